Background: an optimization exercise with open tools, aiming at small area, a short achievable clock period and few clock cycles. Do not read the settings as production practice. Where RTL was checked, it was by simulation tests only, not by an equivalence proof against the original. The runs stand in the order in which they began. Some may have run side by side, so a run need not build on the results above it, and the first need not be the original design. Not every run is shown, and edits may drop behaviour that the tests do not exercise. Function not checked in runs 2 to 4: the RTL went through the layout flow alone. No activity file was given, so power comes from the tool's default toggle rates.

`design.v`:
```
module Controller (
	input  wire  rst_n,
	input  wire  CLK,
	input  wire	 Mem_Wr,
	input  wire  Mem_Rd,
	input  wire  Miss,
	input  wire  Ready,
	output reg   block_wr,
	output reg   EnMain_Rd,
	output reg	 stall
);
localparam IDLE       = 2'b00;
localparam READ_DATA  = 2'b01;
localparam WRITE_DATA = 2'b10;
reg [1:0]   CS;
reg [1:0]   NS;
always @(posedge CLK,negedge rst_n) begin
	if(!rst_n) begin
		CS <= IDLE;
	end 
	else begin
		CS <= NS;
	end
end
always @(*) begin
	case (CS)
		IDLE: begin
			if (Mem_Wr) begin
				NS = WRITE_DATA;
			end
			else if (Mem_Rd && Miss) begin
				NS = READ_DATA;
			end
			else begin
				NS = IDLE;
			end
		end
		READ_DATA: begin
			if (Ready) begin
				NS = IDLE;
			end
			else begin
				NS = READ_DATA;
			end
		end
		WRITE_DATA: begin
			if (Ready) begin
				NS = IDLE;
			end
			else begin
				NS = WRITE_DATA;
			end
		end
		default: begin
			NS = IDLE;
		end
	endcase
end
always @(*) begin
	stall     = 1'b0;
	EnMain_Rd = 1'b0;
	block_wr  = 1'b0;
	if ((CS == IDLE && Miss) || (CS == IDLE && Mem_Wr)) begin
		stall     = 1'b1;
	end
	else if (CS == READ_DATA && Ready) begin
		block_wr  = 1'b1;
		stall     = 1'b1;
	end
	else if (CS == READ_DATA) begin
		stall     = 1'b1;
		EnMain_Rd = 1'b1;
	end
	else if (CS == WRITE_DATA && !Ready) begin
		stall      = 1'b1;
	end
	else begin
		stall     = 1'b0;
		EnMain_Rd = 1'b0;
	end
end
endmodule
module Cache_Memory #(
	parameter DATA_WIDTH = 32, 		  
	parameter ADDR_WIDTH = 10,  		    
	parameter BLOCKS_NUM = 32,  		    
	parameter INDEX      = $clog2(BLOCKS_NUM), 
	parameter OFFSET     = 2,               
	parameter TAG        = ADDR_WIDTH - INDEX - OFFSET
)
(
	input  wire 	              rst_n,
	input  wire 	              CLK,
	input  wire                   block_wr,
	input  wire                   Mem_Wr,
	input  wire                   Mem_Rd,
	input  wire [ADDR_WIDTH-1:0]  Address,
	input  wire [DATA_WIDTH-1:0]  Data_in,    
	input  wire [DATA_WIDTH-1:0]  cache_in0,  
	input  wire [DATA_WIDTH-1:0]  cache_in1,
	input  wire [DATA_WIDTH-1:0]  cache_in2,
	input  wire [DATA_WIDTH-1:0]  cache_in3,
	output reg                    Miss,
	output reg  [DATA_WIDTH-1:0]  Data_out    
);
integer i;
wire [INDEX-1:0]     index_mapping;
wire [TAG-1:0]       tag_mapping; 
wire [OFFSET-1:0]    offset_mapping; 
reg [TAG-1:0] tag   [BLOCKS_NUM-1:0];
reg 		  valid [BLOCKS_NUM-1:0];
assign offset_mapping = Address[OFFSET-1:0];
assign index_mapping  = Address[ADDR_WIDTH-TAG-1:ADDR_WIDTH-TAG-INDEX];
assign tag_mapping    = Address[ADDR_WIDTH-1:ADDR_WIDTH-TAG];
reg [DATA_WIDTH-1:0] cache_word0 [BLOCKS_NUM-1:0];
reg [DATA_WIDTH-1:0] cache_word1 [BLOCKS_NUM-1:0];
reg [DATA_WIDTH-1:0] cache_word2 [BLOCKS_NUM-1:0];
reg [DATA_WIDTH-1:0] cache_word3 [BLOCKS_NUM-1:0];
always @(posedge CLK,negedge rst_n) begin
	if (!rst_n) begin
		for (i = 0;i < BLOCKS_NUM;i = i + 1) begin
			valid[i]       <= 1'b0;
			tag[i]         <= 'b0;
			cache_word0[i] <= 'b0;
			cache_word1[i] <= 'b0;
			cache_word2[i] <= 'b0;
			cache_word3[i] <= 'b0;
		end
	end
	else if (block_wr) begin
		cache_word0[index_mapping] <= cache_in0;
		cache_word1[index_mapping] <= cache_in1;
		cache_word2[index_mapping] <= cache_in2;
		cache_word3[index_mapping] <= cache_in3;
		valid[index_mapping]       <= 1'b1;
		tag[index_mapping]         <= tag_mapping;
	end
	else if (Mem_Wr && !Miss) begin
		if (offset_mapping == 2'b00) begin       
			cache_word0[index_mapping] <= Data_in;
		end 
		else if (offset_mapping == 2'b01) begin  
			cache_word1[index_mapping] <= Data_in;
		end
		else if (offset_mapping == 2'b10) begin  
			cache_word2[index_mapping] <= Data_in;
		end
		else begin                          
			cache_word3[index_mapping] <= Data_in;
		end
	end
end
always @(*) begin
	if (Mem_Wr || Mem_Rd) begin
		if ((tag[index_mapping] != tag_mapping) || !valid[index_mapping]) begin
			Miss = 1'b1;
		end
		else begin
			Miss = 1'b0;
		end
	end
	else begin
		Miss = 1'b0;
	end
end
always @(*) begin
	if (offset_mapping == 2'b00) begin
		Data_out = cache_word0[index_mapping];
	end
	else if (offset_mapping == 2'b01) begin
		Data_out = cache_word1[index_mapping];
	end
	else if (offset_mapping == 2'b10) begin
		Data_out = cache_word2[index_mapping];
	end
	else begin
		Data_out = cache_word3[index_mapping];
	end
end
endmodule
module data_memory_system #(
	parameter DATA_WIDTH = 32,
	parameter ADDR_WIDTH = 10
)
(
	input  wire  			     CLK,
	input  wire  				 rst_n,
	input  wire 				 MemRead,
	input  wire  				 MemWrite,
	input  wire [ADDR_WIDTH-1:0] WordAddress,
	input  wire [DATA_WIDTH-1:0] DataIn,
	output wire                  Stall,
	output wire [DATA_WIDTH-1:0] DataOut,
	output wire                  MainRead,
	output wire                  MainWrite,
	output wire [ADDR_WIDTH-1:0] MainAddress,
	output wire [DATA_WIDTH-1:0] MainWriteData,
	input  wire                  MainReady,
	input  wire [DATA_WIDTH-1:0] MainData0,
	input  wire [DATA_WIDTH-1:0] MainData1,
	input  wire [DATA_WIDTH-1:0] MainData2,
	input  wire [DATA_WIDTH-1:0] MainData3
);
wire                  block_wr_int;
wire                  Miss_int;
wire                  EnMain_Rd_int;
Controller ctrl (
	.rst_n(rst_n),
	.CLK(CLK),
	.Mem_Wr(MemWrite),
	.Mem_Rd(MemRead),
	.Miss(Miss_int),
	.Ready(MainReady),
	.block_wr(block_wr_int),
	.EnMain_Rd(EnMain_Rd_int),
	.stall(Stall)
);
Cache_Memory #(
	.DATA_WIDTH(DATA_WIDTH),
	.ADDR_WIDTH(ADDR_WIDTH)
) cache (
	.rst_n(rst_n),
	.CLK(CLK),
	.block_wr(block_wr_int),
	.Address(WordAddress),
	.Data_in(DataIn),
	.Mem_Rd(MemRead),
	.Mem_Wr(MemWrite),
	.cache_in0(MainData0),
	.cache_in1(MainData1),
	.cache_in2(MainData2),
	.cache_in3(MainData3),
	.Miss(Miss_int),
	.Data_out(DataOut)
);
assign MainRead      = EnMain_Rd_int;
assign MainWrite     = MemWrite;
assign MainAddress   = WordAddress;
assign MainWriteData = DataIn;
endmodule
```
`run.sh`:
```
#!/bin/bash
# synth_recipe.tcl (not shown) runs the flow's synth.tcl, then flattens the netlist and writes it again
# the make line also repeats each setting of config.mk as NAME=value (left out here)
make -C /OpenROAD-flow-scripts/flow DESIGN_CONFIG=/design/flow/config.mk WORK_HOME=/design/flow/orfs CLKGATE_MAP_FILE= SYNTH_SCRIPT=/design/flow/synth_recipe.tcl finish
```
`config.mk`:
```
export PLATFORM = sky130hd
export DESIGN_NAME = data_memory_system
export DESIGN_NICKNAME = data_memory_system
export VERILOG_FILES = /design/flow/design.v
export SDC_FILE = /design/flow/constraint.sdc
export NUM_CORES = 8
export LEC_CHECK = 0
export CAP_MARGIN = 20
export CORE_MARGIN = 2
export CORE_UTILIZATION = 40
export SETUP_SLACK_MARGIN = 0.4
export SLEW_MARGIN = 20
```
`constraint.sdc`:
```
create_clock -name core_clock -period 12.0 [get_ports {CLK}]
set_input_delay 2.4000 -clock core_clock [delete_from_list [all_inputs] [get_ports {CLK}]]
set_output_delay 2.4000 -clock core_clock [all_outputs]
set_load 0.01 [all_outputs]
```
==> metrics.csv, run 1 <==
metric,value,unit
sequential power share,48.3,%
worst-case clock buffer depth,4,
CTS root buffer,clkbuf_16,
Vias,147304,
Synth top area share,55.3,%
Worst Max-Slew Pin Slew,1370,ps
Setup TNS,0,ps
post-synthesis net count,14786,
"FFs w/ async S/R, synth",100,%
routability cong.,0.968,
layout cells sized above 1,29.1,%
Critical Path RT,9600,ps
CP startpoint kind,input pin,
fin area,218000,µm²
net switching power,0.00912,W
total grt overflow,0,
Worst Path Max Fanout,39,
Sink Count,4226,
drt pass-1 iters,7,
Rel. slew slack,8.39,%
I/O Buffers,251,
GRT Util Overall,34.3,%
clock share of power,41.3,%
Core ar.,475000,µm²
Internal Power,0.0258,W
Post-CTS Setup Repair Bufs,0,
Cells after Synth,14611,
CTS resizes,0,
Ports,252,
leakage power of the design,99.6,nW
Clock transition at path regs,60,ps
worst r2r src,cache.tag[29][0]$_DFFE_PN0P_,
total of max-cap violations,0,
Final nets,14499,
cell area after synthesis,191000,µm²
Row Count,253,
clk_skew,80.8,ps
Hold Path Sink,cache.valid[28]$_DFFE_PN0P_,
mean post-synth cell area,13.1,µm²
Filler cells,42832,
r2r setup slk,6210,ps
"commonest non-fill, non-tap cells in the layout","4226 x dfrtp_1, 1883 x a22oi_1, 1528 x a2bb2oi_2",
RSZ-0062 raised after global routing,false,
number of synthesized register bits,4226,
post-synth top area cell,dfrtp_1,
initial antenna violation count,60,
CP arrival,8770,ps
total wire length,850000,µm
Post-synth top flop,dfrtp_1,
endpoints failing hold,0,
number of enable flip-flop cells after synthesis,0,
WS Path Type,input pin to output port,
number of distinct library cells after synthesis,72,
Sw Ratio,26.1,%
hold wc startpoint,cache.valid[28]$_DFFE_PN0P_,
DRC Markers,0,
DIE AREA,483000,µm²
Die X,695,µm
outcome,no timing/DRC/antenna violations,
"commonest non-fill, non-tap cell in the layout",dfrtp_1,
Pins Over Slew Limit,0,
Worst Reg-to-Reg Cells,11,
Die Height,695,µm
Inst Count DP,20242,
crit path time final,11170,ps
sequential cell area fraction in the yosys report,55.3,%
Max Freq,0.0895,GHz
Yosys warnings,8,
vias in the first global route,142399,
RR Endpoint,cache.cache_word0[8][4]$_DFFE_PN0P_,
Gate power share,10.4,%
Final ANT Viol Nets,0,
hold depth,1,
CTS tree,yes,
final setup fails,0,
first-pass GRT wire length,1180000,µm
fin crit share,93.1,%
largest net degree at the start of global routing,188,
Sequential Area,106000,µm²
CP Capture Type,output port,
fin cells,21162,
peak supply drop,0.130,mV
CTS Hold Bufs,0,
H-tree depth,5,
Placed Area,202000,µm²
initial DRC count,21365,
DR vias/cell,6.96,
worst hold-check path type,flip-flop to flip-flop,
Pwr Density,160,nW/µm²
total CTS buffers,450,
Starting Density,40.2,%
dpl hpwl,505000,µm
post-DR wirelength/cell,40.1,µm
multi-input combinational cell area,78800,µm²
Area Growth Syn to Fin,13.8,%
Clock Latency Late Sink,1080,ps
synth top area cells,"dfrtp_1 55%, a2bb2oi_2 12%, a22oi_1 7.4%, o22a_1 6.0%, mux2_2 5.4%",
-- worst max-delay path, cell delays in order --
cell and delay, ps:
clkdlybuf4s50_1 650, or2_1 850, nor2_4 360, buf_12 310
buf_4 400, a22oi_1 230, nand2_1 90, nor4_1 450
a21oi_1 240, nor2_1 1070, o21ai_0 700, buf_4 350
clkdlybuf4s50_1 490
-- synthesized netlist by cell type (all sizes together), types with 19 or more instances --
master / instances
a221oi: 34
nor2b: 24
mux2: 1041
o22ai: 52
nand3: 89
mux2i: 19
dfrtp: 4226
nand2: 1115
and3: 24
a41oi: 21
nand2b: 56
a2bb2oi: 1760
nor4: 185
nor3: 103
o21ai: 187
nor2: 141
a21oi: 320
buf: 790
a22oi: 1883
o22a: 1314
clkbuf: 945
o41ai: 26
nand4: 79
-- metrics by stage --
stage	hold slack (ps)	util [%]	setup WS [ps]	total power, W
after floorplan	425	-	4590	0.0190
after global placement	444	42.4	597	0.0205
after detailed placement	444	42.5	1240	0.0206
after CTS	459	45.7	1200	0.0348
after global routing	466	45.7	1080	0.0358
final	460	45.8	830	0.0349
-- power by group through the flow --
stage | Clock (W) | Sequential, W | Combinational [W]
after floorplan | 0 | 0.0168 | 0.00225
after global placement | 0 | 0.0170 | 0.00345
after detailed placement | 0 | 0.0171 | 0.00354
after CTS | 0.0144 | 0.0168 | 0.00354
after global routing | 0.0150 | 0.0170 | 0.00380
final | 0.0144 | 0.0168 | 0.00362
-- sequential cells by signal, indices dropped and copies added (netlist names) --
register / cells
cache.cache_word0: 1024
cache.cache_word1: 1024
cache.cache_word2: 1024
cache.cache_word3: 1024
cache.tag: 96
cache.valid: 32
ctrl.CS: 2
-- cell families (layout without fill, tap and decap cells) --
kind of cell    count (synthesis)  in the layout  synth area share [%]
buf+inv                      1749           1832                  4.55
other cells                     0             93                     0
mux                          1060           1060                  6.23
xor+xnor                        1              1               0.00458
compound gates               5694           5694                  29.4
flops                        4226           4226                  55.3
simple gates                 1881           1881                  4.44
-- worst max-delay path by stage --
stage,from,end,cells past startpoint
2_1_floorplan,WordAddress[5],DataOut[8],13
3_3_place_gp,WordAddress[5],DataOut[10],14
3_5_place_dp,WordAddress[5],DataOut[19],12
4_1_cts,WordAddress[5],DataOut[19],12
5_1_grt,WordAddress[5],DataOut[19],13
6_report,WordAddress[2],DataOut[8],13
-- routing by layer --
layer | global-route usage [%] | vias up | share of wire (%)
li1 | - | 55810 | -
met1 | 45.3 | 78064 | 39
met2 | 47.8 | 10615 | 41
met3 | 13.8 | 2757 | 14
met4 | 18.5 | 58 | 6.5
met5 | 1.14 | - | 0.092
-- layout make-up --
type | count | share of cell area [%]
sequential | 4226 | 48.6
multi-input combinational | 8636 | 36.2
clock buffer | 679 | 6.06
timing repair buffer | 996 | 4.46
tap | 6375 | 3.67
clock inverter | 143 | 0.840
antenna | 93 | 0.107
inverter | 14 | 0.0242
Testbench counts, summed over its fixed seeds: cycles 104,262.
==> run 2: changes to the inputs <==
==> design.v (replaced) <==
module Controller (
	input  wire  rst_n,
	input  wire  CLK,
	input  wire  Mem_Wr,
	input  wire  Mem_Rd,
	input  wire  Hit,
	input  wire  Ready,
	output wire  idle,
	output wire  mem,
	output reg   EnMain_Rd,
	output reg   EnMain_Wr,
	output reg   st_hit,
	output reg   stall
);
localparam IDLE = 2'd0;
localparam MEM  = 2'd1;
localparam DONE = 2'd2;
reg [1:0] CS;
assign idle = (CS == IDLE);
assign mem  = (CS == MEM);
always @(posedge CLK, negedge rst_n) begin
	if (!rst_n) begin
		CS        <= IDLE;
		stall     <= 1'b1;
		EnMain_Rd <= 1'b0;
		EnMain_Wr <= 1'b0;
	end
	else begin
		case (CS)
			IDLE: begin
				if (Mem_Wr) begin
					CS        <= MEM;
					EnMain_Wr <= 1'b1;
				end
				else if (Mem_Rd && !Hit) begin
					CS        <= MEM;
					EnMain_Rd <= 1'b1;
				end
				else if (Mem_Rd) begin
					CS        <= DONE;
					stall     <= 1'b0;
				end
			end
			MEM: begin
				if (Ready) begin
					CS        <= DONE;
					stall     <= 1'b0;
					EnMain_Rd <= 1'b0;
					EnMain_Wr <= 1'b0;
				end
			end
			default: begin
				CS    <= IDLE;
				stall <= 1'b1;
			end
		endcase
	end
end
always @(posedge CLK) begin
	if (CS == IDLE)
		st_hit <= Hit;
end
endmodule
module Cache_Memory #(
	parameter DATA_WIDTH = 32,
	parameter ADDR_WIDTH = 10,
	parameter BLOCKS_NUM = 32,
	parameter INDEX      = $clog2(BLOCKS_NUM),
	parameter OFFSET     = 2,
	parameter TAG        = ADDR_WIDTH - INDEX - OFFSET
)
(
	input  wire                   rst_n,
	input  wire                   CLK,
	input  wire [ADDR_WIDTH-1:0]  Address,
	output wire                   Hit,
	output wire [DATA_WIDTH-1:0]  Data_out,
	input  wire [ADDR_WIDTH-1:0]  Wr_Address,
	input  wire                   Tag_wr,     
	input  wire                   Fill_wr,    
	input  wire                   Word_wr,    
	input  wire [DATA_WIDTH-1:0]  Word_in,
	input  wire [DATA_WIDTH-1:0]  cache_in0,
	input  wire [DATA_WIDTH-1:0]  cache_in1,
	input  wire [DATA_WIDTH-1:0]  cache_in2,
	input  wire [DATA_WIDTH-1:0]  cache_in3
);
integer i;
wire [INDEX-1:0]  index_mapping  = Address[OFFSET+INDEX-1:OFFSET];
wire [TAG-1:0]    tag_mapping    = Address[ADDR_WIDTH-1:OFFSET+INDEX];
wire [OFFSET-1:0] offset_mapping = Address[OFFSET-1:0];
wire [INDEX-1:0]  wr_index  = Wr_Address[OFFSET+INDEX-1:OFFSET];
wire [TAG-1:0]    wr_tag    = Wr_Address[ADDR_WIDTH-1:OFFSET+INDEX];
wire [OFFSET-1:0] wr_offset = Wr_Address[OFFSET-1:0];
reg [TAG-1:0]        tag   [BLOCKS_NUM-1:0];
reg                  valid [BLOCKS_NUM-1:0];
reg [DATA_WIDTH-1:0] cache_word0 [BLOCKS_NUM-1:0];
reg [DATA_WIDTH-1:0] cache_word1 [BLOCKS_NUM-1:0];
reg [DATA_WIDTH-1:0] cache_word2 [BLOCKS_NUM-1:0];
reg [DATA_WIDTH-1:0] cache_word3 [BLOCKS_NUM-1:0];
always @(posedge CLK, negedge rst_n) begin
	if (!rst_n) begin
		for (i = 0; i < BLOCKS_NUM; i = i + 1)
			valid[i] <= 1'b0;
	end
	else if (Tag_wr) begin
		valid[wr_index] <= 1'b1;
	end
end
always @(posedge CLK) begin
	if (Tag_wr)
		tag[wr_index] <= wr_tag;
	if (Fill_wr || (Word_wr && wr_offset == 2'd0))
		cache_word0[wr_index] <= Fill_wr ? cache_in0 : Word_in;
	if (Fill_wr || (Word_wr && wr_offset == 2'd1))
		cache_word1[wr_index] <= Fill_wr ? cache_in1 : Word_in;
	if (Fill_wr || (Word_wr && wr_offset == 2'd2))
		cache_word2[wr_index] <= Fill_wr ? cache_in2 : Word_in;
	if (Fill_wr || (Word_wr && wr_offset == 2'd3))
		cache_word3[wr_index] <= Fill_wr ? cache_in3 : Word_in;
end
assign Hit = valid[index_mapping] && (tag[index_mapping] == tag_mapping);
reg [DATA_WIDTH-1:0] word;
always @(*) begin
	case (offset_mapping)
		2'd0:    word = cache_word0[index_mapping];
		2'd1:    word = cache_word1[index_mapping];
		2'd2:    word = cache_word2[index_mapping];
		default: word = cache_word3[index_mapping];
	endcase
end
assign Data_out = word;
endmodule
module data_memory_system #(
	parameter DATA_WIDTH = 32,
	parameter ADDR_WIDTH = 10
)
(
	input  wire  			     CLK,
	input  wire  				 rst_n,
	input  wire 				 MemRead,
	input  wire  				 MemWrite,
	input  wire [ADDR_WIDTH-1:0] WordAddress,
	input  wire [DATA_WIDTH-1:0] DataIn,
	output wire                  Stall,
	output wire [DATA_WIDTH-1:0] DataOut,
	output wire                  MainRead,
	output wire                  MainWrite,
	output wire [ADDR_WIDTH-1:0] MainAddress,
	output wire [DATA_WIDTH-1:0] MainWriteData,
	input  wire                  MainReady,
	input  wire [DATA_WIDTH-1:0] MainData0,
	input  wire [DATA_WIDTH-1:0] MainData1,
	input  wire [DATA_WIDTH-1:0] MainData2,
	input  wire [DATA_WIDTH-1:0] MainData3
);
wire                  idle, mem, st_hit, hit;
wire [DATA_WIDTH-1:0] lookup_data;
reg  [ADDR_WIDTH-1:0] addr_q;
reg  [DATA_WIDTH-1:0] wdata_q;
reg  [DATA_WIDTH-1:0] dout_q;
Controller ctrl (
	.rst_n(rst_n),
	.CLK(CLK),
	.Mem_Wr(MemWrite),
	.Mem_Rd(MemRead),
	.Hit(hit),
	.Ready(MainReady),
	.idle(idle),
	.mem(mem),
	.EnMain_Rd(MainRead),
	.EnMain_Wr(MainWrite),
	.st_hit(st_hit),
	.stall(Stall)
);
Cache_Memory #(
	.DATA_WIDTH(DATA_WIDTH),
	.ADDR_WIDTH(ADDR_WIDTH)
) cache (
	.rst_n(rst_n),
	.CLK(CLK),
	.Address(WordAddress),
	.Hit(hit),
	.Data_out(lookup_data),
	.Wr_Address(addr_q),
	.Tag_wr(mem && MainRead),
	.Fill_wr(mem && MainRead),
	.Word_wr(mem && MainWrite && st_hit),
	.Word_in(wdata_q),
	.cache_in0(MainData0),
	.cache_in1(MainData1),
	.cache_in2(MainData2),
	.cache_in3(MainData3)
);
reg [DATA_WIDTH-1:0] main_word;
always @(*) begin
	case (addr_q[1:0])
		2'd0:    main_word = MainData0;
		2'd1:    main_word = MainData1;
		2'd2:    main_word = MainData2;
		default: main_word = MainData3;
	endcase
end
always @(posedge CLK) begin
	if (idle) begin
		addr_q  <= WordAddress;
		wdata_q <= DataIn;
	end
	dout_q <= idle ? lookup_data : main_word;
end
assign DataOut       = dout_q;
assign MainAddress   = addr_q;
assign MainWriteData = wdata_q;
endmodule
==> run 2 against run 1 <==
  * Critical endpoint is now dout_q[1]$_DFF_P_
  * Synthesized area fell by 13%
  * Global-route usage fell by 11 points
  * Largest power group unchanged
  * Sequential power rose by 14%
  * Still clean
  * Sequential cell count rose by 78
  * Sequential share of layout area rose by 19 points
  * Count of clock-buffer cells in the layout fell by 128
  * Critical path depth fell by 6
==> metrics.csv, run 2 <==
metric,value,unit,change
outcome,no timing/DRC/antenna violations,,
Post-synth top cells,"4235 x edfxtp_1, 1231 x mux4_2, 436 x nand2_1",,
setup ws final,6070,ps,+5240 ps
fin crit share,49.4,%,-44 points
Internal Power,0.0274,W,+6.3%
Final ANT Viol Nets,0,,unchanged
Synth top area share,76.8,%,+21 points
Post-synth top flop,edfxtp_1,,
Max Freq,0.169,GHz,+88%
slowest CP cell,buf_4,,
Row Count,236,,-6.7%
H-tree depth,5,,unchanged
initial DRC count,12862,,-40%
Clock Latency Late Sink,1030,ps,-50 ps
Total Power,0.0372,W,+6.8%
"FFs w/ async S/R, synth",0.860,%,-99 points
top-count cell post-synth,edfxtp_1,,
synth top area cells,"edfxtp_1 77%, mux4_2 17%, nand2_1 0.99%, mux2i_1 0.65%, dfrtp_1 0.54%",,
Ports,252,,unchanged
DIE AREA,419000,µm²,-13%
routability cong.,0.826,,-15%
"commonest non-fill, non-tap cell in the layout",edfxtp_1,,
met2 usage,37.9,%,-10 points
sequential cell area fraction in the yosys report,77.7,%,+22 points
Yosys warnings,4,,-4
Clock transition at path regs,60,ps,about the same
Post-CTS Setup Repair Bufs,0,,unchanged
Die Height,647,µm,-6.9%
CP startpoint kind,input pin,,
Starting Density,40.1,%,-0.078 points
Sink Count,4304,,+1.8%
net switching power,0.00985,W,+8.1%
Final nets,7938,,-45%
total of max-cap violations,0,,unchanged
Critical Path RT,12800,ps,+3200 ps
DR vias/cell,6.12,,-12%
clk_skew,116,ps,+34.7 ps
I/O Buffers,251,,unchanged
Setup TNS,0,ps,unchanged
total CTS buffers,428,,-4.9%
crit path time final,5930,ps,-5240 ps
leakage power of the design,58.9,nW,-41%
most frequent CP cell,buf_4,,
Core ar.,413000,µm²,-13%
post-DR wirelength/cell,37.1,µm,-7.6%
CP arrival,6730,ps,-2040 ps
Post-Place Setup Slack,5060,ps,+3820 ps
mean post-synth cell area,23.0,µm²,+76%
met3 Use GR,5.24,%,-8.6 points
Cells after Synth,7204,,-51%
Sw Ratio,26.5,%,+0.31 points
clock share of power,35.5,%,-5.8 points
final setup fails,0,,unchanged
sequential power share,51.3,%,+3.0 points
endpoints failing hold,0,,unchanged
largest net degree at the start of global routing,124,,-34%
worst hold-check path type,flip-flop to flip-flop,,
post-synth top area cell,edfxtp_1,,
total grt overflow,0,,unchanged
GRT Util Overall,23.8,%,-11 points
Worst Max-Slew Pin Slew,1210,ps,-158 ps
number of enable flip-flop cells after synthesis,4235,,+4235
DRC Markers,0,,unchanged
number of synthesized register bits,4304,,+1.8%
Filler cells,33764,,-21%
CTS Hold Bufs,0,,unchanged
vias in the first global route,82339,,-42%
CP top delay family,buffers and inverters,,
Gate power share,13.2,%,+2.8 points
WS Path Type,input pin to flip-flop,,
peak supply drop,0.138,mV,+6.3%
Vias,83378,,-43%
RSZ-0062 raised after global routing,false,,
Worst Path Max Fanout,48,,+23%
Rel. slew slack,19.1,%,+11 points
total wire length,505000,µm,-41%
worst path bufs/invs,4,,-1
delay of the slowest critical-path stage,840,ps,-230 ps
CP Capture Type,flip-flop,,
initial antenna violation count,30,,-50%
met1 usage in global routing,32.0,%,-13 points
CTS root buffer,clkbuf_16,,
Area Growth Syn to Fin,14.8,%,
layout cells sized above 1,29.0,%,-0.031 points
Pwr Density,196,nW/µm²,+22%
Die X,647,µm,-6.9%
worst-case clock buffer depth,4,,unchanged
dpl hpwl,277000,µm,-45%
cell area after synthesis,166000,µm²,-13%
GR peak layer,met2,,
"commonest non-fill, non-tap cells in the layout","4235 x edfxtp_1, 1231 x mux4_2, 431 x clkbuf_16",,
drt pass-1 iters,8,,+1
CTS tree,yes,,
crit-path cells,buf_4 -> inv_8 -> buf_4 -> buf_4 -> mux4_2 -> a32oi_1 -> a31oi_1,,
Pins Over Slew Limit,0,,unchanged
first-pass GRT wire length,683000,µm,-42%
CTS resizes,0,,unchanged
post-synthesis net count,7379,,-50%
number of distinct library cells after synthesis,64,,-11%
[run 2: area by class of cell]
type / instances / area [µm²] / area share [%]
clock buffer: 551 / 11300 / 5.96
antenna: 7 / 17.5 / 0.00921
multi-input combinational: 2499 / 36000 / 18.9
clock inverter: 254 / 2430 / 1.28
sequential: 4304 / 129000 / 67.7
inverter: 8 / 42.5 / 0.0224
timing repair buffer: 522 / 4750 / 2.50
tap: 5474 / 6850 / 3.60
[run 2: kinds of logic after synthesis]
kind of cell | Yosys count | synth area share (%)
AOI/OAI and AO/OA | 374 | 1.57
buffers and inverters | 401 | 1.26
DFF | 4304 | 77.7
muxes | 1354 | 17.5
and+or+nand+nor | 771 | 1.94
[run 2: worst paths after layout]
kind,startpoint,endpoint,slack [ps],cells after the start
setup / recovery,WordAddress[5],dout_q[1]$_DFF_P_,6070,7
hold / removal,cache.valid[3]$_DFFE_PN0P_,cache.valid[3]$_DFFE_PN0P_,460,1
setup reg to reg,ctrl.CS[0]$_DFFE_PN0P_,cache.cache_word0[5][11]$_DFFE_PP_,8040,6
hold reg to reg,cache.valid[3]$_DFFE_PN0P_,cache.valid[3]$_DFFE_PN0P_,460,1
max in group asynchronous,rst_n,cache.valid[18]$_DFFE_PN0P_,9750,1
min in group asynchronous,rst_n,ctrl.EnMain_Wr$_DFFE_PN0P_,1620,1
[run 2: per-stage QoR]
step / std cells / instance area, µm² / hold slack [ps] / util (%)
finish: 13619 / 190000 / 461 / 46.1
global route: 13613 / 190000 / 473 / 46.1
CTS: 13605 / 190000 / 460 / 46.0
detailed placement: 12800 / 176000 / 446 / 42.7
global placement: 12794 / 176000 / 443 / 42.7
floorplan: 7204 / 166000 / 430 / -
[run 2: power by group through the flow]
stage	Sequential [W]	Combinational, W	Clock (W)
floorplan	0.0193	0.00226	0
global placement	0.0194	0.00460	0
detailed placement	0.0195	0.00484	0
CTS	0.0191	0.00484	0.0134
global route	0.0191	0.00516	0.0139
finish	0.0191	0.00492	0.0132
[run 2: metal layers]
layer,wire length (µm),up-vias
met3,53300,891
li1,-,31792
met5,124,-
met4,23800,18
met1,189000,45752
met2,239000,4925
==> run 3: changes to the inputs <==
==> flow/run.sh (new file) <==
#!/bin/bash
# Standard ORFS layout, with timing repair aiming at a much tighter
# setup target than the 12 ns clock needs.
set -euo pipefail
bash standard.sh SETUP_SLACK_MARGIN=8.4 finish > make_finish.log 2>&1
==> standard.sh (new file) <==
#!/bin/bash
# synth_recipe.tcl (not shown) runs the flow's synth.tcl, then flattens the netlist and writes it again
# the make line also repeats each setting of config.mk as NAME=value (left out here)
make -C /OpenROAD-flow-scripts/flow DESIGN_CONFIG=/design/flow/config.mk WORK_HOME=/design/flow/orfs CLKGATE_MAP_FILE= SYNTH_SCRIPT=/design/flow/synth_recipe.tcl "${@:-finish}"
removed: run.sh
==> run 3 against run 2 <==
  * Die area did not move
  * Clock skew is 56 ps lower
  * Critical path depth grew 1
  * Cell area increased by 5.0%
  * Synthesized area unchanged
  * Register-to-register slack lost 30 ps
  * Count of clock-buffer cells in the layout fell by 26
  * Sequential cell count unchanged
  * Synthesized cell count unchanged
==> metrics.csv, run 3 <==
metric,value,unit,change
Placed Area,176000,µm²,about the same
Post-synth top cells,"4235 x edfxtp_1, 1231 x mux4_2, 436 x nand2_1",,
r2r setup slk,8010,ps,-30 ps
CP startpoint kind,input pin,,
Worst Max-Slew Pin Slew,1090,ps,-123 ps
post-synthesis net count,7379,,unchanged
Ports,252,,unchanged
number of enable flip-flop cells after synthesis,4235,,unchanged
Area Growth Syn to Fin,20.6,%,
I/O Buffers,251,,unchanged
WS Path Type,input pin to flip-flop,,
Hold Path Sink,cache.valid[20]$_DFFE_PN0P_,,
"commonest non-fill, non-tap cell in the layout",edfxtp_1,,
drt pass-1 iters,7,,-1
total grt overflow,0,,unchanged
Yosys warnings,4,,unchanged
Final ANT Viol Nets,0,,unchanged
Post-synth top flop,edfxtp_1,,
Clock Latency Late Sink,1000,ps,-30 ps
first-pass GRT wire length,728000,µm,+6.6%
Sink Count,4304,,unchanged
total CTS buffers,426,,-0.47%
vias in the first global route,85048,,+3.3%
Starting Density,40.1,%,unchanged
H-tree depth,5,,unchanged
hold wc startpoint,cache.valid[20]$_DFFE_PN0P_,,
Vias,87258,,+4.7%
crit path time final,4240,ps,-1690 ps
GRT Util Overall,25.6,%,+1.8 points
Core ar.,413000,µm²,unchanged
initial antenna violation count,20,,-33%
"commonest non-fill, non-tap cells in the layout","4235 x edfxtp_1, 1231 x mux4_2, 445 x clkbuf_16",,
fin cells,13995,,+2.8%
sequential cell area fraction in the yosys report,77.7,%,unchanged
CTS tree,yes,,
synth top area cells,"edfxtp_1 77%, mux4_2 17%, nand2_1 0.99%, mux2i_1 0.65%, dfrtp_1 0.54%",,
peak supply drop,0.166,mV,+20%
cell area after synthesis,166000,µm²,unchanged
post-synth top area cell,edfxtp_1,,
leakage power of the design,63.3,nW,+7.5%
worst-case clock buffer depth,4,,unchanged
DRC Markers,0,,unchanged
dpl hpwl,283000,µm,+2.2%
RR Endpoint,dout_q[4]$_DFF_P_,,
final setup fails,0,,unchanged
Setup TNS,0,ps,unchanged
initial DRC count,14064,,+9.3%
post-layout util,48.4,%,+2.3 points
Rel. slew slack,27.3,%,+8.2 points
clk_skew,59.1,ps,-56.4 ps
hold depth,1,,unchanged
fin crit share,35.3,%,-14 points
CP Capture Type,flip-flop,,
Worst Reg-to-Reg Cells,8,,+2
layout cells sized above 1,36.8,%,+7.7 points
routability cong.,0.856,,+3.5%
number of distinct library cells after synthesis,64,,unchanged
Clock transition at path regs,60,ps,about the same
total of max-cap violations,0,,unchanged
outcome,no timing/DRC/antenna violations,,
Filler cells,32803,,-2.8%
Die Height,647,µm,unchanged
Critical Path RT,12900,ps,+100 ps
CTS Hold Bufs,0,,unchanged
fin area,200000,µm²,+5.0%
number of synthesized register bits,4304,,unchanged
Synth top area share,76.8,%,unchanged
Cells after Synth,7204,,unchanged
worst r2r src,ctrl.CS[0]$_DFFE_PN0P_,,
DR vias/cell,6.23,,+1.8%
Max Freq,0.236,GHz,+40%
CP arrival,5140,ps,-1590 ps
Row Count,236,,unchanged
Worst Path Max Fanout,25,,-48%
DIE AREA,419000,µm²,unchanged
CTS root buffer,clkbuf_16,,
mean post-synth cell area,23.0,µm²,unchanged
post-DR wirelength/cell,38.8,µm,+4.6%
Inst Count DP,12802,,+0.016%
total wire length,543000,µm,+7.5%
endpoints failing hold,0,,unchanged
"FFs w/ async S/R, synth",0.860,%,unchanged
worst hold-check path type,flip-flop to flip-flop,,
Hold Slack,462,ps,+1.76 ps
Pins Over Slew Limit,0,,unchanged
largest net degree at the start of global routing,69,,-44%
top-count cell post-synth,edfxtp_1,,
Final nets,8334,,+5.0%
Pwr Density,190,nW/µm²,-2.9%
RSZ-0062 raised after global routing,true,,
Die X,647,µm,unchanged
[run 3: cell counts after synthesis]
No cell type changed its count.
[run 3: power by group]
group	internal (W)	leakage [nW]	total (W)	switching (W)
Combinational	0.00145	17.7	0.00563	0.00418
Clock	0.00749	6.73	0.0133	0.00576
Sequential	0.0188	38.9	0.0191	0.000224
Total	0.0278	63.3	0.0380	0.0102
[run 3: area by class of cell]
class,count,area (µm²),share of cell area [%]
Antenna cell,7,17.5,0.00877
Inverter,8,55.1,0.0276
Multi-Input combinational cell,2499,38000,19.0
Timing Repair Buffer,919,12200,6.11
Clock buffer,525,11300,5.68
Tap cell,5474,6850,3.43
Clock inverter,258,2380,1.19
Timing Repair inverter,1,8.76,0.00439
Sequential cell,4304,129000,64.5
[run 3: how the worst max path moves through the flow]
stage                          startpoint                  to  slack, ps  depth (start not counted)
CTS                 wdata_q[29]$_DFFE_PP_   MainWriteData[29]       7800                          2
detailed placement         WordAddress[2]  dout_q[14]$_DFF_P_       4800                          9
global placement           WordAddress[2]  dout_q[14]$_DFF_P_       4790                          9
global route               WordAddress[2]   dout_q[6]$_DFF_P_       7790                         11
floorplan                  WordAddress[2]  dout_q[17]$_DFF_P_       7620                          8
finish                     WordAddress[1]   dout_q[3]$_DFF_P_       7760                          8
[run 3: kinds of logic (layout without fill, tap and decap cells)]
kind of cell | after synthesis | count (layout) | share of synthesized area [%]
AOI/OAI and AO/OA | 374 | 374 | 1.57
buffers and inverters | 401 | 1711 | 1.26
DFF | 4304 | 4304 | 77.7
muxes | 1354 | 1354 | 17.5
other | 0 | 7 | 0
and+or+nand+nor | 771 | 771 | 1.94
[run 3: per-stage QoR]
| step | power (W) | worst slack (ps) |
|---|---|---|
| 4_1_cts | 0.0379 | 7800 |
| 3_5_place_dp | 0.0243 | 4800 |
| 6_report | 0.0380 | 7760 |
| 5_1_grt | 0.0388 | 7790 |
| 3_3_place_gp | 0.0241 | 4790 |
| 2_1_floorplan | 0.0216 | 7620 |
[run 3: worst max-delay path, cell delays in order]
cell	delay [ps]
buf_2	80
buf_6	310
buf_12	290
nand2_1	200
buf_4	290
a311oi_2	660
nand3_2	460
a31oi_1	280
[run 3: layer usage]
layer | global-route usage (%) | part of all wire [%] | up-vias
met1 | 33.9 | 36 | 47735
met3 | 5.60 | 11 | 1042
met2 | 40.9 | 47 | 5791
met5 | 0.197 | 0.034 | -
li1 | - | - | 32680
met4 | 11.0 | 5.3 | 10
[run 3: repair_timing]
action / 4_1_cts / 5_1_grt
setup endpoints to repair: 2862 / 1315
resized for setup: 1040 / 163
pin swaps: 93 / 78
cloned: 100 / 14
buffers inserted: 195 / 88
==> run 4: changes to the inputs <==
==> design.v (replaced) <==
module Controller (
	input  wire  rst_n,
	input  wire  CLK,
	input  wire  Mem_Wr,
	input  wire  Mem_Rd,
	input  wire  Hit,
	input  wire  Ready,
	output reg   idle,
	output reg   mem,
	output reg   fill,        
	output reg   st_hit,      
	output reg   EnMain_Rd,
	output reg   EnMain_Wr,
	output reg   stall
);
always @(posedge CLK, negedge rst_n) begin
	if (!rst_n) begin
		idle      <= 1'b1;
		mem       <= 1'b0;
		stall     <= 1'b1;
		EnMain_Rd <= 1'b0;
		EnMain_Wr <= 1'b0;
	end
	else if (idle) begin
		if (Mem_Wr) begin
			idle      <= 1'b0;
			mem       <= 1'b1;
			EnMain_Wr <= 1'b1;
		end
		else if (Mem_Rd && !Hit) begin
			idle      <= 1'b0;
			mem       <= 1'b1;
			EnMain_Rd <= 1'b1;
		end
		else if (Mem_Rd) begin
			idle      <= 1'b0;
			stall     <= 1'b0;
		end
	end
	else if (mem) begin
		if (Ready) begin
			mem       <= 1'b0;
			stall     <= 1'b0;
			EnMain_Rd <= 1'b0;
			EnMain_Wr <= 1'b0;
		end
	end
	else begin
		idle  <= 1'b1;
		stall <= 1'b1;
	end
end
always @(posedge CLK) begin
	if (idle) begin
		fill   <= Mem_Rd && !Hit;
		st_hit <= Mem_Wr && Hit;
	end
end
endmodule
module Cache_Memory #(
	parameter DATA_WIDTH = 32,
	parameter ADDR_WIDTH = 10,
	parameter BLOCKS_NUM = 32,
	parameter INDEX      = $clog2(BLOCKS_NUM),
	parameter OFFSET     = 2,
	parameter TAG        = ADDR_WIDTH - INDEX - OFFSET
)
(
	input  wire                   rst_n,
	input  wire                   CLK,
	input  wire                   Rd_en,      
	input  wire [ADDR_WIDTH-1:0]  Address,
	output reg                    Hit,
	output reg  [DATA_WIDTH-1:0]  Data_out,
	input  wire [ADDR_WIDTH-1:0]  Wr_Address,
	input  wire                   Fill_wr,    
	input  wire                   Word_wr,    
	input  wire [DATA_WIDTH-1:0]  Word_in,
	input  wire [DATA_WIDTH-1:0]  cache_in0,
	input  wire [DATA_WIDTH-1:0]  cache_in1,
	input  wire [DATA_WIDTH-1:0]  cache_in2,
	input  wire [DATA_WIDTH-1:0]  cache_in3
);
localparam WORDS = BLOCKS_NUM * 4;
integer i;
wire [INDEX-1:0]  index_mapping  = Address[OFFSET+INDEX-1:OFFSET];
wire [TAG-1:0]    tag_mapping    = Address[ADDR_WIDTH-1:OFFSET+INDEX];
wire [OFFSET+INDEX-1:0] word_mapping = Address[OFFSET+INDEX-1:0];
wire [INDEX-1:0]  wr_index  = Wr_Address[OFFSET+INDEX-1:OFFSET];
wire [TAG-1:0]    wr_tag    = Wr_Address[ADDR_WIDTH-1:OFFSET+INDEX];
wire [OFFSET-1:0] wr_offset = Wr_Address[OFFSET-1:0];
reg [TAG-1:0]        tag   [BLOCKS_NUM-1:0];
reg                  valid [BLOCKS_NUM-1:0];
reg [DATA_WIDTH-1:0] data  [WORDS-1:0];      
always @(posedge CLK, negedge rst_n) begin
	if (!rst_n) begin
		for (i = 0; i < BLOCKS_NUM; i = i + 1)
			valid[i] <= 1'b0;
	end
	else begin
		for (i = 0; i < BLOCKS_NUM; i = i + 1)
			if (Fill_wr && wr_index == i)
				valid[i] <= 1'b1;
	end
end
reg [DATA_WIDTH-1:0] wr_word [3:0];
always @(*) begin
	wr_word[0] = Fill_wr ? cache_in0 : Word_in;
	wr_word[1] = Fill_wr ? cache_in1 : Word_in;
	wr_word[2] = Fill_wr ? cache_in2 : Word_in;
	wr_word[3] = Fill_wr ? cache_in3 : Word_in;
end
always @(posedge CLK) begin
	for (i = 0; i < BLOCKS_NUM; i = i + 1)
		if (Fill_wr && wr_index == i)
			tag[i] <= wr_tag;
	for (i = 0; i < WORDS; i = i + 1)
		if ((Fill_wr || (Word_wr && wr_offset == i % 4)) && wr_index == i / 4)
			data[i] <= wr_word[i % 4];
end
always @(*) begin
	Hit = 1'b0;
	for (i = 0; i < BLOCKS_NUM; i = i + 1)
		Hit = Hit | ((index_mapping == i) && valid[i] && tag[i] == tag_mapping);
	Data_out = {DATA_WIDTH{1'b0}};
	for (i = 0; i < WORDS; i = i + 1)
		Data_out = Data_out | (data[i] & {DATA_WIDTH{Rd_en && word_mapping == i}});
end
endmodule
module data_memory_system #(
	parameter DATA_WIDTH = 32,
	parameter ADDR_WIDTH = 10
)
(
	input  wire  			     CLK,
	input  wire  				 rst_n,
	input  wire 				 MemRead,
	input  wire  				 MemWrite,
	input  wire [ADDR_WIDTH-1:0] WordAddress,
	input  wire [DATA_WIDTH-1:0] DataIn,
	output wire                  Stall,
	output wire [DATA_WIDTH-1:0] DataOut,
	output wire                  MainRead,
	output wire                  MainWrite,
	output wire [ADDR_WIDTH-1:0] MainAddress,
	output wire [DATA_WIDTH-1:0] MainWriteData,
	input  wire                  MainReady,
	input  wire [DATA_WIDTH-1:0] MainData0,
	input  wire [DATA_WIDTH-1:0] MainData1,
	input  wire [DATA_WIDTH-1:0] MainData2,
	input  wire [DATA_WIDTH-1:0] MainData3
);
wire                  idle, mem, fill, st_hit, hit;
wire [DATA_WIDTH-1:0] lookup_data;
reg  [ADDR_WIDTH-1:0] addr_q;
reg  [DATA_WIDTH-1:0] wdata_q;
reg  [ADDR_WIDTH-1:0] waddr_c;
reg  [DATA_WIDTH-1:0] wdata_c;
reg  [DATA_WIDTH-1:0] dout_q;
Controller ctrl (
	.rst_n(rst_n),
	.CLK(CLK),
	.Mem_Wr(MemWrite),
	.Mem_Rd(MemRead),
	.Hit(hit),
	.Ready(MainReady),
	.idle(idle),
	.mem(mem),
	.fill(fill),
	.st_hit(st_hit),
	.EnMain_Rd(MainRead),
	.EnMain_Wr(MainWrite),
	.stall(Stall)
);
Cache_Memory #(
	.DATA_WIDTH(DATA_WIDTH),
	.ADDR_WIDTH(ADDR_WIDTH)
) cache (
	.rst_n(rst_n),
	.CLK(CLK),
	.Rd_en(idle),
	.Address(WordAddress),
	.Hit(hit),
	.Data_out(lookup_data),
	.Wr_Address(waddr_c),
	.Fill_wr(mem && fill),
	.Word_wr(mem && st_hit),
	.Word_in(wdata_c),
	.cache_in0(MainData0),
	.cache_in1(MainData1),
	.cache_in2(MainData2),
	.cache_in3(MainData3)
);
reg [DATA_WIDTH-1:0] main_word;
always @(*) begin
	case (waddr_c[1:0])
		2'd0:    main_word = MainData0;
		2'd1:    main_word = MainData1;
		2'd2:    main_word = MainData2;
		default: main_word = MainData3;
	endcase
end
always @(posedge CLK) begin
	if (idle) begin
		addr_q  <= WordAddress;
		wdata_q <= DataIn;
	end
	if (idle && (MemRead || MemWrite))
		waddr_c <= WordAddress;
	if (idle && MemWrite)
		wdata_c <= DataIn;
	dout_q <= lookup_data | (main_word & {DATA_WIDTH{mem}});
end
assign DataOut       = dout_q;
assign MainAddress   = addr_q;
assign MainWriteData = wdata_q;
endmodule
==> flow/run.sh (replaced) <==
#!/bin/bash
# Standard ORFS layout, with timing repair aiming at a much tighter
# setup target than the 12 ns clock needs.
set -euo pipefail
bash standard.sh SETUP_SLACK_MARGIN=8.0 finish > make_finish.log 2>&1
--- a/config.mk
+++ b/config.mk
@@ -7,6 +7,6 @@
 export LEC_CHECK = 0
 export CAP_MARGIN = 20
 export CORE_MARGIN = 2
-export CORE_UTILIZATION = 40
+export CORE_UTILIZATION = 60
 export SETUP_SLACK_MARGIN = 0.4
 export SLEW_MARGIN = 20
==> run 4 against run 3 <==
  * The run now fails in global routing
  * Synthesized cell count grew 28%
  * Synthesized area shrank 2.4%
==> metrics.csv, run 4 <==
metric,value,unit,change
tool error,[ERROR GRT-0116] Global routing finished with congestion. Check the congestion regions in the DRC Viewer.,,
Ports,252,,unchanged
CTS root buffer,clkbuf_16,,
Die Height,523,µm,-19%
outcome,aborted with a tool error,,
worst-case clock buffer depth,4,,unchanged
Row Count,190,,-19%
synth top area cells,"edfxtp_1 80%, a22oi_1 6.3%, nand2_1 1.3%, clkbuf_1 0.94%, a22o_1 0.91%",,
"FFs w/ async S/R, synth",0.851,%,-0.0085 points
Post-synth top flop,edfxtp_1,,
Placed Area,175000,µm²,-0.91%
total grt overflow,2737,,
Inst Count DP,13170,,+2.9%
post-synthesis net count,9382,,+27%
cell area after synthesis,162000,µm²,-2.4%
mean post-synth cell area,17.5,µm²,-24%
Starting Density,60.3,%,+20 points
H-tree depth,5,,unchanged
number of distinct library cells after synthesis,80,,+25%
sequential cell area fraction in the yosys report,80.5,%,+2.7 points
number of enable flip-flop cells after synthesis,4278,,+1.0%
Yosys warnings,7,,+3
Cells after Synth,9207,,+28%
Die X,523,µm,-19%
post-synth top area cell,edfxtp_1,,
top-count cell post-synth,edfxtp_1,,
number of synthesized register bits,4347,,+1.0%
Post-synth top cells,"4278 x edfxtp_1, 1366 x a22oi_1, 552 x nand2_1",,
first-pass GRT wire length,1650000,µm,
dpl hpwl,680000,µm,+140%
largest net degree at the start of global routing,111,,
last stage reached,global routing,,
vias in the first global route,148996,,
routability cong.,1.21,,+42%
Sink Count,4347,,+1.0%
total CTS buffers,424,,-0.47%
Synth top area share,79.5,%,+2.7 points
GRT Util Overall,92.5,%,
I/O Buffers,251,,unchanged
## run 4: cell types whose count changed after synthesis, moves of 110 or more
cell,previous run,this run
nand4_1,2,208
mux4_2,1231,32
a22o_1,25,167
a221oi_1,15,125
clkbuf_1,123,406
nor2_1,206,373
a22oi_1,81,1366
nand2_1,436,552
## run 4: logic make-up after synthesis
group                     synth area share (%)
AOI/OAI and AO/OA                         10.8
xor gates and xnor gates                 0.520
buffers and inverters                     1.42
DFF                                       80.5
muxes                                     1.15
and+or+nand+nor                           5.67
## run 4: per-layer routing
| layer | track usage, % | overflow |
|---|---|---|
| met1 | 93.3 | 442 |
| met4 | 88.8 | 785 |
| met5 | 79.3 | 67 |
| met3 | 89.2 | 550 |
| met2 | 97.1 | 893 |
## run 4: worst max-delay path by stage
stage,startpoint,to,slack [ps],cells past startpoint
after CTS,WordAddress[5],dout_q[27]$_DFF_P_,7360,10
after detailed placement,WordAddress[0],dout_q[13]$_DFF_P_,4250,11
after global placement,WordAddress[0],dout_q[13]$_DFF_P_,4300,11
after floorplan,WordAddress[0],dout_q[17]$_DFF_P_,7140,10
## run 4: power groups by stage
stage               registers (W)  clock network [W]  logic (W)
floorplan                  0.0194                  0    0.00185
global placement           0.0195                  0    0.00629
detailed placement         0.0195                  0    0.00637
CTS                        0.0192             0.0132    0.00675
## run 4: metrics by stage
step	total power [W]	setup WS [ps]
after floorplan	0.0212	7140
after CTS	0.0391	7360
after detailed placement	0.0259	4250
after global placement	0.0258	4300
## run 4: what timing repair did
action / in CTS
resized for setup: 1395
pin swaps: 301
gates cloned: 46
setup endpoints to repair: 171
buffers inserted: 601
hold buffers: 0
==> run 5: changes to the inputs <==
--- a/design.v
+++ b/design.v
@@ -68,7 +68,6 @@
 (
 	input  wire                   rst_n,
 	input  wire                   CLK,
-	input  wire                   Rd_en,      
 	input  wire [ADDR_WIDTH-1:0]  Address,
 	output reg                    Hit,
 	output reg  [DATA_WIDTH-1:0]  Data_out,
@@ -91,7 +90,10 @@
 wire [OFFSET-1:0] wr_offset = Wr_Address[OFFSET-1:0];
 reg [TAG-1:0]        tag   [BLOCKS_NUM-1:0];
 reg                  valid [BLOCKS_NUM-1:0];
-reg [DATA_WIDTH-1:0] data  [WORDS-1:0];      
+reg [DATA_WIDTH-1:0] cache_word0 [BLOCKS_NUM-1:0];
+reg [DATA_WIDTH-1:0] cache_word1 [BLOCKS_NUM-1:0];
+reg [DATA_WIDTH-1:0] cache_word2 [BLOCKS_NUM-1:0];
+reg [DATA_WIDTH-1:0] cache_word3 [BLOCKS_NUM-1:0];
 always @(posedge CLK, negedge rst_n) begin
 	if (!rst_n) begin
 		for (i = 0; i < BLOCKS_NUM; i = i + 1)
@@ -114,17 +116,25 @@
 	for (i = 0; i < BLOCKS_NUM; i = i + 1)
 		if (Fill_wr && wr_index == i)
 			tag[i] <= wr_tag;
-	for (i = 0; i < WORDS; i = i + 1)
-		if ((Fill_wr || (Word_wr && wr_offset == i % 4)) && wr_index == i / 4)
-			data[i] <= wr_word[i % 4];
+	if (Fill_wr || (Word_wr && wr_offset == 2'd0))
+		cache_word0[wr_index] <= wr_word[0];
+	if (Fill_wr || (Word_wr && wr_offset == 2'd1))
+		cache_word1[wr_index] <= wr_word[1];
+	if (Fill_wr || (Word_wr && wr_offset == 2'd2))
+		cache_word2[wr_index] <= wr_word[2];
+	if (Fill_wr || (Word_wr && wr_offset == 2'd3))
+		cache_word3[wr_index] <= wr_word[3];
 end
 always @(*) begin
 	Hit = 1'b0;
 	for (i = 0; i < BLOCKS_NUM; i = i + 1)
 		Hit = Hit | ((index_mapping == i) && valid[i] && tag[i] == tag_mapping);
-	Data_out = {DATA_WIDTH{1'b0}};
-	for (i = 0; i < WORDS; i = i + 1)
-		Data_out = Data_out | (data[i] & {DATA_WIDTH{Rd_en && word_mapping == i}});
+	case (Address[OFFSET-1:0])
+		2'd0:    Data_out = cache_word0[index_mapping];
+		2'd1:    Data_out = cache_word1[index_mapping];
+		2'd2:    Data_out = cache_word2[index_mapping];
+		default: Data_out = cache_word3[index_mapping];
+	endcase
 end
 endmodule
 module data_memory_system #(
@@ -154,8 +164,6 @@
 wire [DATA_WIDTH-1:0] lookup_data;
 reg  [ADDR_WIDTH-1:0] addr_q;
 reg  [DATA_WIDTH-1:0] wdata_q;
-reg  [ADDR_WIDTH-1:0] waddr_c;
-reg  [DATA_WIDTH-1:0] wdata_c;
 reg  [DATA_WIDTH-1:0] dout_q;
 Controller ctrl (
 	.rst_n(rst_n),
@@ -178,14 +186,13 @@
 ) cache (
 	.rst_n(rst_n),
 	.CLK(CLK),
-	.Rd_en(idle),
 	.Address(WordAddress),
 	.Hit(hit),
 	.Data_out(lookup_data),
-	.Wr_Address(waddr_c),
+	.Wr_Address(addr_q),
 	.Fill_wr(mem && fill),
 	.Word_wr(mem && st_hit),
-	.Word_in(wdata_c),
+	.Word_in(wdata_q),
 	.cache_in0(MainData0),
 	.cache_in1(MainData1),
 	.cache_in2(MainData2),
@@ -193,7 +200,7 @@
 );
 reg [DATA_WIDTH-1:0] main_word;
 always @(*) begin
-	case (waddr_c[1:0])
+	case (addr_q[1:0])
 		2'd0:    main_word = MainData0;
 		2'd1:    main_word = MainData1;
 		2'd2:    main_word = MainData2;
@@ -201,15 +208,9 @@
 	endcase
 end
 always @(posedge CLK) begin
-	if (idle) begin
-		addr_q  <= WordAddress;
-		wdata_q <= DataIn;
-	end
-	if (idle && (MemRead || MemWrite))
-		waddr_c <= WordAddress;
-	if (idle && MemWrite)
-		wdata_c <= DataIn;
-	dout_q <= lookup_data | (main_word & {DATA_WIDTH{mem}});
+	addr_q  <= WordAddress;
+	wdata_q <= DataIn;
+	dout_q <= idle ? lookup_data : main_word;
 end
 assign DataOut       = dout_q;
 assign MainAddress   = addr_q;
==> flow/run.sh (replaced) <==
#!/bin/bash
# Standard ORFS layout (standard.sh), with timing repair aiming at
# a tighter setup target than the 12 ns clock needs.
set -euo pipefail
bash standard.sh SETUP_SLACK_MARGIN=8.0 finish > make_finish.log 2>&1
--- a/config.mk
+++ b/config.mk
@@ -7,6 +7,8 @@
 export LEC_CHECK = 0
 export CAP_MARGIN = 20
 export CORE_MARGIN = 2
-export CORE_UTILIZATION = 60
+export CORE_UTILIZATION = 40
+export CTS_CLUSTER_DIAMETER = 150
+export CTS_CLUSTER_SIZE = 30
 export SETUP_SLACK_MARGIN = 0.4
 export SLEW_MARGIN = 20
==> run 5 against run 4 <==
  * Now clean on timing, DRC and antenna
  * Synthesized area is 2.5% higher
  * Synthesized cell count decreased by 14%
==> metrics.csv, run 5 <==
metric,value,unit,change
"commonest non-fill, non-tap cell in the layout",edfxtp_1,,
RR Endpoint,cache.cache_word1[6][28]$_DFFE_PP_,,
DRC Markers,0,,
sequential cell area fraction in the yosys report,77.5,%,-3.0 points
crit path time final,4220,ps,
largest net degree at the start of global routing,61,,
number of distinct library cells after synthesis,62,,-23%
Post-synth top cells,"4194 x edfxtp_1, 873 x mux4_2, 452 x mux2i_1",,
vias in the first global route,86441,,
Final ANT Viol Nets,0,,
WS Path Type,input pin to flip-flop,,
number of synthesized register bits,4305,,-0.97%
mean post-synth cell area,20.9,µm²,+19%
endpoints failing hold,0,,
layout cells sized above 1,27.7,%,
Clock Latency Late Sink,980,ps,
Hold Path Sink,cache.valid[18]$_DFFE_PN0P_,,
CP arrival,5020,ps,
Post-synth top flop,edfxtp_1,,
Die X,647,µm,+24%
Worst Max-Slew Pin Slew,1130,ps,
r2r setup slk,7910,ps,
Starting Density,40.1,%,-20 points
cell area after synthesis,166000,µm²,+2.5%
clk_skew,63.0,ps,
CTS tree,yes,,
total CTS buffers,166,,-61%
drt pass-1 iters,6,,
Yosys warnings,6,,-1
outcome,no timing/DRC/antenna violations,,
Rel. slew slack,24.5,%,
leakage power of the design,60.0,nW,
worst-case clock buffer depth,4,,unchanged
hold depth,1,,
post-DR wirelength/cell,42.0,µm,
Row Count,236,,+24%
Synth top area share,76.1,%,-3.5 points
Inst Count DP,13513,,+2.6%
RSZ-0062 raised after global routing,true,,
number of enable flip-flop cells after synthesis,4194,,-2.0%
total grt overflow,0,,
Setup TNS,0,ps,
peak supply drop,0.123,mV,
Sink Count,4305,,-0.97%
Clock transition at path regs,110,ps,
"commonest non-fill, non-tap cells in the layout","4194 x edfxtp_1, 873 x mux4_2, 448 x mux2i_1",,
fin cells,14176,,
routability cong.,0.833,,-31%
I/O Buffers,251,,unchanged
net switching power,0.00841,W,
Final nets,8740,,
Gate power share,15.4,%,
final setup fails,0,,
worst hold-check path type,flip-flop to flip-flop,,
post-synth top area cell,edfxtp_1,,
"FFs w/ async S/R, synth",0.859,%,+0.0083 points
sequential power share,60.6,%,
Post-Place Setup Slack,4630,ps,+384 ps
H-tree depth,4,,-1
crit-path cells,buf_16 -> buf_16 -> buf_6 -> buf_12 -> buf_16 -> buf_12 -> buf_12 -> mux4_2 -> mux4_2 -> a22oi_2 -> a41oi_2,,
first-pass GRT wire length,781000,µm,
total wire length,596000,µm,
Core ar.,413000,µm²,
Ports,252,,unchanged
Critical Path RT,12810,ps,
Internal Power,0.0221,W,
Total Power,0.0305,W,
Vias,91518,,
setup ws final,7780,ps,
dpl hpwl,306000,µm,-55%
Area Growth Syn to Fin,15.0,%,
delay of the slowest critical-path stage,490,ps,
clock share of power,24.0,%,
Pwr Density,160,nW/µm²,
post-synthesis net count,8091,,-14%
GRT Util Overall,27.7,%,
Sw Ratio,27.5,%,
CP startpoint kind,input pin,,
Worst Path Max Fanout,7,,
Worst Reg-to-Reg Cells,4,,
initial DRC count,16001,,
Max Freq,0.237,GHz,
worst r2r src,ctrl.mem$_DFFE_PN0P_,,
Die Height,647,µm,+24%
top-count cell post-synth,edfxtp_1,,
initial antenna violation count,34,,
post-layout util,46.1,%,
CP Capture Type,flip-flop,,
CTS root buffer,clkbuf_16,,
slowest CP cell,mux4_2,,
Pins Over Slew Limit,0,,
DIE AREA,419000,µm²,
hold wc startpoint,cache.valid[18]$_DFFE_PN0P_,,
total of max-cap violations,0,,
Cells after Synth,7916,,-14%
DR vias/cell,6.46,,
Filler cells,34045,,
fin crit share,35.1,%,
synth top area cells,"edfxtp_1 76%, mux4_2 12%, mux2i_1 2.7%, nand2_1 1.0%, dfxtp_1 0.89%",,
run 5: per-stage QoR:
step                      hold slack, ps  cell area, µm²
after global placement               451          176000
after detailed placement             453          177000
after floorplan                      439          166000
after CTS                            482          188000
after global routing                 490          190000
final                                481          190000
run 5: critical path, delay by kind of cell:
kind / cells / cell delay [ps]
AOI/OAI and AO/OA: 2 / 660
buffers and inverters: 7 / 950
muxes: 2 / 960
run 5: final cells by class:
type | count | area [µm²] | share of cell area (%)
Tap cell | 5474 | 6850 | 3.60
Sequential cell | 4305 | 129000 | 67.5
Inverter | 7 | 47.5 | 0.0250
Multi-Input combinational cell | 3145 | 37800 | 19.9
Clock inverter | 11 | 189 | 0.0992
Antenna cell | 20 | 50.0 | 0.0263
Clock buffer | 274 | 4640 | 2.44
Timing Repair Buffer | 940 | 12200 | 6.41
run 5: timing repair:
action	CTS	global route
pin swaps	50	98
hold buffers	0	0
cloned	88	25
buffers inserted	138	106
endpoints found under the hold margin	0	0
endpoints found under the setup margin	514	533
resized for setup	882	239
run 5: power groups by stage:
| stage | Clock, W | Sequential (W) | Combinational [W] |
|---|---|---|---|
| detailed placement | 0 | 0.0188 | 0.00418 |
| finish | 0.00733 | 0.0185 | 0.00470 |
| CTS | 0.00735 | 0.0185 | 0.00449 |
| global placement | 0 | 0.0188 | 0.00400 |
| global route | 0.00779 | 0.0185 | 0.00484 |
| floorplan | 0 | 0.0186 | 0.00194 |
run 5: worst max path at each step:
stage	from	to	depth (start not counted)
3_5_place_dp	WordAddress[2]	dout_q[16]$_DFF_P_	10
6_report	WordAddress[2]	dout_q[22]$_DFF_P_	11
4_1_cts	wdata_q[4]$_DFF_P_	MainWriteData[4]	1
3_3_place_gp	WordAddress[2]	dout_q[20]$_DFF_P_	12
5_1_grt	WordAddress[2]	dout_q[9]$_DFF_P_	12
2_1_floorplan	WordAddress[2]	dout_q[28]$_DFF_P_	8
run 5: routing by layer:
metal,track usage [%],vias to the layer above,part of all wire [%]
met1,36.5,49270,35
met4,14.7,24,6.5
li1,-,34067,-
met2,42.9,6953,45
met3,6.56,1204,13
met5,0,-,0.026
run 5: cells by family after synthesis:
kind of cell	after synthesis	synth area share, %
muxes	1329	14.6
DFF	4305	77.5
and+or+nand+nor	868	2.19
AOI/OAI and AO/OA	851	3.66
xor gates and xnor gates	96	0.508
buffers and inverters	467	1.50
Testbench counts for the RTL of run 5, summed over its fixed seeds: cycles 138,291.
==> run 6: changes to the inputs <==
==> design.v (replaced) <==
module Controller (
	input  wire  rst_n,
	input  wire  CLK,
	input  wire  Mem_Wr,
	input  wire  Mem_Rd,
	input  wire  Hit,
	input  wire  Ready,
	output reg   idle,
	output reg   Fill_wr,
	output reg   Word_wr,
	output reg   EnMain_Rd,
	output reg   EnMain_Wr,
	output reg   stall
);
always @(posedge CLK, negedge rst_n) begin
	if (!rst_n) begin
		idle      <= 1'b1;
		stall     <= 1'b1;
		EnMain_Rd <= 1'b0;
		EnMain_Wr <= 1'b0;
	end
	else if (idle) begin
		if (Mem_Wr) begin
			idle      <= 1'b0;
			EnMain_Wr <= 1'b1;
		end
		else if (Mem_Rd && !Hit) begin
			idle      <= 1'b0;
			EnMain_Rd <= 1'b1;
		end
		else if (Mem_Rd) begin
			idle      <= 1'b0;
			stall     <= 1'b0;
		end
	end
	else if (EnMain_Rd || EnMain_Wr) begin
		if (Ready) begin
			stall     <= 1'b0;
			EnMain_Rd <= 1'b0;
			EnMain_Wr <= 1'b0;
		end
	end
	else begin
		idle  <= 1'b1;
		stall <= 1'b1;
	end
end
always @(posedge CLK, negedge rst_n) begin
	if (!rst_n) begin
		Fill_wr <= 1'b0;
		Word_wr <= 1'b0;
	end
	else if (idle) begin
		Fill_wr <= Mem_Rd && !Mem_Wr && !Hit;
		Word_wr <= Mem_Wr && Hit;
	end
	else if (Ready) begin
		Fill_wr <= 1'b0;
		Word_wr <= 1'b0;
	end
end
endmodule
module Cache_Memory #(
	parameter DATA_WIDTH = 32,
	parameter ADDR_WIDTH = 10,
	parameter BLOCKS_NUM = 32,
	parameter INDEX      = $clog2(BLOCKS_NUM),
	parameter OFFSET     = 2,
	parameter TAG        = ADDR_WIDTH - INDEX - OFFSET
)
(
	input  wire                   rst_n,
	input  wire                   CLK,
	input  wire [ADDR_WIDTH-1:0]  Address,
	output wire                   Hit,
	output reg  [DATA_WIDTH-1:0]  Data_out,
	input  wire [ADDR_WIDTH-1:0]  Wr_Address,
	input  wire                   Fill_wr,    
	input  wire                   Word_wr,    
	input  wire                   Fill_data,  
	input  wire [DATA_WIDTH-1:0]  Word_in,
	input  wire [DATA_WIDTH-1:0]  cache_in0,
	input  wire [DATA_WIDTH-1:0]  cache_in1,
	input  wire [DATA_WIDTH-1:0]  cache_in2,
	input  wire [DATA_WIDTH-1:0]  cache_in3
);
integer i;
wire [INDEX-1:0]  index_mapping  = Address[OFFSET+INDEX-1:OFFSET];
wire [TAG-1:0]    tag_mapping    = Address[ADDR_WIDTH-1:OFFSET+INDEX];
wire [OFFSET-1:0] offset_mapping = Address[OFFSET-1:0];
wire [INDEX-1:0]  wr_index  = Wr_Address[OFFSET+INDEX-1:OFFSET];
wire [TAG-1:0]    wr_tag    = Wr_Address[ADDR_WIDTH-1:OFFSET+INDEX];
wire [OFFSET-1:0] wr_offset = Wr_Address[OFFSET-1:0];
reg [TAG-1:0]        tag   [BLOCKS_NUM-1:0];
reg                  valid [BLOCKS_NUM-1:0];
reg [DATA_WIDTH-1:0] cache_word0 [BLOCKS_NUM-1:0];
reg [DATA_WIDTH-1:0] cache_word1 [BLOCKS_NUM-1:0];
reg [DATA_WIDTH-1:0] cache_word2 [BLOCKS_NUM-1:0];
reg [DATA_WIDTH-1:0] cache_word3 [BLOCKS_NUM-1:0];
always @(posedge CLK, negedge rst_n) begin
	if (!rst_n) begin
		for (i = 0; i < BLOCKS_NUM; i = i + 1)
			valid[i] <= 1'b0;
	end
	else if (Fill_wr) begin
		valid[wr_index] <= 1'b1;
	end
end
always @(posedge CLK) begin
	if (Fill_wr)
		tag[wr_index] <= wr_tag;
	if (Fill_wr || (Word_wr && wr_offset == 2'd0))
		cache_word0[wr_index] <= Fill_data ? cache_in0 : Word_in;
	if (Fill_wr || (Word_wr && wr_offset == 2'd1))
		cache_word1[wr_index] <= Fill_data ? cache_in1 : Word_in;
	if (Fill_wr || (Word_wr && wr_offset == 2'd2))
		cache_word2[wr_index] <= Fill_data ? cache_in2 : Word_in;
	if (Fill_wr || (Word_wr && wr_offset == 2'd3))
		cache_word3[wr_index] <= Fill_data ? cache_in3 : Word_in;
end
assign Hit = valid[index_mapping] && (tag[index_mapping] == tag_mapping);
always @(*) begin
	case (offset_mapping)
		2'd0:    Data_out = cache_word0[index_mapping];
		2'd1:    Data_out = cache_word1[index_mapping];
		2'd2:    Data_out = cache_word2[index_mapping];
		default: Data_out = cache_word3[index_mapping];
	endcase
end
endmodule
module data_memory_system #(
	parameter DATA_WIDTH = 32,
	parameter ADDR_WIDTH = 10
)
(
	input  wire  			     CLK,
	input  wire  				 rst_n,
	input  wire 				 MemRead,
	input  wire  				 MemWrite,
	input  wire [ADDR_WIDTH-1:0] WordAddress,
	input  wire [DATA_WIDTH-1:0] DataIn,
	output wire                  Stall,
	output wire [DATA_WIDTH-1:0] DataOut,
	output wire                  MainRead,
	output wire                  MainWrite,
	output wire [ADDR_WIDTH-1:0] MainAddress,
	output wire [DATA_WIDTH-1:0] MainWriteData,
	input  wire                  MainReady,
	input  wire [DATA_WIDTH-1:0] MainData0,
	input  wire [DATA_WIDTH-1:0] MainData1,
	input  wire [DATA_WIDTH-1:0] MainData2,
	input  wire [DATA_WIDTH-1:0] MainData3
);
wire                  idle, fill_wr, word_wr, hit;
wire [DATA_WIDTH-1:0] lookup_data;
reg  [ADDR_WIDTH-1:0] addr_q;
reg  [DATA_WIDTH-1:0] wdata_q;
reg  [ADDR_WIDTH-1:0] addr_c;
reg  [DATA_WIDTH-1:0] wdata_c;
reg                   rd_c;
reg  [DATA_WIDTH-1:0] dout_q;
Controller ctrl (
	.rst_n(rst_n),
	.CLK(CLK),
	.Mem_Wr(MemWrite),
	.Mem_Rd(MemRead),
	.Hit(hit),
	.Ready(MainReady),
	.idle(idle),
	.Fill_wr(fill_wr),
	.Word_wr(word_wr),
	.EnMain_Rd(MainRead),
	.EnMain_Wr(MainWrite),
	.stall(Stall)
);
Cache_Memory #(
	.DATA_WIDTH(DATA_WIDTH),
	.ADDR_WIDTH(ADDR_WIDTH)
) cache (
	.rst_n(rst_n),
	.CLK(CLK),
	.Address(WordAddress),
	.Hit(hit),
	.Data_out(lookup_data),
	.Wr_Address(addr_c),
	.Fill_wr(fill_wr),
	.Word_wr(word_wr),
	.Fill_data(rd_c),
	.Word_in(wdata_c),
	.cache_in0(MainData0),
	.cache_in1(MainData1),
	.cache_in2(MainData2),
	.cache_in3(MainData3)
);
reg [DATA_WIDTH-1:0] main_word;
always @(*) begin
	case (addr_c[1:0])
		2'd0:    main_word = MainData0;
		2'd1:    main_word = MainData1;
		2'd2:    main_word = MainData2;
		default: main_word = MainData3;
	endcase
end
always @(posedge CLK) begin
	addr_q  <= WordAddress;
	wdata_q <= DataIn;
	if (idle)
		addr_c <= WordAddress;
	wdata_c <= DataIn & {DATA_WIDTH{MemWrite}};
	rd_c    <= MemRead;
	dout_q  <= idle ? lookup_data : main_word;
end
assign DataOut       = dout_q;
assign MainAddress   = addr_q;
assign MainWriteData = wdata_q;
endmodule
==> flow/run.sh (replaced) <==
#!/bin/bash
# The standard ORFS layout (standard.sh, unchanged synthesis) with:
#  - timing repair aiming at a tighter setup target than the 12 ns clock needs
#  - buf_4 as the port buffer cell (buffer_ports picks a delay cell otherwise)
#  - sizing free to change a cell's footprint (so any buffer can be resized)
# Each ORFS step keeps its own log under orfs/logs; make's output goes to
# make_finish.log.
set -euo pipefail
bash standard.sh SETUP_SLACK_MARGIN=8.0 MATCH_CELL_FOOTPRINT=0 \
  "BUFFER_PORTS_ARGS=-buffer_cell sky130_fd_sc_hd__buf_4" finish > make_finish.log 2>&1
--- a/config.mk
+++ b/config.mk
@@ -5,10 +5,11 @@
 export SDC_FILE = /design/flow/constraint.sdc
 export NUM_CORES = 8
 export LEC_CHECK = 0
+export ABC_AREA = 1
 export CAP_MARGIN = 20
 export CORE_MARGIN = 2
 export CORE_UTILIZATION = 40
-export CTS_CLUSTER_DIAMETER = 150
-export CTS_CLUSTER_SIZE = 30
+export CTS_CLUSTER_DIAMETER = 100
+export CTS_CLUSTER_SIZE = 20
 export SETUP_SLACK_MARGIN = 0.4
 export SLEW_MARGIN = 20
==> run 6 against run 5 <==
  * Still clean on timing, DRC and antenna
  * Setup slack better by 23 ps
  * Sequential power shrank 6%
  * Core utilization down 0.47 points
  * Combinational power down 28%
  * Routed wire length increased by 2.6%
  * Clock power rose by 18%
  * Total power shrank 3.7%
  * Critical path type unchanged
  * Critical endpoint is now dout_q[14]$_DFF_P_
  * Largest cell class unchanged
==> metrics.csv, run 6 <==
metric,value,unit,change
outcome,no timing/DRC/antenna violations,,
Starting Density,40.1,%,about the same
Critical Path RT,12860,ps,+50 ps
Clock Latency Late Sink,1060,ps,+80 ps
Total Power,0.0294,W,-3.7%
leakage power of the design,59.3,nW,-1.2%
initial antenna violation count,35,,+2.9%
"FFs w/ async S/R, synth",0.874,%,+0.015 points
vias in the first global route,97196,,+12%
CP top delay family,buffers and inverters,,
Worst Path Max Fanout,13,,+6
worst-case clock buffer depth,4,,unchanged
"commonest non-fill, non-tap cell in the layout",edfxtp_1,,
total of max-cap violations,0,,unchanged
Worst Max-Slew Pin Slew,1250,ps,+118 ps
final setup fails,0,,unchanged
CTS Hold Bufs,0,,unchanged
Yosys warnings,4,,-2
Die Height,642,µm,-0.90%
layout cells sized above 1,13.2,%,-14 points
synth top area cells,"edfxtp_1 78%, a22oi_1 7.8%, nand2_1 4.1%, a21oi_1 2.3%, dfxtp_1 1.3%",,
Area Growth Syn to Fin,13.8,%,
clk_skew,126,ps,+62.9 ps
largest net degree at the start of global routing,78,,+28%
Post-synth top cells,"4202 x edfxtp_1, 1768 x nand2_1, 1697 x a22oi_1",,
H-tree depth,4,,unchanged
Inst Count DP,15948,,+18%
RSZ-0062 raised after global routing,true,,
Clock transition at path regs,90,ps,-20 ps
Hold Path Sink,cache.valid[23]$_DFFE_PN0P_,,
Max Freq,0.238,GHz,+0.54%
drt pass-1 iters,9,,+3
total grt overflow,0,,unchanged
Final ANT Viol Nets,0,,unchanged
Core ar.,406000,µm²,-1.8%
post-layout util,45.6,%,-0.47 points
Worst Reg-to-Reg Cells,8,,+4
hold depth,1,,unchanged
mean post-synth cell area,15.3,µm²,-27%
delay of the slowest critical-path stage,330,ps,-160 ps
number of synthesized register bits,4347,,+0.98%
DIE AREA,412000,µm²,-1.8%
hold wc startpoint,cache.valid[23]$_DFFE_PN0P_,,
Ports,252,,unchanged
total wire length,611000,µm,+2.6%
crit-path cells,buf_6 -> clkinvlp_4 -> nand2_8 -> buf_4 -> buf_12 -> a21oi_1 -> or2_2 -> o31ai_4 -> nand3_4 -> nand2_4 -> clkinvlp_4 -> nand2_1 -> nand2_1,,
crit path time final,4190,ps,-22.6 ps
r2r setup slk,7960,ps,+50 ps
CTS tree,yes,,
first-pass GRT wire length,792000,µm,+1.3%
post-synthesis net count,10816,,+34%
Sink Count,4347,,+0.98%
CP startpoint kind,input pin,,
dpl hpwl,288000,µm,-5.8%
peak supply drop,0.144,mV,+17%
WS Path Type,input pin to flip-flop,,
sequential cell area fraction in the yosys report,79.5,%,+2.0 points
worst path bufs/invs,5,,-2
endpoints failing hold,0,,unchanged
I/O Buffers,251,,unchanged
post-synth top area cell,edfxtp_1,,
total CTS buffers,241,,+45%
Synth top area share,77.6,%,+1.5 points
Post-synth top flop,edfxtp_1,,
initial DRC count,18421,,+15%
RR Endpoint,cache.cache_word2[3][14]$_DFFE_PP_,,
Setup TNS,0,ps,unchanged
CP arrival,5050,ps,+30 ps
Filler cells,34657,,+1.8%
top-count cell post-synth,edfxtp_1,,
Cells after Synth,10641,,+34%
number of distinct library cells after synthesis,39,,-37%
"commonest non-fill, non-tap cells in the layout","4202 x edfxtp_1, 1724 x nand2_1, 1684 x a22oi_1",,
routability cong.,0.866,,+4.0%
Pwr Density,159,nW/µm²,-0.91%
CTS root buffer,clkbuf_16,,
worst r2r src,addr_c[1]$_DFFE_PP_,,
slowest CP cell,o31ai_4,,
Pins Over Slew Limit,0,,unchanged
number of enable flip-flop cells after synthesis,4202,,+0.19%
DRC Markers,0,,unchanged
post-DR wirelength/cell,36.8,µm,-12%
cell area after synthesis,163000,µm²,-1.8%
fin cells,16608,,+17%
Vias,105960,,+16%
Rel. slew slack,16.6,%,-7.9 points
Row Count,234,,-0.85%
GRT Util Overall,27.7,%,about the same
Final nets,11174,,+28%
DR vias/cell,6.38,,-1.2%
CP Capture Type,flip-flop,,
worst hold-check path type,flip-flop to flip-flop,,
fin crit share,35.0,%,-0.19 points
Die X,642,µm,-0.90%
-- run 6: cell types whose count changed after synthesis, sizes merged, moves of 228 or more --
cell,change
a22oi,+1514
nand2,+1319
mux4,-873
a21oi,+574
mux2i,-452
a31oi,+246
nor3,+228
-- run 6: per-stage QoR --
stage	instance area (µm²)	worst slack, ps	hold slack, ps
after floorplan	163000	7990	424
after global placement	172000	4780	443
after detailed placement	172000	4770	452
after CTS	182000	7870	472
after global routing	185000	7850	492
final	185000	7810	473
-- run 6: report_power, final --
group          switching (W)  internal (W)  leakage [nW]
registers           0.000215        0.0172          39.5
clock network        0.00487       0.00379          3.26
logic                0.00258      0.000816          16.5
-- run 6: final cells by class --
class	count	area, µm²	share of cell area, %
Timing Repair inverter	7	78.8	0.0426
Clock inverter	16	231	0.125
Timing Repair Buffer	780	9200	4.97
Clock buffer	378	6600	3.56
Sequential cell	4347	129000	69.9
Tap cell	5428	6790	3.67
Inverter	189	878	0.475
Antenna cell	30	75.1	0.0406
Multi-Input combinational cell	5433	31900	17.2
-- run 6: worst reg2reg max path: cells and delay by family (launching register included) --
kind / cells / cell delay [ps]
buf+inv: 5 / 1690
compound gates: 1 / 720
simple gates: 2 / 310
flops: 1 / 900
-- run 6: how the worst max path moves through the flow --
stage,startpoint,end,cells after the start
final,WordAddress[4],dout_q[14]$_DFF_P_,13
after detailed placement,WordAddress[2],dout_q[4]$_DFF_P_,13
after CTS,ctrl.stall$_DFFE_PN1P_,Stall,1
after global routing,WordAddress[2],dout_q[14]$_DFF_P_,14
after floorplan,WordAddress[3],dout_q[3]$_DFF_P_,13
after global placement,WordAddress[2],dout_q[4]$_DFF_P_,13
-- run 6: layer usage --
metal | routed length [µm] | vias to the layer above | part of all wire [%] | global-route usage [%]
met5 | 170 | - | 0.028 | 0
met4 | 47400 | 22 | 7.7 | 17.2
met1 | 208000 | 53999 | 34 | 34.9
met2 | 277000 | 8332 | 45 | 44.1
li1 | - | 41880 | - | -
met3 | 78800 | 1727 | 13 | 5.62
-- run 6: cells by family (layout without fill, tap and decap cells) --
family,after synthesis,count (layout),share of synthesized area [%]
AND/OR/NAND/NOR,2545,2546,6.32
flip-flops,4347,4347,79.5
AO/OA/AOI/OAI,2887,2887,11.8
buffers and inverters,862,1370,2.35
other,0,30,0
-- run 6: what timing repair did --
action	in CTS	in global routing
resized for setup	404	124
setup buffers	32	71
setup endpoints to repair	661	1706
cloned	66	62
pin swaps	19	27
Testbench counts for the RTL of run 6, summed over its fixed seeds: cycles 138,291.
==> run 7: changes to the inputs <==
--- a/design.v
+++ b/design.v
@@ -10,12 +10,14 @@
 	output reg   Word_wr,
 	output reg   EnMain_Rd,
 	output reg   EnMain_Wr,
-	output reg   stall
-);
+	output wire  stall
+);
+reg done;
+assign stall = !done;
 always @(posedge CLK, negedge rst_n) begin
 	if (!rst_n) begin
 		idle      <= 1'b1;
-		stall     <= 1'b1;
+		done      <= 1'b0;
 		EnMain_Rd <= 1'b0;
 		EnMain_Wr <= 1'b0;
 	end
@@ -30,19 +32,19 @@
 		end
 		else if (Mem_Rd) begin
 			idle      <= 1'b0;
-			stall     <= 1'b0;
+			done      <= 1'b1;
 		end
 	end
 	else if (EnMain_Rd || EnMain_Wr) begin
 		if (Ready) begin
-			stall     <= 1'b0;
+			done      <= 1'b1;
 			EnMain_Rd <= 1'b0;
 			EnMain_Wr <= 1'b0;
 		end
 	end
 	else begin
 		idle  <= 1'b1;
-		stall <= 1'b1;
+		done  <= 1'b0;
 	end
 end
 always @(posedge CLK, negedge rst_n) begin
@@ -204,8 +206,7 @@
 always @(posedge CLK) begin
 	addr_q  <= WordAddress;
 	wdata_q <= DataIn;
-	if (idle)
-		addr_c <= WordAddress;
+	addr_c  <= WordAddress & {ADDR_WIDTH{MemRead || MemWrite}};
 	wdata_c <= DataIn & {DATA_WIDTH{MemWrite}};
 	rd_c    <= MemRead;
 	dout_q  <= idle ? lookup_data : main_word;
==> flow/run.sh (replaced) <==
#!/bin/bash
# The standard ORFS layout (standard.sh, unchanged synthesis), with:
#  - timing repair aiming at a tighter setup target than the 12 ns clock
#    needs: 8.0 ns of margin up to CTS, 8.3 ns at global routing (to leave
#    room for what detailed routing adds)
#  - buf_4 as the port buffer cell (buffer_ports picks a delay cell otherwise)
#  - sizing free to change a cell's footprint, so any buffer can be resized
# Each ORFS step keeps its own log under orfs/logs; make's output goes to
# make_cts.log and make_finish.log.
set -euo pipefail
export BUFFER_PORTS_ARGS="-buffer_cell sky130_fd_sc_hd__buf_4"
bash standard.sh SETUP_SLACK_MARGIN=8.0 MATCH_CELL_FOOTPRINT=0 cts > make_cts.log 2>&1
bash standard.sh SETUP_SLACK_MARGIN=8.3 MATCH_CELL_FOOTPRINT=0 finish > make_finish.log 2>&1
--- a/config.mk
+++ b/config.mk
@@ -9,7 +9,8 @@
 export CAP_MARGIN = 20
 export CORE_MARGIN = 2
 export CORE_UTILIZATION = 40
-export CTS_CLUSTER_DIAMETER = 100
-export CTS_CLUSTER_SIZE = 20
+export CTS_CLUSTER_DIAMETER = 120
+export CTS_CLUSTER_SIZE = 25
 export SETUP_SLACK_MARGIN = 0.4
 export SLEW_MARGIN = 20
+export TNS_END_PERCENT = 10
==> run 7 against run 6 <==
  * Still clean on timing, DRC and antenna
  * Clock power down 9.5%
  * Sequential power is essentially flat
  * Count of clock-buffer cells in the layout shrank 80
  * Maximum frequency is 1.3% higher
  * Sequential share of layout area grew 0.34 points
  * Sequential cell count did not move
  * Cell count is 1.1% lower
  * Via count is 0.61% lower
  * Critical endpoint is now dout_q[0]$_DFF_P_
  * Largest cell class unchanged
==> metrics.csv, run 7 <==
metric,value,unit,change
CTS tree,yes,,
Die X,642,µm,+0.14%
leakage power of the design,59.2,nW,-0.16%
Sw Ratio,24.9,%,-1.1 points
met1 usage in global routing,36.0,%,+1.1 points
peak supply drop,0.133,mV,-7.7%
total of max-cap violations,0,,unchanged
net switching power,0.00690,W,-10%
first-pass GRT wire length,815000,µm,+3.0%
initial antenna violation count,30,,-14%
outcome,no timing/DRC/antenna violations,,
Starting Density,40.2,%,+0.056 points
Post-synth top cells,"4192 x edfxtp_1, 1886 x a22oi_1, 1454 x nand2_1",,
worst hold-check path type,flip-flop to flip-flop,,
"FFs w/ async S/R, synth",0.874,%,unchanged
Pins Over Slew Limit,0,,unchanged
r2r setup slk,8150,ps,+190 ps
Vias,105312,,-0.61%
Worst Max-Slew Pin Slew,1320,ps,+65.6 ps
cell area after synthesis,163000,µm²,+0.28%
final setup fails,0,,unchanged
Total Power,0.0277,W,-5.9%
vias in the first global route,98187,,+1.0%
number of enable flip-flop cells after synthesis,4192,,-0.24%
CTS root buffer,clkbuf_16,,
clock share of power,28.3,%,-1.1 points
"commonest non-fill, non-tap cell in the layout",edfxtp_1,,
DIE AREA,413000,µm²,+0.28%
met2 usage,43.8,%,-0.37 points
WS Path Type,input pin to flip-flop,,
met3 Use GR,7.75,%,+2.1 points
"commonest non-fill, non-tap cells in the layout","4192 x edfxtp_1, 1878 x a22oi_1, 1417 x nand2_1",,
fin area,184000,µm²,-0.56%
CP startpoint kind,input pin,,
Post-synth top flop,edfxtp_1,,
sequential cell area fraction in the yosys report,79.2,%,-0.29 points
CP Capture Type,flip-flop,,
mean post-synth cell area,15.5,µm²,+1.2%
endpoints failing hold,0,,unchanged
total grt overflow,0,,unchanged
top-count cell post-synth,edfxtp_1,,
initial DRC count,18477,,+0.30%
Die Height,642,µm,+0.14%
CP arrival,5020,ps,-30 ps
Core ar.,406000,µm²,+0.14%
post-DR wirelength/cell,37.5,µm,+1.8%
Clock Latency Late Sink,1010,ps,-50 ps
total wire length,616000,µm,+0.69%
Hold Slack,473,ps,-0.0540 ps
drt pass-1 iters,10,,+1
GR peak layer,met2,,
layout cells sized above 1,13.3,%,+0.15 points
total CTS buffers,198,,-18%
synth top area cells,"edfxtp_1 77%, a22oi_1 8.7%, nand2_1 3.3%, a21oi_1 2.7%, dfxtp_1 1.4%",,
crit path time final,4140,ps,-51.8 ps
worst-case clock buffer depth,4,,unchanged
Internal Power,0.0208,W,-4.5%
RSZ-0062 raised after global routing,true,,
Yosys warnings,4,,unchanged
Placed Area,172000,µm²,about the same
Clock transition at path regs,100,ps,about the same
Setup TNS,0,ps,unchanged
Rel. slew slack,12.2,%,-4.4 points
Synth top area share,77.2,%,-0.40 points
Sink Count,4347,,unchanged
number of synthesized register bits,4347,,unchanged
number of distinct library cells after synthesis,40,,+2.6%
Max Freq,0.241,GHz,+1.3%
Critical Path RT,12880,ps,+20 ps
Final nets,11039,,-1.2%
Area Growth Syn to Fin,12.9,%,
routability cong.,0.949,,+9.5%
fin cells,16420,,-1.1%
DR vias/cell,6.41,,+0.53%
sequential power share,61.9,%,+2.9 points
post-synthesis net count,10717,,-0.92%
fin crit share,34.5,%,-0.43 points
dpl hpwl,300000,µm,+4.0%
H-tree depth,4,,unchanged
post-synth top area cell,edfxtp_1,,
Cells after Synth,10542,,-0.93%
Inst Count DP,15865,,-0.52%
DRC Markers,0,,unchanged
Gate power share,9.8,%,-1.7 points
Ports,252,,unchanged
Final ANT Viol Nets,0,,unchanged
Row Count,234,,unchanged
GRT Util Overall,28.4,%,+0.65 points
Pwr Density,150,nW/µm²,-5.4%
largest net degree at the start of global routing,80,,+2.6%
I/O Buffers,251,,unchanged
Worst Path Max Fanout,50,,+37
clk_skew,101,ps,-24.9 ps
[run 7: timing repair]
action,4_1_cts,5_1_grt
pin swaps,20,36
buffers inserted,50,53
hold buffers,0,0
setup endpoints to repair,81,927
gates cloned,88,35
resized for setup,438,119
[run 7: worst max-delay path: stages]
cell	delay, ps
clkbuf_8	250
inv_16	400
buf_12	360
buf_6	410
a21oi_1	90
nand2_1	140
nand3_2	230
nand3_4	330
o21ai_1	90
nand2_1	100
[run 7: cells by family after synthesis]
family,synth area share (%)
AOI/OAI and AO/OA,12.5
DFF,79.2
buffers and inverters,2.62
and+or+nand+nor,5.67
[run 7: worst paths after layout]
check	end	depth (start not counted)	from
max	dout_q[0]$_DFF_P_	10	WordAddress[6]
min	cache.valid[24]$_DFFE_PN0P_	1	cache.valid[24]$_DFFE_PN0P_
max reg2reg	dout_q[8]$_DFF_P_	8	addr_c[1]$_DFF_P_
min reg2reg	cache.valid[24]$_DFFE_PN0P_	1	cache.valid[24]$_DFFE_PN0P_
max in group asynchronous	cache.valid[29]$_DFFE_PN0P_	1	rst_n
min in group asynchronous	ctrl.done$_DFFE_PN0P_	1	rst_n
[run 7: power groups by stage]
stage / clock (W) / sequential, W / combinational [W]
6_report: 0.00784 / 0.0171 / 0.00272
3_3_place_gp: 0 / 0.0175 / 0.00222
5_1_grt: 0.00832 / 0.0171 / 0.00278
4_1_cts: 0.00782 / 0.0171 / 0.00252
3_5_place_dp: 0 / 0.0175 / 0.00227
2_1_floorplan: 0 / 0.0174 / 0.00110
[run 7: metrics by stage]
step	setup slack, ps	utilization, %
final	7860	45.3
after global routing	7960	45.3
after CTS	7920	44.8
after detailed placement	4740	42.4
after global placement	4750	42.4
after floorplan	7820	-
[run 7: layer usage]
layer	vias up	share of wire [%]
met1	53751	34
met4	22	7.1
met2	8375	45
met5	-	0.041
li1	41523	-
met3	1641	14
[run 7: final cells by class]
cell class              instances  area (µm²)
clock buffers                 298        5370
inverters                     207         961
clock inverters                14         213
repair buffers                789        9320
fillers                     34948      222000
well taps                    5428        6790
flip-flops and latches       4347      129000
multi-input cells            5316       32100
repair inverters                5        56.3
diodes                         16        40.0
Testbench counts for the RTL of run 7, summed over its fixed seeds: cycles 138,291.
==> run 8: changes to the inputs <==
--- a/config.mk
+++ b/config.mk
@@ -13,4 +13,4 @@
 export CTS_CLUSTER_SIZE = 25
 export SETUP_SLACK_MARGIN = 0.4
 export SLEW_MARGIN = 20
-export TNS_END_PERCENT = 10
+export TNS_END_PERCENT = 5
==> run 8 against run 7 <==
  * Count of clock-buffer cells in the layout stayed put
  * Critical path depth increased by 3
  * Total power about the same
  * Setup slack improved by 85 ps
  * Core utilization is essentially flat
  * Non-clock buffer count is 9 lower
  * Die area is the same
  * Critical path type unchanged
  * Register-to-register slack got worse by 160 ps
==> metrics.csv, run 8 <==
metric,value,unit,change
outcome,no timing/DRC/antenna violations,,
mux contribution to synthesized area,0,%,unchanged
cell area after synthesis,163000,µm²,unchanged
CTS root buffer,clkbuf_16,,
DIE AREA,413000,µm²,unchanged
Final nets,11031,,-0.072%
"commonest non-fill, non-tap cell in the layout",edfxtp_1,,
Worst Reg-to-Reg Cells,5,,-3
first-pass GRT wire length,815000,µm,about the same
Sequential Area,129000,µm²,about the same
Clock Latency Late Sink,1010,ps,about the same
largest net degree at the start of global routing,80,,unchanged
final setup fails,0,,unchanged
Die X,642,µm,unchanged
Internal Power,0.0208,W,about the same
routability cong.,0.949,,unchanged
Gate power share,9.8,%,about the same
Area Growth Syn to Fin,12.8,%,about the same
Post-Place Setup Slack,4740,ps,unchanged
Sw Ratio,24.9,%,about the same
Vias,105452,,+0.13%
synth top area cells,"edfxtp_1 77%, a22oi_1 8.7%, nand2_1 3.3%, a21oi_1 2.7%, dfxtp_1 1.4%",,
number of distinct library cells after synthesis,40,,unchanged
total of max-cap violations,0,,unchanged
Pins Over Slew Limit,0,,unchanged
number of synthesized register bits,4347,,unchanged
Rel. slew slack,13.5,%,+1.3 points
Cells after Synth,10542,,unchanged
sequential cell area fraction in the yosys report,79.2,%,unchanged
mean post-synth cell area,15.5,µm²,unchanged
Post-synth top flop,edfxtp_1,,
Synth top area share,77.2,%,unchanged
delay of the slowest critical-path stage,290,ps,-120 ps
CP Capture Type,flip-flop,,
Filler cells,34964,,+0.046%
total CTS buffers,198,,unchanged
Final ANT Viol Nets,0,,unchanged
GRT Util Overall,28.4,%,about the same
multi-input combinational cell area,32100,µm²,about the same
fin crit share,33.8,%,-0.70 points
largest family of logic cells by synthesized area,compound AO/OA/AOI/OAI gates,,
"FFs w/ async S/R, synth",0.874,%,unchanged
CP startpoint kind,input pin,,
Critical Path RT,12830,ps,-50 ps
simple-gate share of the synthesized area,5.67,%,unchanged
drt pass-1 iters,12,,+2
adder-cell share of the synthesized area,0,%,unchanged
number of enable flip-flop cells after synthesis,4192,,unchanged
total wire length,616000,µm,about the same
crit path time final,4060,ps,-84.6 ps
leakage power of the design,59.1,nW,-0.11%
DR vias/cell,6.42,,+0.16%
Yosys warnings,4,,unchanged
post-DR wirelength/cell,37.5,µm,about the same
CP arrival,4890,ps,-130 ps
total grt overflow,0,,unchanged
Starting Density,40.2,%,unchanged
sequential power share,61.9,%,about the same
post-layout util,45.3,%,about the same
vias in the first global route,98120,,-0.068%
Worst Path Max Fanout,37,,-26%
Worst Max-Slew Pin Slew,1300,ps,-19.2 ps
Sink Count,4347,,unchanged
layout cells sized above 1,13.2,%,-0.11 points
Ports,252,,unchanged
crit-path cells,buf_16 -> nand2_8 -> clkinv_16 -> buf_8 -> buf_16 -> a22oi_1 -> a21oi_1 -> nor3_1 -> nand2_1 -> nand3_2 -> nand3_4 -> o21ai_1 -> nand2_1,,
Setup TNS,0,ps,unchanged
CTS tree,yes,,
post-synthesis net count,10717,,unchanged
Core ar.,406000,µm²,unchanged
dpl hpwl,300000,µm,unchanged
Row Count,234,,unchanged
clock share of power,28.3,%,about the same
"commonest non-fill, non-tap cells in the layout","4192 x edfxtp_1, 1875 x a22oi_1, 1418 x nand2_1",,
Clock transition at path regs,100,ps,about the same
post-synth top area cell,edfxtp_1,,
initial antenna violation count,30,,unchanged
Pwr Density,151,nW/µm²,about the same
Max Freq,0.246,GHz,+2.1%
Post-Synth XOR/XNOR Area,0,%,unchanged
H-tree depth,4,,unchanged
setup ws final,7940,ps,+84.6 ps
WS Path Type,input pin to flip-flop,,
DRC Markers,0,,unchanged
Die Height,642,µm,unchanged
complex-gate fraction of the synthesized area,12.5,%,unchanged
hold depth,1,,unchanged
endpoints failing hold,0,,unchanged
slowest CP cell,buf_8,,
clk_skew,92.0,ps,-9.04 ps
I/O Buffers,251,,unchanged
net switching power,0.00690,W,about the same
initial DRC count,18824,,+1.9%
worst-case clock buffer depth,4,,unchanged
Post-synth top cells,"4192 x edfxtp_1, 1886 x a22oi_1, 1454 x nand2_1",,
RSZ-0062 raised after global routing,true,,
worst hold-check path type,flip-flop to flip-flop,,
peak supply drop,0.133,mV,+0.47%
top-count cell post-synth,edfxtp_1,,
-- run 8: layer usage --
layer | vias up | part of all wire (%) | GRT usage, %
li1 | 41526 | - | -
met1 | 53750 | 34 | 36.1
met2 | 8449 | 45 | 43.8
met3 | 1699 | 14 | 7.54
met4 | 28 | 7.2 | 16.4
met5 | - | 0.035 | 0.150
-- run 8: timing repair --
action	4_1_cts	5_1_grt
pin swaps	20	41
gates resized for setup	431	132
endpoints found under the setup margin	81	928
hold buffers	0	0
gates cloned	86	31
buffers inserted	50	51
-- run 8: path summary, 6_finish.rpt --
check                                             from                            endpoint  slack [ps]
min reg2reg                cache.valid[24]$_DFFE_PN0P_         cache.valid[24]$_DFFE_PN0P_         470
max reg2reg                          addr_c[0]$_DFF_P_  cache.cache_word1[4][15]$_DFFE_PP_        7990
min                        cache.valid[24]$_DFFE_PN0P_         cache.valid[24]$_DFFE_PN0P_         470
max in group asynchronous                        rst_n         cache.valid[23]$_DFFE_PN0P_       10180
max                                     WordAddress[3]                   dout_q[0]$_DFF_P_        7940
min in group asynchronous                        rst_n          cache.valid[1]$_DFFE_PN0P_        1440
-- run 8: area by class of cell --
| type | count | share of cell area, % |
|---|---|---|
| sequential | 4347 | 70.3 |
| multi-input combinational | 5316 | 17.4 |
| timing repair buffer | 780 | 5.00 |
| tap | 5428 | 3.69 |
| clock buffer | 298 | 2.92 |
| inverter | 207 | 0.522 |
| clock inverter | 14 | 0.116 |
| timing repair inverter | 6 | 0.0367 |
| antenna | 19 | 0.0258 |
-- run 8: logic make-up after synthesis --
family                 count (synthesis)
flip-flops                          4347
AO/OA/AOI/OAI                       3059
AND/OR/NAND/NOR                     2252
buffers and inverters                884
-- run 8: through the flow --
stage | hold WS [ps] | area (µm²) | cells | power, W
after floorplan | 427 | 163000 | 10542 | 0.0185
after global placement | 441 | 172000 | 15861 | 0.0197
after detailed placement | 452 | 172000 | 15865 | 0.0197
after CTS | 476 | 182000 | 16313 | 0.0275
after global routing | 497 | 184000 | 16397 | 0.0282
final | 473 | 184000 | 16415 | 0.0277
-- run 8: power by group through the flow --
stage	clock network [W]	registers (W)	logic, W
after floorplan	0	0.0174	0.00110
after global placement	0	0.0175	0.00222
after detailed placement	0	0.0175	0.00227
after CTS	0.00782	0.0171	0.00251
after global routing	0.00832	0.0171	0.00278
final	0.00785	0.0171	0.00271
-- run 8: worst max-delay path, delay by kind of cell --
family / cells / cell delay, ps
buffers and inverters: 4 / 780
AND/OR/NAND/NOR: 6 / 1050
AO/OA/AOI/OAI: 3 / 500

afterwards: timing with drivers on the ports:
How much do the figures lean on ideal ports? The routed layouts below were timed once more, with nothing changed but the port constraints. Step 1: set_driving_cell puts a clkbuf_16 on CLK and a buf_2 on each other input, an assumption about the parent block. Step 2 adds t to the input delays and takes it off the output delays; t is the mean of the earliest and latest rising clock arrival at the registers after step 1. Input paths then give back, and output paths get back, about the clock's delay inside the block. Three values: ideal ports, drivers, drivers and shift; two values: the first two.
| run | t (ns) | setup WS [ns] | latest minus earliest clock arrival (ns) | cell pins on the clock port's net |
|---|---|---|---|---|
| run 1 | 1.165 | 0.830 / 0.628 / 0.628 | 0.081 / 0.081 | 1 |
| run 2 | 1.079 | 6.066 / 6.151 / 5.071 | 0.120 / 0.119 | 1 |
| run 3 | 1.074 | 7.759 / 7.425 / 6.351 | 0.070 / 0.071 | 1 |
| run 5 | 1.062 | 7.783 / 7.497 / 6.435 | 0.077 / 0.077 | 1 |
| run 6 | 1.097 | 7.805 / 7.636 / 6.540 | 0.133 / 0.133 | 1 |
| run 7 | 1.067 | 7.857 / 7.872 / 6.865 | 0.125 / 0.125 | 1 |
| run 8 | 1.059 | 7.942 / 7.861 / 6.847 | 0.117 / 0.118 | 1 |
After both steps every run listed still meets setup and hold. For run 3, which loses most, drivers alone change the setup slack by -0.334 ns; drivers and shift together by -1.408 ns.
